Context: an optimization exercise on an open-source flow, tuned for small area. The choices shown serve that exercise and are no tape-out recipe. At most, simulation tests tie the RTL to the original design; equivalence was not proved. Runs are listed by start time; runs that overlapped did not see each other's results, and the first one shown may already differ from the original design. Some runs may be left out. An edit can pass the tests and still lose a function that they never use. Function not checked in runs 3 and 4: the RTL went through the layout flow alone. No driver is modelled on the clock port, so clocking that relies on it looks cheaper here than on a real chip.

==> flow/design.v <==
module cordic_0 (
    input         aclk,
    input         aresetn,
    input         s_axis_cartesian_tvalid,
    input  [23:0] s_axis_cartesian_tdata,
    output        m_axis_dout_tvalid,
    output [15:0] m_axis_dout_tdata
);
reg [23:0] x;
reg [11:0] q;
reg [13:0] r;
reg [3:0]  cnt;
reg        busy;
reg        dout_val;
wire [13:0] r_sh  = {r[11:0], x[23:22]};
wire [13:0] trial = {q, 2'b01};
wire        ge    = r_sh >= trial;
always @(posedge aclk) begin
    if (!aresetn) begin
        x        <= 0;
        q        <= 0;
        r        <= 0;
        cnt      <= 0;
        busy     <= 0;
        dout_val <= 0;
    end else begin
        dout_val <= 0;
        if (s_axis_cartesian_tvalid) begin
            x    <= s_axis_cartesian_tdata;
            q    <= 0;
            r    <= 0;
            cnt  <= 0;
            busy <= 1;
        end else if (busy) begin
            x <= {x[21:0], 2'b00};
            if (ge) begin
                r <= r_sh - trial;
                q <= {q[10:0], 1'b1};
            end else begin
                r <= r_sh;
                q <= {q[10:0], 1'b0};
            end
            cnt <= cnt + 1;
            if (cnt == 11) begin
                busy     <= 0;
                dout_val <= 1;
            end
        end
    end
end
assign m_axis_dout_tvalid = dout_val;
assign m_axis_dout_tdata  = {4'b0000, q};
endmodule
module diff_square_calc #(
    parameter DATA_WIDTH = 10
)(
    input                   clk,
    input                   reset_n,
    input[2:0]              mode_i,
    input                   data_val_i,
    input                   enable_i,     
    input[DATA_WIDTH-1:0]   I_data_i,
    input[DATA_WIDTH-1:0]   Q_data_i,
    output                  valid_o,
    output[15:0]            sqrt_R_o      
);
localparam fm4_mode = 3'b001;
localparam fm8_mode = 3'b010;
localparam idealI_qpsk = 180;
localparam idealQ_qpsk = 180;
localparam idealI_8psk = 256;
localparam idealQ_8psk = 98;
reg cordic_in_data_val;
reg [23:0] square_R;	  
cordic_0 sqrt(
	.aclk					 (clk),					 
	.aresetn				 (reset_n),				 
	.s_axis_cartesian_tvalid (cordic_in_data_val),	 
	.s_axis_cartesian_tdata	 (square_R),			 
	.m_axis_dout_tvalid		 (valid_o),	             
	.m_axis_dout_tdata		 (sqrt_R_o)				 
);
reg[DATA_WIDTH-1:0] absI, absQ;
reg start_abs_calc, end_abs_calc;
always @( posedge clk ) begin
    if( !reset_n ) begin
        absI <= 0;
        absQ <= 0;
    end else begin
        if(start_abs_calc) begin
            if( I_data_i[DATA_WIDTH-1] ) absI <= ~I_data_i + 1;
            else                         absI <=  I_data_i;
            if( Q_data_i[DATA_WIDTH-1] ) absQ <= ~Q_data_i + 1;
            else                         absQ <=  Q_data_i;
            end_abs_calc <= 1;
        end else begin
            end_abs_calc <= 0;
        end
    end
end
reg signed [DATA_WIDTH:0] diff_I, diff_Q;  
reg[2*DATA_WIDTH:0] square_I, square_Q;  
reg start_sqar_calc;
reg end_sqar_calc;
always@(posedge clk) begin
    if( !reset_n ) begin
        diff_I <= 0;
        diff_Q <= 0;
        square_I <= 0;
        square_Q <= 0;
        square_R <= 0;
    end else begin
        if( start_sqar_calc ) begin
            if( mode_i == fm4_mode ) begin  
                diff_I   <= $signed({1'b0, absI}) - idealI_qpsk;
                diff_Q   <= $signed({1'b0, absQ}) - idealQ_qpsk;
                square_I <= diff_I * diff_I;
                square_Q <= diff_Q * diff_Q;
                square_R <= square_I + square_Q;
            end else begin
                if( absI < absQ ) begin
                    diff_I   <= $signed({1'b0, absQ}) - idealI_8psk;
					diff_Q   <= $signed({1'b0, absI}) - idealQ_8psk;
					square_I <= diff_I * diff_I;
					square_Q <= diff_Q * diff_Q;
					square_R <= square_I + square_Q;
                end else begin
                    diff_I   <= $signed({1'b0, absI}) - idealI_8psk;
					diff_Q   <= $signed({1'b0, absQ}) - idealQ_8psk;
					square_I <= diff_I * diff_I;
					square_Q <= diff_Q * diff_Q;
					square_R <= square_I + square_Q;
                end
            end
            end_sqar_calc <= 1;
        end else begin
            end_sqar_calc <= 0;
        end
    end        
end
reg[1:0] state, nextstate;
localparam IDLE_ST        = 0;
localparam ABS_CALC_ST    = 1;
localparam SQAR_CALC_ST   = 2;
localparam WAIT_CORDIC_ST = 3;
always@(posedge clk) begin
    if( !reset_n ) state <= IDLE_ST;
    else           state <= nextstate;
end
always@(*) begin
    nextstate          = IDLE_ST;
    start_abs_calc     = 0;
    start_sqar_calc    = 0;
    cordic_in_data_val = 0;
    case(state)
        IDLE_ST: begin
            nextstate = IDLE_ST;
            if( data_val_i && enable_i) begin
                start_abs_calc = 1;
                nextstate      = ABS_CALC_ST;
            end
        end
        ABS_CALC_ST: begin
            nextstate = ABS_CALC_ST;
            if( end_abs_calc ) begin
                start_sqar_calc = 1;
                nextstate       = SQAR_CALC_ST;
            end
        end
        SQAR_CALC_ST: begin
            nextstate = SQAR_CALC_ST;
            if( end_sqar_calc ) begin
                cordic_in_data_val = 1;
                nextstate          = WAIT_CORDIC_ST;
            end
        end
        WAIT_CORDIC_ST: begin
            nextstate = WAIT_CORDIC_ST;
            if( valid_o ) nextstate = IDLE_ST;            
        end
    endcase
end
endmodule
module statistic_accum #(
    parameter DATA_WIDTH      = 16,
    parameter BOUND_WIDTH     = 10,     
    parameter BOUND_NUM       = 32,     
    parameter BOUND_NUM_WIDTH = 5       
)(
    input                            clk,
    input                            reset_n,
    input                            data_val_i,        
    input                            start_search_max,  
    input                            clear_i,           
    input[DATA_WIDTH-1:0]            data_i,
    output                           data_val_o,
    output[BOUND_NUM_WIDTH-1:0]      max_num_o,
    output[DATA_WIDTH*BOUND_NUM-1:0] arr_o
);
reg[DATA_WIDTH-1:0] hit_arr[0:BOUND_NUM-1];
genvar i;
generate            
    for(i = 0; i < BOUND_NUM; i = i + 1) begin
        always@(posedge clk) begin
            if( !reset_n || clear_i ) begin
                hit_arr[i] <= 0;
            end else if( data_val_i ) begin 
                if( (data_i >= i*BOUND_WIDTH) && (data_i < i*BOUND_WIDTH + BOUND_WIDTH) ) begin
                    hit_arr[i] <= hit_arr[i] + 1;
                end
            end
        end        
    end    
endgenerate
generate
    for(i = 0; i < BOUND_NUM; i = i + 1) begin
        assign arr_o[(i*DATA_WIDTH + DATA_WIDTH)-1 : i*DATA_WIDTH] = hit_arr[i];
    end    
endgenerate 
reg data_val;
reg[DATA_WIDTH-1:0]      max_value;
reg[BOUND_NUM_WIDTH:0] max_num, cnt_max;
always@(posedge clk) begin
    if (!reset_n || clear_i ) begin
        cnt_max    <= 0;
        max_num    <= 0;
        max_value  <= 0;
        data_val   <= 0;
    end else if( start_search_max ) begin
        if( cnt_max < BOUND_NUM ) begin
            if( max_value < hit_arr[cnt_max] ) begin
                max_value <= hit_arr[cnt_max];
                max_num   <= cnt_max;
            end
            cnt_max <= cnt_max + 1;
        end else begin
            data_val <= 1;
        end    
    end
end
assign data_val_o = data_val;
assign max_num_o  = max_num;
endmodule
module lock_calc #(
    parameter DATA_WIDTH      = 16,
    parameter BOUND_WIDTH     = 10,     
    parameter BOUND_NUM       = 32,     
    parameter BOUND_NUM_WIDTH = 5       
)(
    input                           clk,
    input                           reset_n,
    input[2:0]                      mode_i,    
    input                           data_val_i,
    input[BOUND_NUM_WIDTH-1:0]      max_num_i,
    input[DATA_WIDTH*BOUND_NUM-1:0] data_i,
    output                          val_o,
    output                          lock_o   
);
localparam fm4_mode = 3'b001;
localparam fm8_mode = 3'b010;
localparam fm4_max_coef = 4;	 
localparam fm4_in_coef  = 3;	 
localparam fm8_max_coef = 2;	 
localparam fm8_in_coef  = 2;	 
localparam out_coef     = 1;	 
reg[DATA_WIDTH-1:0] arr_in[0:BOUND_NUM-1];
genvar i;
generate
    for(i = 0; i < BOUND_NUM; i = i + 1) begin
        always@(posedge clk) begin
            if( !reset_n ) begin
                arr_in[i] <= 0;
            end else if( data_val_i ) begin
                arr_in[i] <= data_i[(i*DATA_WIDTH + DATA_WIDTH)-1 : i*DATA_WIDTH];
            end
        end
    end
endgenerate
wire[DATA_WIDTH:0]   sum_0    [0:BOUND_NUM/2-1];
reg [DATA_WIDTH:0]   sum_0_reg[0:BOUND_NUM/2-1];
wire[DATA_WIDTH+1:0] sum_1    [0:BOUND_NUM/4-1];
reg [DATA_WIDTH+1:0] sum_1_reg[0:BOUND_NUM/4-1];
wire[DATA_WIDTH+2:0] sum_2    [0:BOUND_NUM/8-1];
reg [DATA_WIDTH+2:0] sum_2_reg[0:BOUND_NUM/8-1];
wire[DATA_WIDTH+3:0] sum_3    [0:BOUND_NUM/16-1];
reg [DATA_WIDTH+3:0] sum_3_reg[0:BOUND_NUM/16-1];
wire[DATA_WIDTH+4:0] sum_4;
reg [DATA_WIDTH+4:0] sum_4_reg;
reg lock_sum_0, lock_sum_1, lock_sum_2, lock_sum_3, lock_sum_4;
reg end_sum_0, end_sum_1, end_sum_2, end_sum_3, end_sum_4, end_calc;
generate
    for(i = 0; i < BOUND_NUM/2; i = i + 1) begin                    
        assign sum_0[i] = arr_in[2*i] + arr_in[2*i+1];
    end
endgenerate
generate
    for(i = 0; i < BOUND_NUM/2; i = i + 1) begin
        if( i == 0 ) begin
            always@(posedge clk) begin
                if( !reset_n ) begin
                    sum_0_reg[i] <= 0;
                    end_sum_0    <= 0;
                end else if(lock_sum_0) begin
                    sum_0_reg[i] <= sum_0[i];
                    end_sum_0    <= 1;
                end else begin
                    end_sum_0 <= 0;
                end
            end
        end else begin
            always@(posedge clk) begin
                if( !reset_n ) begin
                    sum_0_reg[i] <= 0;                   
                end else if(lock_sum_0) begin
                    sum_0_reg[i] <= sum_0[i];
                end
            end
        end
    end 
endgenerate
generate
    for(i = 0; i < BOUND_NUM/4; i = i + 1) begin        
        assign sum_1[i] = sum_0_reg[2*i] + sum_0_reg[2*i+1];        
    end
endgenerate
generate
    for(i = 0; i < BOUND_NUM/4; i = i + 1) begin
        if( i == 0 ) begin
            always@(posedge clk) begin
                if( !reset_n ) begin
                    sum_1_reg[i] <= 0;
                    end_sum_1    <= 0;
                end else if(lock_sum_1) begin
                    sum_1_reg[i] <= sum_1[i];
                    end_sum_1    <= 1;
                end else begin
                    end_sum_1 <= 0;
                end
            end
        end else begin
            always@(posedge clk) begin
                if( !reset_n ) begin
                    sum_1_reg[i] <= 0;
                end else if(lock_sum_1) begin
                    sum_1_reg[i] <= sum_1[i];
                end
            end
        end
    end 
endgenerate
generate
    for(i = 0; i < BOUND_NUM/8; i = i + 1) begin        
        assign sum_2[i] = sum_1_reg[2*i] + sum_1_reg[2*i+1];        
    end
endgenerate
generate
    for(i = 0; i < BOUND_NUM/8; i = i + 1) begin
        if( i == 0 ) begin
            always@(posedge clk) begin
                if( !reset_n ) begin
                    sum_2_reg[i] <= 0;
                    end_sum_2    <= 0;
                end else if(lock_sum_2) begin
                    sum_2_reg[i] <= sum_2[i];
                    end_sum_2    <= 1;
                end else begin
                    end_sum_2 <= 0;
                end
            end
        end else begin
            always@(posedge clk) begin
                if( !reset_n ) begin
                    sum_2_reg[i] <= 0;
                end else if(lock_sum_2) begin
                    sum_2_reg[i] <= sum_2[i];
                end
            end
        end 
    end 
endgenerate
generate
    for(i = 0; i < BOUND_NUM/16; i = i + 1) begin       
        assign sum_3[i] = sum_2_reg[2*i] + sum_2_reg[2*i+1];        
    end
endgenerate
generate
    for(i = 0; i < BOUND_NUM/16; i = i + 1) begin
        if ( i == 0 ) begin
            always@(posedge clk) begin
                if( !reset_n ) begin
                    sum_3_reg[i] <= 0;
                    end_sum_3    <= 0;
                end else if(lock_sum_3) begin
                    sum_3_reg[i] <= sum_3[i];
                    end_sum_3    <= 1;
                end else begin
                    end_sum_3 <= 0;
                end
            end
        end else begin
            always@(posedge clk) begin
                if( !reset_n ) begin
                    sum_3_reg[i] <= 0;
                end else if(lock_sum_3) begin
                    sum_3_reg[i] <= sum_3[i];
                end
            end
        end
    end 
endgenerate
assign sum_4 = sum_3_reg[0] + sum_3_reg[1];
always@(posedge clk) begin
    if( !reset_n ) begin
        sum_4_reg <= 0;
        end_sum_4 <= 0;
    end else if( lock_sum_4) begin
        sum_4_reg <= sum_4;
        end_sum_4 <= 1;
    end else begin
        end_sum_4 <= 0;
    end
end
reg[DATA_WIDTH-1:0] max_value;
reg[DATA_WIDTH:0]   closely_sum;
always@(posedge clk) begin
    if( !reset_n ) begin
        max_value   <= 0;
        closely_sum <= 0;
    end else if( lock_sum_1 ) begin
        if( max_num_i == 0 ) begin
            max_value   <= arr_in[0];
            closely_sum <= arr_in[1];
        end else if( max_num_i == 31 ) begin
            max_value   <= arr_in[31];
            closely_sum <= arr_in[30];
        end else begin
            max_value   <= arr_in[max_num_i];
            closely_sum <= arr_in[max_num_i-1] + arr_in[max_num_i+1];
        end
    end
end
reg[DATA_WIDTH+2:0] max_mult, closely_mult;
reg[DATA_WIDTH+1:0] sum_in;
always@(posedge clk) begin
    if( !reset_n ) begin
        max_mult     <= 0;
        closely_mult <= 0;
        sum_in       <= 0;
    end else if( lock_sum_3 ) begin
        if( mode_i == fm4_mode ) begin
            max_mult     <= max_value   * fm4_max_coef;
            closely_mult <= closely_sum * fm4_in_coef;
        end else begin
            max_mult     <= max_value   * fm8_max_coef;
            closely_mult <= closely_sum * fm8_in_coef;
        end
        sum_in <= max_value + closely_sum;
    end
end
reg[DATA_WIDTH+4:0] point_out, point_in;
reg start_last_calc;
always@(posedge clk) begin
    if( !reset_n ) begin
        point_in  <= 0;
        point_out <= 0;
        end_calc  <= 0;
    end else if( start_last_calc ) begin
        point_in  <= max_mult + closely_mult;
        point_out <= sum_4_reg - sum_in ;
        end_calc  <= 1;
    end else begin
        end_calc  <= 0;
    end
end
reg lock_flag, out_val;
reg start_check;    
always@(posedge clk) begin
    if( !reset_n ) begin
        lock_flag <= 0;
        out_val   <= 0;
    end else if ( start_check ) begin
        if( point_in >= point_out ) lock_flag <= 1;
        else                        lock_flag <= 0;
        out_val <= 1;
    end else begin
        out_val <= 0;
    end
end
reg[2:0] state, nextstate;
localparam IDLE_ST      = 0;
localparam SUM_0_ST     = 1;
localparam SUM_1_ST     = 2;
localparam SUM_2_ST     = 3;
localparam SUM_3_ST     = 4;
localparam SUM_4_ST     = 5;
localparam LAST_CALC_ST = 6;
localparam CHECK_ST     = 7;
always@(posedge clk) begin
    if( !reset_n ) state <= IDLE_ST;
    else           state <= nextstate;
end
always@(*) begin
    nextstate       = 'hX;
    lock_sum_0      = 0;
    lock_sum_1      = 0;
    lock_sum_2      = 0;
    lock_sum_3      = 0;
    lock_sum_4      = 0;
    start_last_calc = 0;
    start_check     = 0;
    case( state )
        IDLE_ST: begin
            nextstate = IDLE_ST;
            if( data_val_i ) begin
                nextstate   = SUM_0_ST;
            end
        end
        SUM_0_ST: begin
            lock_sum_0 = 1;
            nextstate  = SUM_1_ST;
        end
        SUM_1_ST: begin
            nextstate = SUM_1_ST;
            if( end_sum_0 ) begin
                lock_sum_1 = 1;
                nextstate  = SUM_2_ST;
            end
        end
        SUM_2_ST: begin
            nextstate = SUM_2_ST;
            if( end_sum_1 ) begin
                lock_sum_2 = 1;
                nextstate  = SUM_3_ST;
            end
        end
        SUM_3_ST: begin
            nextstate = SUM_3_ST;
            if( end_sum_2 ) begin
                lock_sum_3 = 1;
                nextstate  = SUM_4_ST;
            end
        end
        SUM_4_ST: begin
            nextstate = SUM_4_ST;
            if( end_sum_3 ) begin
                lock_sum_4 = 1;
                nextstate  = LAST_CALC_ST;
            end
        end
        LAST_CALC_ST: begin
            nextstate = LAST_CALC_ST;
            if( end_sum_4 ) begin
                start_last_calc = 1;
                nextstate       = CHECK_ST;
            end
        end
        CHECK_ST: begin
            nextstate = CHECK_ST;
            if( end_calc ) begin
                start_check = 1;
                nextstate   = IDLE_ST;
            end
        end 
    endcase
end
assign val_o  = out_val;
assign lock_o = lock_flag;
endmodule
module pcma_detector #(
    parameter DATA_WIDTH_IQ   = 10,   
    parameter DATA_WIDTH_CORD = 16,  
    parameter PERIOD_WIDTH 	  = 16,   
    parameter BOUND_WIDTH     = 10,   
    parameter BOUND_NUM       = 32,   
    parameter BOUND_NUM_WIDTH = 5     
)(							  
    input                     clk, 
    input                     reset_n,
    input [2:0]               mode_i,         
    input [DATA_WIDTH_IQ-1:0] I_data_i,       
    input [DATA_WIDTH_IQ-1:0] Q_data_i,       
    input                     data_val_i, 
    input [PERIOD_WIDTH-1:0]  period_seek_i,  
    input [PERIOD_WIDTH-1:0]  period_lock_i,  
    output                    lock_o
);
wire suare_calc_val;  
wire[15:0] sqrt_R;    
reg        sqare_en;  
wire                           stat_accum_val;   
wire[BOUND_NUM_WIDTH-1:0]      max_num;          
wire[DATA_WIDTH_CORD*BOUND_NUM-1:0] accum_arr;   
reg srart_calc;
wire lock_val;
reg start_search_max;
reg clear;
diff_square_calc #(
    .DATA_WIDTH(DATA_WIDTH_IQ)
)diff_square_calc_inst(
    .clk        (clk),
    .reset_n    (reset_n),
    .mode_i     (mode_i),
    .enable_i   (sqare_en),
    .data_val_i (data_val_i),
    .I_data_i   (I_data_i),
    .Q_data_i   (Q_data_i),
    .valid_o    (suare_calc_val),
    .sqrt_R_o   (sqrt_R)
);
statistic_accum #(
    .DATA_WIDTH      (DATA_WIDTH_CORD),     
    .BOUND_WIDTH     (BOUND_WIDTH),
    .BOUND_NUM       (BOUND_NUM),
    .BOUND_NUM_WIDTH (BOUND_NUM_WIDTH)
)statistic_accum_inst(
    .clk              (clk),
    .reset_n          (reset_n),
    .data_val_i       (suare_calc_val),
    .start_search_max (start_search_max),
    .clear_i          (clear),
    .data_i           (sqrt_R),
    .data_val_o       (stat_accum_val),
    .max_num_o        (max_num),
    .arr_o            (accum_arr)
);
lock_calc #(
    .DATA_WIDTH      (DATA_WIDTH_CORD),     
    .BOUND_WIDTH     (BOUND_WIDTH),
    .BOUND_NUM       (BOUND_NUM),
    .BOUND_NUM_WIDTH (BOUND_NUM_WIDTH)
)lock_calc_inst(
    .clk        (clk),
    .reset_n    (reset_n),
    .mode_i     (mode_i),
    .data_val_i (srart_calc),
    .max_num_i  (max_num),
    .data_i     (accum_arr),
    .val_o      (lock_val),
    .lock_o     (lock_o)
);
reg[PERIOD_WIDTH-1:0] cntr;
reg[PERIOD_WIDTH-1:0] meas_period;
always@(posedge clk) begin
    if( !reset_n ) begin
        cntr <= 0;
    end else begin
        if( cntr != 0 ) begin
            if( suare_calc_val ) begin
                cntr <= cntr - 1;
            end
        end else begin
            cntr <= meas_period;
        end
    end
end
reg[2:0] state, nextstate;
localparam IDLE_ST       = 0;
localparam ACCUM_ST      = 1;
localparam SEARCH_MAX_ST = 2;
localparam CALC_ST       = 3;
always@(posedge clk) begin
    if( !reset_n ) state <= IDLE_ST;
    else           state <= nextstate;
end
always@(*) begin
    nextstate        = 'hX;
    meas_period      = 0;
    start_search_max = 0;
    clear            = 0;
    srart_calc       = 0;
    sqare_en         = 0;
    case(state)
        IDLE_ST: begin
            nextstate = IDLE_ST;
            clear = 1;
            if( data_val_i ) begin
                if( lock_o ) meas_period = period_lock_i;
                else         meas_period = period_seek_i;
                sqare_en  = 1;
                clear     = 1;  
                nextstate = ACCUM_ST;
            end
        end
        ACCUM_ST: begin
            nextstate = ACCUM_ST;
            sqare_en  = 1;
            if( cntr == 0 ) begin
                start_search_max = 1;
                nextstate        = SEARCH_MAX_ST;
            end
        end
        SEARCH_MAX_ST: begin
            nextstate        = SEARCH_MAX_ST;
            start_search_max = 1;
            if( stat_accum_val ) begin
                srart_calc = 1;
                nextstate  = CALC_ST;
            end
        end
        CALC_ST: begin
            nextstate = CALC_ST;
            if( lock_val ) nextstate = IDLE_ST;                
        end
    endcase
end
endmodule
==> flow/run.sh <==
#!/bin/bash
# synth_recipe.tcl (not shown) runs the flow's synth.tcl, then flattens the netlist and writes it again
# the make line also repeats each setting of config.mk as NAME=value (left out here)
make -C /OpenROAD-flow-scripts/flow DESIGN_CONFIG=/design/flow/config.mk WORK_HOME=/design/flow/orfs CLKGATE_MAP_FILE= SYNTH_SCRIPT=/design/flow/synth_recipe.tcl finish
==> flow/config.mk <==
export PLATFORM = sky130hd
export DESIGN_NAME = pcma_detector
export DESIGN_NICKNAME = pcma_detector
export VERILOG_FILES = /design/flow/design.v
export SDC_FILE = /design/flow/constraint.sdc
export NUM_CORES = 4
export LEC_CHECK = 0
export CAP_MARGIN = 20
export CORE_MARGIN = 2
export CORE_UTILIZATION = 30
export PLACE_DENSITY = 0.45
export SLEW_MARGIN = 20
==> flow/constraint.sdc <==
create_clock -name core_clock -period 10.0 [get_ports {clk}]
set_input_delay 2.0000 -clock core_clock [delete_from_list [all_inputs] [get_ports {clk}]]
set_output_delay 2.0000 -clock core_clock [all_outputs]
set_load 0.01 [all_outputs]
==> results of run 1 <==
## worst max-delay path by stage
stage | startpoint | end | slack (ps) | depth (start not counted)
finish | statistic_accum_inst.max_num[3] | lock_calc_inst.closely_sum[16] | 2030 | 22
global route | statistic_accum_inst.max_num[3] | lock_calc_inst.closely_sum[10] | 1910 | 23
CTS | statistic_accum_inst.max_num[1] | lock_calc_inst.closely_sum[16] | 2360 | 22
detailed placement | statistic_accum_inst.max_num[1] | lock_calc_inst.closely_sum[16] | 2390 | 22
global placement | statistic_accum_inst.max_num[1] | lock_calc_inst.closely_sum[10] | 2310 | 23
floorplan | statistic_accum_inst.max_num[1] | lock_calc_inst.closely_sum[16] | 4590 | 25
## final cells by class
cell class              count  area (sq um)
fillers                 42649        262000
clock inverters            89          1210
inverters                 643          2420
diodes                     24          60.1
flip-flops and latches   1924         38500
well taps                5242          6560
repair buffers            459          3700
clock buffers             327          6620
multi-input cells       11788         75900
## layer usage
layer / routed length, microns / up-vias
li1: - / 53405
met1: 293000 / 57965
met2: 271000 / 5984
met3: 66900 / 1550
met4: 45700 / 39
met5: 440 / -
## tightest hold or removal path: stages (launching register included)
cell	delay, ps
dfxtp_1	310
nand2_1	50
a21oi_1	50
## cells in the mapped netlist (341+ instances only)
library cell and number:
a21oi_1 1630, a22oi_1 475, clkbuf_1 770, dfxtp_1 1922
ha_1 816, inv_1 637, nand2_1 2704, nand3_1 341
nor2_1 1098, o21ai_0 524, xnor2_1 444, xor2_1 452
## logic make-up (layout without fill, tap and decap cells)
logic type / Yosys count / in the layout / share of synthesized area
mux: 182 / 182 / 0.0154
buf+inv: 1480 / 1518 / 0.0466
simple gates: 5580 / 5580 / 0.210
xor+xnor: 896 / 896 / 0.0656
flops: 1924 / 1924 / 0.322
other cells: 0 / 24 / 0
compound gates: 4076 / 4076 / 0.215
fa+ha+maj: 1054 / 1054 / 0.125
## stage by stage
stage          std cells  worst slack (ps)  hold WS, ps
3_5_place_dp       20054              2390          445
5_1_grt            20474              1910          463
6_report           20496              2030          451
4_1_cts            20470              2360          443
3_3_place_gp       20054              2310          441
2_1_floorplan      15192              4590          425
==> flow_summary.yaml, run 1 <==
cts:
  cts_sinks: 1924
  htreeDepth: 4
  cts_root_buf: "clkbuf_16"
  cts_hold_buf: 0
  clock_path_buffers: 4
  clock_latency_ps: 1050
  post_cts_buffers: 0
  path_clk_slew_ps: 60
  cts.repair.resized: 0
  cts_tree: "built"
  cts_buffers: 229
floorplan:
  start_util: 0.302
  die_area_sq_um: 404000
  rows: 231
  fp.coreArea_sq_um: 397000
  io_pins: 59
  die_y_microns: 635
  die_w_microns: 635
grt:
  top_usage_layer: "met2"
  met2_usage: 0.458
  grt_max_degree: 195
  grt_pass1_wl_mm: 920
  met1_usage: 0.434
  grt-ovfl-total: 0
  met3_usage: 0.0911
  gr-usage-all-layers: 0.322
  antenna_found_initial: 54
  first_global_vias: 109443
worst_setup_path:
  path_buf_inv: 4
  crit_family: "compound AO/OA/AOI/OAI gates"
  critPathMaxFanout: 38
  critical_path_arrival_ps: 8850
  reg2reg_from: "statistic_accum_inst.max_num[3]"
  r2r_end: "lock_calc_inst.closely_sum[16]"
  slowest_delay_ps: 1010
  rrSetupSlack_ps: 2030
  worstSetupStartpointType: "flop"
  worst_path_max_delay_cell: "dfxtp_1"
  crit_path_cell_trace: "nand4_1 > buf_4 > inv_1 > ha_2 > buf_4 > nand2_1 > nor2_1 > a22oi_1 > nand4_1 > nor4_1 > a21oi_1 > ha_1 > inv_1 > fa_1 > nor2b_1 > o21ai_0 > a21o_1 > a211oi_1 > o221ai_1 > o21ai_1 > nand3_1 > a221oi_1"
  path_class: "reg -> reg"
  cp.required_ps: 10880
  worst_r2r_path_depth: 22
  worst_setup_path_end_kind: "flop"
logic_synthesis:
  ys_warn_count: 11
  ys.flop_type: "dfxtp_1"
  yosysSeqAreaShare: 0.322
  yosysTopAreaCell: "dfxtp_1"
  synth_top_area_frac: 0.322
  synth_area_sq_um: 120000
  avgSynthCellArea_sq_um: 7.87
  synth-async-reset-ratio: 0
  ys_ff_latch: 1924
  synth_cells: 15192
  syn_nets: 16304
  synthTopCellsByArea: "dfxtp_1 32%, ha_1 8.5%, nand2_1 8.5%"
  yosys.cell_types.count: 101
  synth-edff-count: 2
drt:
  antenna_left: 0
  wl_per_cell_microns: 33.1
  drt_first_pass_iters: 11
  route.detailed.drc: 0
  drtIter0Drc: 14940
  via_count: 118943
  via_per_inst: 5.80
  finalWirelength_mm: 677
hold_path:
  hp-class: "reg -> reg"
  worstHoldStart: "lock_calc_inst.point_out[13]"
  hold_depth: 2
  worstHoldEndpoint: "lock_calc_inst.point_out[13]"
layout:
  mostFrequentLayoutCell: "nand2_1"
  drive_above_1_share: 0.0627
  postLayoutCellArea_sq_um: 135000
  area_delta_synth_final_pct: 12.9
  mostFrequentLayoutCells: "2701 x nand2_1, 1919 x dfxtp_1, 1630 x a21oi_1"
  final_nets: 16157
  utilization: 0.340
sta:
  final_max_slew_viol_count: 0
  hold_viol: 0
  min_period_ps: 7970
  post-route-period-util: 0.797
  clock_skew_ps: 141
  maxSlewHeadroom: 0.120
  worst_pin_slew_ps: 1320
  rsz0062_at_grt: "no"
  finalSetupTns_ps: 0
  fmax_ghz: 0.125
  finalSetupViolCount: 0
placement:
  postPlaceCellArea_sq_um: 127000
  hpwl_mm: 533
  port_buffers: 58
  place_congestion: 1.08
run:
  maxCapViolCount: 0
status:
  outcome: "timing/DRC/antenna clean"
Power of run 1 is not shown: the default activity estimate is doubtful for this run.
==> inputs of run 2 (changes only) <==
==> flow/design.v (replaced) <==
module pcma_detector #(
    parameter DATA_WIDTH_IQ   = 10,
    parameter DATA_WIDTH_CORD = 16,
    parameter PERIOD_WIDTH    = 16,
    parameter BOUND_WIDTH     = 10,
    parameter BOUND_NUM       = 32,
    parameter BOUND_NUM_WIDTH = 5
)(
    input                     clk,
    input                     reset_n,
    input [2:0]               mode_i,
    input [DATA_WIDTH_IQ-1:0] I_data_i,
    input [DATA_WIDTH_IQ-1:0] Q_data_i,
    input                     data_val_i,
    input [PERIOD_WIDTH-1:0]  period_seek_i,
    input [PERIOD_WIDTH-1:0]  period_lock_i,
    output                    lock_o
);
localparam S_IDLE = 2'd0, S_ACC = 2'd1, S_POST = 2'd2;
reg  [1:0]  st;
reg  [15:0] cntr;      
reg  [3:0]  stm;       
reg         lock_r;
reg         res;
wire        idle_d = (stm == 4'd15);
wire        vld    = (stm == 4'd14);           
wire [15:0] per    = lock_r ? period_lock_i : period_seek_i;
wire        cz     = (cntr == 16'd0);
wire        at_c   = (st == S_ACC) && cz;      
wire        acc    = data_val_i && idle_d && (st != S_POST);   
wire        t37    = (st == S_POST) && (cntr[5:0] == 6'd28);
wire        t40    = (st == S_POST) && (cntr[5:0] == 6'd25);
wire        t41    = (st == S_POST) && (cntr[5:0] == 6'd24);
always @(posedge clk) begin
    if (!reset_n) begin
        st     <= S_IDLE;
        stm    <= 4'd15;
        lock_r <= 1'b0;
    end else begin
        case (st)
            S_IDLE: if (data_val_i) st <= S_ACC;
            S_ACC:  if (cz)         st <= S_POST;
            default: if (t41)       st <= S_IDLE;
        endcase
        if (acc)          stm <= 4'd0;
        else if (!idle_d) stm <= stm + 4'd1;
        if (t40) lock_r <= res;
    end
end
always @(posedge clk) begin
    if (st == S_IDLE)                      cntr <= per;
    else if ((st == S_POST) || (vld && !cz)) cntr <= cntr - 16'd1;
end
reg  [9:0] U, V;       
reg  [8:0] H;          
reg        oor;        
reg        have;       
reg  [5:0] W;          
wire [9:0] aI = U[9] ? (~U + 10'd1) : U;
wire [9:0] aQ = V[9] ? (~V + 10'd1) : V;
wire       qp = (mode_i == 3'b001);
wire       swp = !qp && (aI < aQ);
wire [9:0] cI = qp ? 10'd180 : (swp ? 10'd98  : 10'd256);
wire [9:0] cQ = qp ? 10'd180 : (swp ? 10'd256 : 10'd98);
wire [10:0] dI = {1'b0, aI} - {1'b0, cI};
wire [10:0] dQ = {1'b0, aQ} - {1'b0, cQ};
wire [9:0] uI = dI[10] ? (~dI[9:0] + 10'd1) : dI[9:0];
wire [9:0] uQ = dQ[10] ? (~dQ[9:0] + 10'd1) : dQ[9:0];
wire [3:0] sj   = stm - 4'd1;                  
wire [7:0] mask = 8'hff >> sj;
wire [7:0] up   = U[8:1] & mask;
wire [7:0] vp   = V[8:1] & mask;
wire [10:0] sq  = {2'b00, H} + (U[0] ? {1'b0, up, 2'b01} : 11'd0)
                             + (V[0] ? {1'b0, vp, 2'b01} : 11'd0);
wire [17:0] xs = {V[8], U[8], V[7], U[7], V[6], U[6], V[5], U[5], V[4], U[4],
                  V[3], U[3], V[2], U[2], V[1], U[1], V[0], U[0]};
reg  [5:0] binw;
integer t;
always @(*) begin
    binw = 6'd32;
    for (t = 31; t >= 0; t = t - 1)
        if (xs < 100 * (t + 1) * (t + 1)) binw = t;
    if (oor) binw = 6'd32;
    binw[5] = !binw[5];    
end
always @(posedge clk) begin
    if (!reset_n) begin
        have <= 1'b0;
    end else if (acc) begin
        have <= 1'b1;
    end
end
always @(posedge clk) begin
    if (acc) begin
        U <= I_data_i;
        V <= Q_data_i;
        W <= have ? binw : 6'b100000;
    end else if (stm == 4'd0) begin
        U[8:0] <= uI[8:0];
        V[8:0] <= uQ[8:0];
        oor    <= (uI >= 10'd320) || (uQ >= 10'd320);
        H      <= 9'd0;
    end else if (stm <= 4'd9) begin
        U[8:0] <= {sq[0], U[8:1]};
        V[8:0] <= {sq[1], V[8:1]};
        H      <= sq[10:2];
    end
end
reg  [3:0]  ph;        
reg         pend;      
reg         dpend;     
reg         inp;       
reg         isdec;     
reg         ia;        
reg         clr;       
reg         fresh;     
reg  [5:0]  IDX;       
reg  [5:0]  LIDX;      
reg  [4:0]  m;         
reg         cy, cT;    
reg         Tov;       
reg  [15:0] hr [0:31];
reg  [15:0] tr;
wire        ph0  = (ph == 4'd0);
wire        ph15 = (ph == 4'd15);
wire [31:0] tap;
genvar g;
generate
    for (g = 0; g < 32; g = g + 1) begin : g_tap
        assign tap[g] = hr[g][0];
    end
endgenerate
wire        cin  = ph0 ? ia : cy;
wire [31:0] dIDX = 32'd1 << IDX[4:0];
wire [31:0] dm   = 32'd1 << m;
wire [31:0] dL   = 32'd1 << LIDX[4:0];
wire [31:0] pre  = tap & {32{!clr}};
wire [31:0] inj  = dIDX & {32{cin}};
wire [31:0] post = pre ^ inj;
wire        preb  = |(pre & dIDX);
wire        postb = preb ^ cin;
wire        pm    = |(post & dm);
wire        pl    = |(post & (dm >> 1));
wire        pr    = |(post & (dm << 1));
wire        pL    = |(post & dL);
wire        tpre  = tr[0] & !clr;
wire        tcin  = ph0 ? ia : cT;
wire        tpost = tpre ^ tcin;
integer k;
always @(posedge clk) begin
    for (k = 0; k < 32; k = k + 1)
        hr[k] <= {post[k], hr[k][15:1]};
    tr <= {tpost, tr[15:1]};
    cy <= cin & preb;
    cT <= tcin & tpre;
end
reg  e0, e1, e0m, e1m, e0b, e1b, cL;
wire cLin = ph0 ? 1'b1 : cL;
wire lp1  = pL ^ cLin;                          
wire e0n  = (ph0 ? 1'b1 : e0)  & (preb  == pm);
wire e1n  = (ph0 ? 1'b1 : e1)  & (postb == pm);
wire e0mn = (ph0 ? 1'b1 : e0m) & (pL    == pm);
wire e1mn = (ph0 ? 1'b1 : e1m) & (lp1   == pm);
wire e0bn = (ph0 ? 1'b1 : e0b) & (pL    == postb);
wire e1bn = (ph0 ? 1'b1 : e1b) & (lp1   == postb);
always @(posedge clk) begin
    e0  <= e0n;  e1  <= e1n;
    e0m <= e0mn; e1m <= e1mn;
    e0b <= e0bn; e1b <= e1bn;
    cL  <= cLin & pL;
end
wire sw    = inp && ia && (e0n || (e1n && (IDX[4:0] < m)));
wire [4:0] mown = sw ? IDX[4:0] : m;
wire lsw   = LIDX[4] && (sw ? (e0bn || (e1bn && (LIDX[4:0] < IDX[4:0])))
                            : (e0mn || (e1mn && (LIDX[4:0] < m))));
wire late  = pend && LIDX[5];
always @(posedge clk) begin
    if (!reset_n) begin
        ph    <= 4'd0;
        pend  <= 1'b0;
        dpend <= 1'b0;
        inp   <= 1'b0;
        ia    <= 1'b0;
        isdec <= 1'b0;
        clr   <= 1'b0;
        fresh <= 1'b1;
        LIDX  <= 6'b100000;
    end else begin
        ph    <= ph + 4'd1;
        pend  <= acc || (pend && !ph15);
        dpend <= (st == S_IDLE && data_val_i && per == 16'd0) || (at_c && idle_d)
                 || (dpend && !ph15);
        if (st == S_IDLE)    fresh <= 1'b1;
        else if (ph15 && (pend || dpend)) fresh <= 1'b0;
        if (ph15) begin
            inp   <= pend || dpend;
            isdec <= dpend;
            ia    <= pend && LIDX[5];
            clr   <= fresh && (pend || dpend);
            if (pend) begin
                IDX  <= LIDX;
                LIDX <= W;
            end
        end
    end
end
always @(posedge clk) begin
    if (st == S_IDLE)
        m <= 5'd0;
    else if (ph15) begin
        if (dpend) begin
            if (fresh)    
                m <= (late && (LIDX[4] || LIDX[3:0] == 4'd15)) ? LIDX[4:0] : 5'd0;
            else
                m <= (late && lsw) ? LIDX[4:0] : mown;
        end else
            m <= mown;
    end
end
wire bco = cin & preb;
wire tco = tcin & tpre;
always @(posedge clk) begin
    if (ph15 && inp)
        Tov <= (Tov && !clr) || (tco && !bco);
end
reg  [1:0] cs;
reg        cq, c8, sd1, sd2, gq, g8, dpd;
wire       dact = inp && isdec;
wire       mi = dact & pm;
wire       li = dact & pl;
wire       ri = dact & pr;
wire       ti = dact ? tpost : (dpd && ph0 && Tov);
wire [2:0] s3 = mi + li + ri + cs;
wire       sb = s3[0];
wire [1:0] xq = mi + sd2 + cq;
wire [1:0] x8 = sb + sd1 + c8;
always @(posedge clk) begin
    if (ph15) dpd <= dact;
    if (ph15 && dpend) begin
        cs <= 2'd0; cq <= 1'b0; c8 <= 1'b0; sd1 <= 1'b0; sd2 <= 1'b0;
        gq <= 1'b1; g8 <= 1'b1;
    end else begin
        cs  <= s3[2:1];
        cq  <= xq[1];
        c8  <= x8[1];
        sd1 <= sb;
        sd2 <= sd1;
        if (xq[0] != ti) gq <= xq[0];
        if (x8[0] != ti) g8 <= x8[0];
    end
    if (t37) res <= qp ? gq : g8;
end
assign lock_o = lock_r;
endmodule
==> run 2 against run 1 <==
- synthesized cell count fell by 87%
- first-iteration DRC count down 92%
- synthesized area shrank 82%
- via count fell by 88%
- flip-flop and latch count shrank 1289
- die area decreased by 81%
- sequential share of layout area up 23 points
==> flow_summary.yaml, run 2 <==
status:
  outcome: "timing/DRC/antenna clean"
layout:
  largest_register_ffs: 512
  area_delta_synth_final_pct: 18.2
  fillCellCount: 7261
  final-seq-area_sq_um: 13300
  drive_above_1_share: 0.0830
  mostFrequentLayoutCells: "575 x dfxtp_1, 154 x nand2_1, 126 x nor2_1"
  mostFrequentLayoutCell: "dfxtp_1"
  multi_input_area_sq_um: 7990
  final_cells: 3095
  final_nets: 2217
  regMostFlops: "hr"
sta:
  clock_skew_ps: 35.1
  post-route-period-util: 0.622
  maxSlewHeadroom: 0.270
  final_max_slew_viol_count: 0
  worst_pin_slew_ps: 1090
  hold_viol: 0
  min_period_ps: 6220
  finalSetupTns_ps: 0
  finalSetupViolCount: 0
  rsz0062_at_grt: "no"
  fmax_ghz: 0.161
placement:
  place_congestion: 0.890
  hpwl_mm: 38.5
  port_buffers: 58
  dp.cells: 2969
drt:
  drtIter0Drc: 1219
  drt_first_pass_iters: 5
  antenna_left: 0
  finalWirelength_mm: 55.1
  wl_per_cell_microns: 17.8
  via_count: 14762
  route.detailed.drc: 0
  via_per_inst: 4.77
worst_setup_path:
  path_class: "reg -> reg"
  critPathMaxFanout: 6
  r2r_end: "oor"
  path_buf_inv: 3
  worst_path_max_delay_cell: "or3b_2"
  slowest_delay_ps: 490
  crit_family: "simple AND/OR/NAND/NOR gates"
  cp.required_ps: 10370
  worstSetupStartpointType: "flop"
  worst_r2r_path_depth: 25
  crit_start: "V[0]"
  crit_cells: 25
  reg2reg_from: "V[0]"
  crit_top_cell: "o21a_1"
  critical_path_arrival_ps: 6590
  rrSetupSlack_ps: 3780
  worst_setup_path_end_kind: "flop"
  critical_path.endpoint: "oor"
logic_synthesis:
  syn_nets: 2152
  synth-edff-count: 60
  yosysSeqAreaShare: 0.604
  synth_top_area_frac: 0.522
  yosys.cell_types.count: 94
  yosysTopAreaCell: "dfxtp_1"
  synth_cells: 2015
  synthTopCellsByArea: "dfxtp_1 52%, edfxtp_1 8.2%, ha_1 3.7%"
  ys_warn_count: 2
  ys.flop_type: "dfxtp_1"
  synth-async-reset-ratio: 0
  synth.most_common_cell: "dfxtp_1"
  ys_ff_latch: 635
  avgSynthCellArea_sq_um: 10.9
  synth_area_sq_um: 22000
  ys_top_cells_by_count: "575 x dfxtp_1, 154 x nand2_1, 127 x nor2_1, 95 x inv_1, 84 x a21oi_1"
cts:
  cts_root_buf: "clkbuf_16"
  cts_tree: "built"
  clock_latency_ps: 620
  path_clk_slew_ps: 60
  cts.repair.resized: 0
  post_cts_buffers: 0
  cts_sinks: 635
  htreeDepth: 3
  cts_buffers: 67
  clock_path_buffers: 3
  cts_hold_buf: 0
floorplan:
  die_w_microns: 275
  die_area_sq_um: 75600
  io_pins: 59
  fp.coreArea_sq_um: 72800
  die_y_microns: 275
  start_util: 0.302
  rows: 99
grt:
  met3_usage: 0.0280
  top_usage_layer: "met2"
  grt_pass1_wl_mm: 85.9
  met1_usage: 0.198
  met2_usage: 0.235
  gr-usage-all-layers: 0.147
  grt_max_degree: 35
  antenna_found_initial: 0
  first_global_vias: 14545
  grt-ovfl-total: 0
hold_path:
  hp-class: "reg -> reg"
run:
  maxCapViolCount: 0
## run 2: worst reg2reg max path, stage by stage, from the launching register on
cell and delay (ps):
edfxtp_1 450, inv_1 130, ha_1 230, nand2b_1 150, xnor2_1 340, inv_1 90, ha_1 280, o21a_1 100
o21a_1 160, o21a_1 160, o21a_1 170, o21a_1 170, o21a_1 160, o21ai_0 160, nand2b_1 100, a21o_1 190
nor2_1 210, ha_1 180, inv_1 60, fa_1 390, xnor2_1 290, or3b_2 490, or3_1 350, o41ai_1 380
xnor2_1 110, or4_1 460
## run 2: logic make-up (layout without fill, tap and decap cells)
| group | count (synthesis) | after routing | share of synthesized area |
|---|---|---|---|
| compound gates | 405 | 405 | 0.128 |
| mux | 25 | 25 | 0.0127 |
| simple gates | 584 | 584 | 0.134 |
| fa+ha+maj | 81 | 81 | 0.0505 |
| xor+xnor | 91 | 91 | 0.0365 |
| other cells | 0 | 3 | 0 |
| buf+inv | 194 | 312 | 0.0340 |
| flops | 635 | 635 | 0.604 |
## run 2: through the flow
stage	util	setup WS (ps)	hold slack, ps	cell area, sq um
floorplan	-	4330	310	22000
global placement	0.325	3080	309	23700
detailed placement	0.325	2970	312	23700
CTS	0.357	3380	310	26000
global route	0.357	3260	316	26000
finish	0.358	3780	314	26000
## run 2: per-layer routing
metal / wire length, microns / vias to the layer above
met5: 0 / -
met1: 25700 / 7042
met2: 25200 / 446
met3: 2770 / 96
met4: 1460 / 0
li1: - / 7178
## run 2: cell type report
type / count / share of cell area
Antenna cell: 3 / 0.000288
Clock buffer: 92 / 0.0731
Clock inverter: 30 / 0.0166
Inverter: 99 / 0.0143
Multi-Input combinational cell: 1186 / 0.307
Sequential cell: 635 / 0.511
Tap cell: 959 / 0.0461
Timing Repair Buffer: 91 / 0.0317
## run 2: worst min-delay path by stage
stage,start,endpoint,slack (ps),cells past startpoint
after global placement,hr[9][9],hr[9][8],310,0
after detailed placement,hr[5][2],hr[5][1],310,0
after floorplan,hr[0][1],hr[0][0],310,0
final,hr[18][12],hr[18][11],310,0
after CTS,hr[25][11],hr[25][10],310,0
after global routing,hr[30][13],hr[30][12],320,0
Power of run 2 is not shown: the default activity estimate is doubtful for this run.
==> inputs of run 3 (changes only) <==
--- a/flow/design.v
+++ b/flow/design.v
@@ -53,7 +53,6 @@
 end
 reg  [9:0] U, V;       
 reg  [8:0] H;          
-reg        oor;        
 reg        have;       
 reg  [5:0] W;          
 wire [9:0] aI = U[9] ? (~U + 10'd1) : U;
@@ -80,7 +79,7 @@
     binw = 6'd32;
     for (t = 31; t >= 0; t = t - 1)
         if (xs < 100 * (t + 1) * (t + 1)) binw = t;
-    if (oor) binw = 6'd32;
+    if (H != 9'd0) binw = 6'd32;    
     binw[5] = !binw[5];    
 end
 always @(posedge clk) begin
@@ -98,7 +97,6 @@
     end else if (stm == 4'd0) begin
         U[8:0] <= uI[8:0];
         V[8:0] <= uQ[8:0];
-        oor    <= (uI >= 10'd320) || (uQ >= 10'd320);
         H      <= 9'd0;
     end else if (stm <= 4'd9) begin
         U[8:0] <= {sq[0], U[8:1]};
@@ -132,17 +130,17 @@
 endgenerate
 wire        cin  = ph0 ? ia : cy;
 wire [31:0] dIDX = 32'd1 << IDX[4:0];
-wire [31:0] dm   = 32'd1 << m;
-wire [31:0] dL   = 32'd1 << LIDX[4:0];
 wire [31:0] pre  = tap & {32{!clr}};
 wire [31:0] inj  = dIDX & {32{cin}};
 wire [31:0] post = pre ^ inj;
-wire        preb  = |(pre & dIDX);
+wire [4:0]  mm1   = m - 5'd1;
+wire [4:0]  mp1   = m + 5'd1;
+wire        preb  = pre[IDX[4:0]];
 wire        postb = preb ^ cin;
-wire        pm    = |(post & dm);
-wire        pl    = |(post & (dm >> 1));
-wire        pr    = |(post & (dm << 1));
-wire        pL    = |(post & dL);
+wire        pm    = post[m];
+wire        pl    = (m != 5'd0)  && post[mm1];
+wire        pr    = (m != 5'd31) && post[mp1];
+wire        pL    = post[LIDX[4:0]];
 wire        tpre  = tr[0] & !clr;
 wire        tcin  = ph0 ? ia : cT;
 wire        tpost = tpre ^ tcin;
--- a/flow/config.mk
+++ b/flow/config.mk
@@ -5,8 +5,12 @@
 export SDC_FILE = /design/flow/constraint.sdc
 export NUM_CORES = 4
 export LEC_CHECK = 0
+export ABC_AREA = 1
 export CAP_MARGIN = 20
 export CORE_MARGIN = 2
-export CORE_UTILIZATION = 30
-export PLACE_DENSITY = 0.45
+export CORE_UTILIZATION = 60
+export CTS_BUF_LIST = sky130_fd_sc_hd__clkbuf_4 sky130_fd_sc_hd__clkbuf_8
+export CTS_CLUSTER_DIAMETER = 50
+export CTS_CLUSTER_SIZE = 12
+export PLACE_DENSITY = 0.75
 export SLEW_MARGIN = 20
==> run 3 against run 2 <==
- still clean
- count of clock-buffer cells in the layout shrank 14
- final cell count shrank 11%
- synthesized area shrank 2.5%
- setup slack gained 940 ps
==> flow_summary.yaml, run 3 <==
status:
  outcome: "timing/DRC/antenna clean"
logic_synthesis:
  synth_mux_area_frac: 0.00466
  ys_top_cells_by_count: "575 x dfxtp_1, 404 x nand2_1, 237 x inv_1, 156 x nor2_1, 127 x o21ai_0"
  synthTopCellsByArea: "dfxtp_1 54%, edfxtp_1 8.2%, nand2_1 7.1%"
  yosysSeqAreaShare: 0.618
  synth_compound_area_frac: 0.0930
  synth_adder_area_share: 0.0532
  yosys.cell_types.count: 58
  synth_cells: 2173
  yosys.area_share.simple: 0.148
  synth-edff-count: 59
  synth.most_common_cell: "dfxtp_1"
  synth_area_sq_um: 21500
  avgSynthCellArea_sq_um: 9.89
  synth_top_family_by_area: "simple AND/OR/NAND/NOR gates"
  synth_xor_area_frac: 0.0306
  ys.flop_type: "dfxtp_1"
  syn_nets: 2314
  synth-async-reset-ratio: 0
  ys_ff_latch: 634
  ys_warn_count: 2
  synth_top_area_frac: 0.536
  yosysTopAreaCell: "dfxtp_1"
sta:
  maxSlewHeadroom: 0.327
  rsz0062_at_grt: "no"
  clock_skew_ps: 43.5
  finalSetupTns_ps: 0
  fmax_ghz: 0.190
  setup_slack_ps: 4720
  post-route-period-util: 0.528
  worst_pin_slew_ps: 1010
  hold_viol: 0
  finalSetupViolCount: 0
  final_max_slew_viol_count: 0
  min_period_ps: 5280
floorplan:
  io_pins: 59
  die_area_sq_um: 37300
  start_util: 0.607
  die_w_microns: 193
  rows: 69
  die_y_microns: 193
  fp.coreArea_sq_um: 35400
worst_setup_path:
  reg2reg_from: "V[0]"
  crit_start: "mode_i[0]"
  worstSetupStartpointType: "primary input"
  critical_path_arrival_ps: 5650
  path_class: "in -> reg"
  cp.required_ps: 10370
  critPathMaxFanout: 10
  worst_setup_path_end_kind: "flop"
grt:
  grt-ovfl-total: 0
  antenna_found_initial: 0
  grt_pass1_wl_mm: 74.0
  gr-usage-all-layers: 0.246
  first_global_vias: 14501
  grt_max_degree: 34
placement:
  place_congestion: 0.987
  hpwl_mm: 32.5
  dp_slack_ps: 4000
  port_buffers: 58
layout:
  regMostFlops: "hr"
  largest_register_ffs: 512
  final-seq-area_sq_um: 13300
  multi_input_area_sq_um: 7090
  mostFrequentLayoutCells: "575 x dfxtp_1, 404 x nand2_1, 237 x inv_1"
  area_delta_synth_final_pct: 10.3
  drive_above_1_share: 0.0691
  final_nets: 2402
  antenna_cells: 0
  fillCellCount: 2794
  mostFrequentLayoutCell: "dfxtp_1"
cts:
  cts_hold_buf: 0
  cts_buffers: 70
  cts_root_buf: "clkbuf_8"
  cts_tree: "built"
  path_clk_slew_ps: 80
  cts_sinks: 634
  cts.repair.resized: 0
  clock_latency_ps: 650
  htreeDepth: 3
  post_cts_buffers: 0
  clock_path_buffers: 3
drt:
  finalWirelength_mm: 45.5
  antenna_left: 0
  via_count: 14810
  drtIter0Drc: 1238
  drt_first_pass_iters: 6
  wl_per_cell_microns: 16.6
  route.detailed.drc: 0
  via_per_inst: 5.39
hold_path:
  hp-class: "reg -> reg"
  worstHoldStart: "tr[11]"
run:
  maxCapViolCount: 0
-- run 3: cell count changes after synthesis, moves of 18 or more --
cell and delta:
o21ai_0 +49, a22oi_1 -23, nand2_1 +250, nor2_1 +29, xor2_1 +24, a21o_1 -18
nand3_1 +25, xnor2_1 -52, nor2b_1 -38, nand2b_1 -37, inv_1 +142, clkbuf_1 -40
-- run 3: worst max-delay path: stages --
cell and delay [ps]:
clkdlybuf4s50_1 450, inv_1 30, nor3_1 630, inv_1 420
nand2_1 240, inv_1 80, ha_1 180, inv_1 80
a21oi_1 60, nand2_1 100, a21oi_1 80, o21bai_1 200
a21oi_1 100, o21bai_1 200, nand2_1 80, nand2_1 210
nor2_1 80, a21oi_1 120, o21ai_0 100, o21ai_0 80
o21ai_0 110
-- run 3: stage by stage --
stage	std cells	util	instance area [sq um]	hold WS (ps)
floorplan	2173	-	21500	310
detailed placement	2650	0.635	22500	312
finish	2747	0.669	23700	314
global route	2747	0.669	23700	310
global placement	2650	0.635	22500	309
CTS	2747	0.669	23700	314
-- run 3: logic make-up after synthesis --
kind of cell             Yosys count
AO/OA/AOI/OAI                    340
XOR/XNOR                          69
adder cells (fa/ha/maj)           83
buffers and inverters            292
flip-flops                       634
multiplexers                      10
AND/OR/NAND/NOR                  745
-- run 3: final cells by class --
| cell class | count | share of cell area |
|---|---|---|
| flip-flops and latches | 634 | 0.561 |
| multi-input cells | 1247 | 0.299 |
| clock buffers | 78 | 0.0440 |
| inverters | 247 | 0.0393 |
| repair buffers | 61 | 0.0255 |
| well taps | 461 | 0.0243 |
| clock inverters | 19 | 0.00702 |
-- run 3: worst paths after layout --
kind         endpoint  slack (ps)  cells past startpoint
min reg2reg    tr[10]         310                      0
min            tr[10]         310                      0
max reg2reg      U[8]        4810                     27
max              V[6]        4720                     21
-- run 3: layer usage --
metal | track usage | up-vias | part of all wire
li1 | - | 7240 | -
met1 | 0.331 | 6882 | 0.44
met2 | 0.392 | 561 | 0.45
met3 | 0.0429 | 127 | 0.064
met4 | 0.111 | 0 | 0.039
met5 | 0 | - | 0
Power of run 3 is not shown: the default activity estimate is doubtful for this run.
==> inputs of run 4 (changes only) <==
--- a/flow/config.mk
+++ b/flow/config.mk
@@ -9,8 +9,8 @@
 export CAP_MARGIN = 20
 export CORE_MARGIN = 2
 export CORE_UTILIZATION = 60
-export CTS_BUF_LIST = sky130_fd_sc_hd__clkbuf_4 sky130_fd_sc_hd__clkbuf_8
-export CTS_CLUSTER_DIAMETER = 50
-export CTS_CLUSTER_SIZE = 12
+export CTS_BUF_LIST = sky130_fd_sc_hd__clkbuf_8
+export CTS_CLUSTER_DIAMETER = 60
+export CTS_CLUSTER_SIZE = 20
 export PLACE_DENSITY = 0.75
 export SLEW_MARGIN = 20
==> run 4 against run 3 <==
- final area shrank 1.5%
- count of clock-buffer cells in the layout fell by 33
- global-route usage shrank 0.55 points
- largest cell class unchanged
==> flow_summary.yaml, run 4 <==
status:
  outcome: "timing/DRC/antenna clean"
sta:
  worst_pin_slew_ps: 1020
  final_max_slew_viol_count: 0
  finalSetupViolCount: 0
  post-route-period-util: 0.521
  rsz0062_at_grt: "no"
  clock_skew_ps: 51.0
  finalSetupTns_ps: 0
  fmax_ghz: 0.192
  hold_viol: 0
  maxSlewHeadroom: 0.322
  min_period_ps: 5210
cts:
  cts_root_buf: "clkbuf_8"
  cts_tree: "built"
  cts_hold_buf: 0
  cts_buffers: 44
  path_clk_slew_ps: 110
  cts.repair.resized: 0
  clock_latency_ps: 670
  post_cts_buffers: 0
  cts_sinks: 634
  htreeDepth: 2
  clock_path_buffers: 3
floorplan:
  rows: 69
  die_area_sq_um: 37300
  io_pins: 59
  fp.coreArea_sq_um: 35400
  die_y_microns: 193
  start_util: 0.607
  die_w_microns: 193
worst_setup_path:
  worst_r2r_path_depth: 27
  worst_setup_path_end_kind: "flop"
  critPathMaxFanout: 10
  critical_path_arrival_ps: 5640
  path_class: "in -> reg"
  worstSetupStartpointType: "primary input"
  crit_start: "mode_i[0]"
  cp.required_ps: 10420
  reg2reg_from: "V[0]"
hold_path:
  worstHoldStart: "hr[13][8]"
  hold_depth: 0
  hp-class: "reg -> reg"
grt:
  gr-usage-all-layers: 0.241
  met2_usage: 0.384
  grt_max_degree: 34
  met1_usage: 0.329
  antenna_found_initial: 0
  top_usage_layer: "met2"
  first_global_vias: 14115
  grt_pass1_wl_mm: 72.5
  grt-ovfl-total: 0
  met3_usage: 0.0443
placement:
  place_congestion: 0.987
  port_buffers: 58
  hpwl_mm: 32.5
run:
  maxCapViolCount: 0
logic_synthesis:
  synth_area_sq_um: 21500
  yosysSeqAreaShare: 0.618
  yosysTopAreaCell: "dfxtp_1"
  synth-async-reset-ratio: 0
  ys.flop_type: "dfxtp_1"
  synth_top_area_frac: 0.536
  synth-edff-count: 59
  syn_nets: 2314
  synthTopCellsByArea: "dfxtp_1 54%, edfxtp_1 8.2%, nand2_1 7.1%"
  yosys.cell_types.count: 58
  ys_ff_latch: 634
  ys_warn_count: 2
  synth.most_common_cell: "dfxtp_1"
  ys_top_cells_by_count: "575 x dfxtp_1, 404 x nand2_1, 237 x inv_1, 156 x nor2_1, 127 x o21ai_0"
  synth_cells: 2173
  avgSynthCellArea_sq_um: 9.89
drt:
  drt_first_pass_iters: 6
  wl_per_cell_microns: 16.4
  finalWirelength_mm: 44.5
  route.detailed.drc: 0
  antenna_left: 0
  via_per_inst: 5.36
  drtIter0Drc: 1218
  via_count: 14544
layout:
  regMostFlops: "hr"
  largest_register_ffs: 512
  mostFrequentLayoutCell: "dfxtp_1"
  antenna_cells: 0
  area_delta_synth_final_pct: 8.62
  fillCellCount: 2827
  mostFrequentLayoutCells: "575 x dfxtp_1, 404 x nand2_1, 238 x inv_1"
  drive_above_1_share: 0.0550
  final_nets: 2376
==> run 4: cell types whose count changed in the layout (fill, tap and decap cells not counted), moves of 3 or more <==
cell        change
clkbuf_4        -5
clkbuf_8       -28
clkinvlp_4      -3
inv_6           -4
==> run 4: metrics by stage <==
step	cell area, sq um	util	hold slack, ps	instances	setup WS, ps
after global routing	23300	0.659	322	2714	4340
after detailed placement	22500	0.635	312	2650	4000
after CTS	23300	0.659	311	2714	4720
final	23300	0.659	312	2714	4790
after floorplan	21500	-	310	2173	5340
after global placement	22500	0.635	309	2650	4070
==> run 4: cells by family (layout without fill, tap and decap cells) <==
logic type,count (synthesis),after routing,share of synthesized area
AOI/OAI and AO/OA,340,340,0.0930
xor gates and xnor gates,69,69,0.0306
adders and majority gates,83,83,0.0532
buffers and inverters,292,372,0.0521
DFF,634,634,0.618
muxes,10,10,0.00466
and+or+nand+nor,745,745,0.148
==> run 4: worst paths after layout <==
kind / endpoint / slack (ps)
worst min register to register: hr[13][7] / 310
worst max-delay path: V[6] / 4790
worst max register to register: U[8] / 4790
worst min-delay path: hr[13][7] / 310
==> run 4: area by class of cell <==
type | instances | area (sq um) | area share
Multi-Input combinational cell | 1247 | 7090 | 0.304
Inverter | 247 | 932 | 0.0399
Tap cell | 461 | 577 | 0.0247
Timing Repair Buffer | 61 | 603 | 0.0258
Sequential cell | 634 | 13300 | 0.569
Clock buffer | 45 | 619 | 0.0265
Clock inverter | 19 | 234 | 0.0100
==> run 4: critical path, cell delays in order <==
cell	delay [ps]
clkdlybuf4s50_1	450
inv_1	30
nor3_1	630
inv_1	420
nand2_1	240
inv_1	80
ha_1	180
inv_1	80
a21oi_1	60
nand2_1	100
a21oi_1	80
o21bai_1	200
a21oi_1	100
o21bai_1	210
nand2_1	80
nand2_1	210
nor2_1	80
a21oi_1	120
o21ai_0	100
o21ai_0	80
o21ai_0	100
==> run 4: metal layers <==
metal | part of all wire | vias up
met1 | 0.45 | 6698
li1 | - | 7191
met2 | 0.45 | 538
met4 | 0.031 | 0
met3 | 0.069 | 117
met5 | 0 | -
Power of run 4 is not shown: the default activity estimate is doubtful for this run.
==> inputs of run 5 (changes only) <==
--- a/flow/design.v
+++ b/flow/design.v
@@ -16,6 +16,79 @@
     input [PERIOD_WIDTH-1:0]  period_lock_i,
     output                    lock_o
 );
+function [15:0] dec16;             
+    input [15:0] x;
+    integer i; reg b;
+    begin b = 1'b1;
+        for (i = 0; i < 16; i = i + 1) begin dec16[i] = x[i] ^ b; b = b & ~x[i]; end
+    end
+endfunction
+function [3:0] inc4;               
+    input [3:0] x;
+    integer i; reg c;
+    begin c = 1'b1;
+        for (i = 0; i < 4; i = i + 1) begin inc4[i] = x[i] ^ c; c = c & x[i]; end
+    end
+endfunction
+function [9:0] cneg10;             
+    input [9:0] x; input s;
+    integer i; reg seen;
+    begin seen = 1'b0;
+        for (i = 0; i < 10; i = i + 1) begin cneg10[i] = x[i] ^ (s & seen); seen = seen | x[i]; end
+    end
+endfunction
+function lt10;                     
+    input [9:0] a; input [9:0] b;
+    integer i;
+    begin lt10 = 1'b0;
+        for (i = 0; i < 10; i = i + 1) lt10 = (~a[i] & b[i]) | (~(a[i] ^ b[i]) & lt10);
+    end
+endfunction
+function lt4;                      
+    input [3:0] a; input [3:0] b;
+    integer i;
+    begin lt4 = 1'b0;
+        for (i = 0; i < 4; i = i + 1) lt4 = (~a[i] & b[i]) | (~(a[i] ^ b[i]) & lt4);
+    end
+endfunction
+function lt5;                      
+    input [4:0] a; input [4:0] b;
+    integer i;
+    begin lt5 = 1'b0;
+        for (i = 0; i < 5; i = i + 1) lt5 = (~a[i] & b[i]) | (~(a[i] ^ b[i]) & lt5);
+    end
+endfunction
+function lt18;                     
+    input [17:0] a; input [17:0] b;
+    integer i;
+    begin lt18 = 1'b0;
+        for (i = 0; i < 18; i = i + 1) lt18 = (~a[i] & b[i]) | (~(a[i] ^ b[i]) & lt18);
+    end
+endfunction
+function [10:0] sub10;             
+    input [9:0] a; input [9:0] b;
+    integer i; reg c;
+    begin c = 1'b1;
+        for (i = 0; i < 10; i = i + 1) begin
+            sub10[i] = a[i] ^ ~b[i] ^ c;
+            c = (a[i] & ~b[i]) | (a[i] & c) | (~b[i] & c);
+        end
+        sub10[10] = ~c;
+    end
+endfunction
+function [10:0] add3;              
+    input [10:0] a; input [10:0] b; input [10:0] c;
+    integer i; reg [10:0] ps, pc; reg cr;
+    begin
+        ps = a ^ b ^ c;
+        pc = ((a & b) | (a & c) | (b & c)) << 1;
+        cr = 1'b0;
+        for (i = 0; i < 11; i = i + 1) begin
+            add3[i] = ps[i] ^ pc[i] ^ cr;
+            cr = (ps[i] & pc[i]) | (ps[i] & cr) | (pc[i] & cr);
+        end
+    end
+endfunction
 localparam S_IDLE = 2'd0, S_ACC = 2'd1, S_POST = 2'd2;
 reg  [1:0]  st;
 reg  [15:0] cntr;      
@@ -43,34 +116,39 @@
             default: if (t41)       st <= S_IDLE;
         endcase
         if (acc)          stm <= 4'd0;
-        else if (!idle_d) stm <= stm + 4'd1;
+        else if (!idle_d) stm <= inc4(stm);
         if (t40) lock_r <= res;
     end
 end
 always @(posedge clk) begin
     if (st == S_IDLE)                      cntr <= per;
-    else if ((st == S_POST) || (vld && !cz)) cntr <= cntr - 16'd1;
+    else if ((st == S_POST) || (vld && !cz)) cntr <= dec16(cntr);
 end
 reg  [9:0] U, V;       
 reg  [8:0] H;          
 reg        have;       
 reg  [5:0] W;          
-wire [9:0] aI = U[9] ? (~U + 10'd1) : U;
-wire [9:0] aQ = V[9] ? (~V + 10'd1) : V;
+genvar g;
+wire [9:0] aI = cneg10(U, U[9]);
+wire [9:0] aQ = cneg10(V, V[9]);
 wire       qp = (mode_i == 3'b001);
-wire       swp = !qp && (aI < aQ);
+wire       swp = !qp && lt10(aI, aQ);
 wire [9:0] cI = qp ? 10'd180 : (swp ? 10'd98  : 10'd256);
 wire [9:0] cQ = qp ? 10'd180 : (swp ? 10'd256 : 10'd98);
-wire [10:0] dI = {1'b0, aI} - {1'b0, cI};
-wire [10:0] dQ = {1'b0, aQ} - {1'b0, cQ};
-wire [9:0] uI = dI[10] ? (~dI[9:0] + 10'd1) : dI[9:0];
-wire [9:0] uQ = dQ[10] ? (~dQ[9:0] + 10'd1) : dQ[9:0];
-wire [3:0] sj   = stm - 4'd1;                  
-wire [7:0] mask = 8'hff >> sj;
+wire [10:0] dI = sub10(aI, cI);
+wire [10:0] dQ = sub10(aQ, cQ);
+wire [9:0] uI = cneg10(dI[9:0], dI[10]);
+wire [9:0] uQ = cneg10(dQ[9:0], dQ[10]);
+wire [7:0] mask;
+generate
+    for (g = 0; g < 8; g = g + 1) begin : g_mask
+        assign mask[g] = lt4(stm, 4'd9 - g);
+    end
+endgenerate
 wire [7:0] up   = U[8:1] & mask;
 wire [7:0] vp   = V[8:1] & mask;
-wire [10:0] sq  = {2'b00, H} + (U[0] ? {1'b0, up, 2'b01} : 11'd0)
-                             + (V[0] ? {1'b0, vp, 2'b01} : 11'd0);
+wire [10:0] sq  = add3({2'b00, H}, U[0] ? {1'b0, up, 2'b01} : 11'd0,
+                                   V[0] ? {1'b0, vp, 2'b01} : 11'd0);
 wire [17:0] xs = {V[8], U[8], V[7], U[7], V[6], U[6], V[5], U[5], V[4], U[4],
                   V[3], U[3], V[2], U[2], V[1], U[1], V[0], U[0]};
 reg  [5:0] binw;
@@ -78,7 +156,7 @@
 always @(*) begin
     binw = 6'd32;
     for (t = 31; t >= 0; t = t - 1)
-        if (xs < 100 * (t + 1) * (t + 1)) binw = t;
+        if (lt18(xs, 100 * (t + 1) * (t + 1))) binw = t;
     if (H != 9'd0) binw = 6'd32;    
     binw[5] = !binw[5];    
 end
@@ -122,25 +200,33 @@
 wire        ph0  = (ph == 4'd0);
 wire        ph15 = (ph == 4'd15);
 wire [31:0] tap;
-genvar g;
 generate
     for (g = 0; g < 32; g = g + 1) begin : g_tap
         assign tap[g] = hr[g][0];
     end
 endgenerate
 wire        cin  = ph0 ? ia : cy;
-wire [31:0] dIDX = 32'd1 << IDX[4:0];
+wire [31:0] dIDX;
+generate
+    for (g = 0; g < 32; g = g + 1) begin : g_dec
+        assign dIDX[g] = (IDX[4:0] == g);
+    end
+endgenerate
 wire [31:0] pre  = tap & {32{!clr}};
 wire [31:0] inj  = dIDX & {32{cin}};
 wire [31:0] post = pre ^ inj;
-wire [4:0]  mm1   = m - 5'd1;
-wire [4:0]  mp1   = m + 5'd1;
 wire        preb  = pre[IDX[4:0]];
 wire        postb = preb ^ cin;
-wire        pm    = post[m];
-wire        pl    = (m != 5'd0)  && post[mm1];
-wire        pr    = (m != 5'd31) && post[mp1];
 wire        pL    = post[LIDX[4:0]];
+wire [33:0] pad   = {1'b0, post, 1'b0};
+wire [17:0] wn4   = m[4] ? pad[33:16] : pad[17:0];
+wire [9:0]  wn3   = m[3] ? wn4[17:8]  : wn4[9:0];
+wire [5:0]  wn2   = m[2] ? wn3[9:4]   : wn3[5:0];
+wire [3:0]  wn1   = m[1] ? wn2[5:2]   : wn2[3:0];
+wire [2:0]  wn0   = m[0] ? wn1[3:1]   : wn1[2:0];
+wire        pl    = wn0[0];
+wire        pm    = wn0[1];
+wire        pr    = wn0[2];
 wire        tpre  = tr[0] & !clr;
 wire        tcin  = ph0 ? ia : cT;
 wire        tpost = tpre ^ tcin;
@@ -167,10 +253,10 @@
     e0b <= e0bn; e1b <= e1bn;
     cL  <= cLin & pL;
 end
-wire sw    = inp && ia && (e0n || (e1n && (IDX[4:0] < m)));
+wire sw    = inp && ia && (e0n || (e1n && lt5(IDX[4:0], m)));
 wire [4:0] mown = sw ? IDX[4:0] : m;
-wire lsw   = LIDX[4] && (sw ? (e0bn || (e1bn && (LIDX[4:0] < IDX[4:0])))
-                            : (e0mn || (e1mn && (LIDX[4:0] < m))));
+wire lsw   = LIDX[4] && (sw ? (e0bn || (e1bn && lt5(LIDX[4:0], IDX[4:0])))
+                            : (e0mn || (e1mn && lt5(LIDX[4:0], m))));
 wire late  = pend && LIDX[5];
 always @(posedge clk) begin
     if (!reset_n) begin
@@ -184,7 +270,7 @@
         fresh <= 1'b1;
         LIDX  <= 6'b100000;
     end else begin
-        ph    <= ph + 4'd1;
+        ph    <= inc4(ph);
         pend  <= acc || (pend && !ph15);
         dpend <= (st == S_IDLE && data_val_i && per == 16'd0) || (at_c && idle_d)
                  || (dpend && !ph15);
@@ -228,10 +314,13 @@
 wire       li = dact & pl;
 wire       ri = dact & pr;
 wire       ti = dact ? tpost : (dpd && ph0 && Tov);
-wire [2:0] s3 = mi + li + ri + cs;
-wire       sb = s3[0];
-wire [1:0] xq = mi + sd2 + cq;
-wire [1:0] x8 = sb + sd1 + c8;
+wire       sa = mi ^ li ^ ri;                           
+wire       sm = (mi & li) | (mi & ri) | (li & ri);      
+wire       sb = sa ^ cs[0];
+wire       sk = sa & cs[0];                             
+wire [2:0] s3 = {(sm & cs[1]) | (sm & sk) | (cs[1] & sk), sm ^ cs[1] ^ sk, sb};
+wire [1:0] xq = {(mi & sd2) | (mi & cq) | (sd2 & cq), mi ^ sd2 ^ cq};
+wire [1:0] x8 = {(sb & sd1) | (sb & c8) | (sd1 & c8), sb ^ sd1 ^ c8};
 always @(posedge clk) begin
     if (ph15) dpd <= dact;
     if (ph15 && dpend) begin
==> run 5 against run 4 <==
- still clean on timing, DRC and antenna
- critical path type is now reg -> reg
- highest routed layer unchanged
- synthesized cell count is 12% lower
- critical path depth increased by 16
- flip-flop and latch count is the same
- setup slack worse by 1300 ps
- fmax down 20%
- via count decreased by 12%
- die area down 4.1%
==> flow_summary.yaml, run 5 <==
drt:
  drt_first_pass_iters: 7
  route.detailed.drc: 0
  antenna_left: 0
  finalWirelength_mm: 41.0
  drtIter0Drc: 847
  wl_per_cell_microns: 16.8
  via_count: 12763
  via_per_inst: 5.22
sta:
  finalSetupViolCount: 0
  post-route-period-util: 0.648
  hold_viol: 0
  maxSlewHeadroom: 0.324
  finalSetupTns_ps: 0
  worst_pin_slew_ps: 1010
  rsz0062_at_grt: "no"
  whs_ps: 323
  clock_skew_ps: 22.6
  min_period_ps: 6480
  fmax_ghz: 0.154
  final_max_slew_viol_count: 0
placement:
  port_buffers: 58
  hpwl_mm: 30.2
  place_congestion: 0.899
  dp.cells: 2385
floorplan:
  die_area_sq_um: 35800
  rows: 67
  die_y_microns: 189
  io_pins: 59
  start_util: 0.612
  die_w_microns: 189
  fp.coreArea_sq_um: 33600
cts:
  post_cts_buffers: 0
  cts_root_buf: "clkbuf_8"
  path_clk_slew_ps: 100
  cts.repair.resized: 0
  cts_sinks: 634
  cts_buffers: 44
  htreeDepth: 2
  clock_latency_ps: 630
  clock_path_buffers: 3
  cts_tree: "built"
  cts_hold_buf: 0
worst_setup_path:
  slowest_delay_ps: 430
  worstSetupStartpointType: "flop"
  critical_path_arrival_ps: 6850
  worst_path_max_delay_cell: "edfxtp_1"
  cp.required_ps: 10370
  path_class: "reg -> reg"
  worst_setup_path_end_kind: "flop"
  critPathMaxFanout: 14
  crit_top_cell: "inv_1"
logic_synthesis:
  synth_cells: 1919
  ys_top_cells_by_count: "575 x dfxtp_1, 376 x nand2_1, 187 x inv_1, 127 x nor2_1, 72 x nand3_1"
  ys_warn_count: 2
  yosysSeqAreaShare: 0.645
  synthTopCellsByArea: "dfxtp_1 56%, edfxtp_1 8.6%, nand2_1 6.9%"
  avgSynthCellArea_sq_um: 10.7
  yosysTopAreaCell: "dfxtp_1"
  synth_top_area_frac: 0.559
  yosys.cell_types.count: 65
  synth_area_sq_um: 20600
  synth-async-reset-ratio: 0
  syn_nets: 2065
  ys.flop_type: "dfxtp_1"
  synth.most_common_cell: "dfxtp_1"
  ys_ff_latch: 634
  synth-edff-count: 59
layout:
  multi_input_area_sq_um: 6360
  fillCellCount: 2636
  antenna_cells: 0
  largest_register_ffs: 512
  final_nets: 2129
  mostFrequentLayoutCells: "575 x dfxtp_1, 376 x nand2_1, 189 x inv_1"
  regMostFlops: "hr"
  area_delta_synth_final_pct: 8.58
  final-seq-area_sq_um: 13300
  drive_above_1_share: 0.0626
  mostFrequentLayoutCell: "dfxtp_1"
  final_cells: 2446
grt:
  grt_max_degree: 34
  grt_pass1_wl_mm: 65.4
  grt-ovfl-total: 0
  antenna_found_initial: 0
  first_global_vias: 12504
  gr-usage-all-layers: 0.235
run:
  maxCapViolCount: 0
hold_path:
  hp-class: "reg -> reg"
status:
  outcome: "timing/DRC/antenna clean"
[run 5: cell count changes after synthesis, sizes merged, moves of 7 or more]
cell    delta
a21oi     -31
nor3      -17
nand2     -32
xor2       -8
o22ai      -7
a31oi      -9
inv       -52
fa        +17
o21ai     -68
nor2      -33
clkbuf     -7
ha        -12
[run 5: routing by layer]
| metal | track usage | wire length, microns |
|---|---|---|
| met4 | 0.105 | 1440 |
| met2 | 0.386 | 19300 |
| met1 | 0.306 | 18000 |
| met3 | 0.0399 | 2310 |
| met5 | 0 | 0 |
[run 5: logic make-up after synthesis]
kind of cell               count (synthesis)  share of synthesized area
and+or+nand+nor                          669                      0.141
adders and majority gates                 88                     0.0648
muxes                                      4                    0.00195
AOI/OAI and AO/OA                        223                     0.0677
DFF                                      634                      0.645
buffers and inverters                    239                     0.0460
xor gates and xnor gates                  62                     0.0330
[run 5: per-stage QoR]
stage	utilization	setup slack, ps	cell area, sq um
4_1_cts	0.665	3560	22300
3_3_place_gp	0.641	3330	21500
2_1_floorplan	-	3430	20600
5_1_grt	0.665	2920	22300
3_5_place_dp	0.641	3200	21500
6_report	0.665	3520	22300
[run 5: final timing paths]
| check | start | endpoint | slack (ps) | depth (start not counted) |
|---|---|---|---|---|
| hold reg to reg | hr[9][14] | hr[9][13] | 320 | 0 |
| setup / recovery | U[0] | U[8] | 3520 | 37 |
| setup reg to reg | U[0] | U[8] | 3520 | 37 |
| hold / removal | hr[9][14] | hr[9][13] | 320 | 0 |
[run 5: critical path, delay by kind of cell (launching register included)]
family,cells,cell delay [ps]
adders and majority gates,9,2260
buffers and inverters,10,1050
xor gates and xnor gates,1,330
and+or+nand+nor,11,1280
DFF,1,430
AOI/OAI and AO/OA,6,850
[run 5: area by class of cell]
cell class | instances | share of cell area
clock buffer | 44 | 0.0271
clock inverter | 17 | 0.00868
inverter | 196 | 0.0331
multi-input combinational | 1046 | 0.285
sequential | 634 | 0.594
tap | 448 | 0.0251
timing repair buffer | 61 | 0.0270
Power of run 5 is not shown: the default activity estimate is doubtful for this run.
==> inputs of run 6 (changes only) <==
==> flow/flow/run.sh (new file) <==
#!/bin/bash
set -euo pipefail
export BUFFER_PORTS_ARGS="-buffer_cell sky130_fd_sc_hd__buf_1"
export CTS_ARGS="-sink_clustering_enable -repair_clock_nets -dont_use_dummy_load -sink_clustering_size 20 -sink_clustering_max_diameter 60 -buf_list sky130_fd_sc_hd__clkbuf_8"
bash standard.sh > standard.log 2>&1
==> flow/standard.sh (new file) <==
#!/bin/bash
# synth_recipe.tcl (not shown) runs the flow's synth.tcl, then flattens the netlist and writes it again
# the make line also repeats each setting of config.mk as NAME=value (left out here)
make -C /OpenROAD-flow-scripts/flow DESIGN_CONFIG=/design/flow/config.mk WORK_HOME=/design/flow/orfs CLKGATE_MAP_FILE= SYNTH_SCRIPT=/design/flow/synth_recipe.tcl "${@:-finish}"
removed: flow/run.sh
==> run 6 against run 5 <==
- via count rose by 0.32%
- global-route usage is 0.082 points higher
- utilization shrank 1.7 points
- critical path depth shrank 3
- final cell count shrank 0.70%
- non-clock buffer count rose by 1
- sequential share of layout area increased by 1.5 points
- die area stayed put
- final area down 2.5%
- wire length grew 0.39%
- synthesized area unchanged
- flip-flop and latch count is the same
- critical path type unchanged
- critical endpoint is now V[8]
- largest cell class unchanged
==> flow_summary.yaml, run 6 <==
logic_synthesis:
  yosys.cell_types.count: 65
  synth.most_common_cell: "dfxtp_1"
  avgSynthCellArea_sq_um: 10.7
  ys_ff_latch: 634
  ys_warn_count: 2
  synth_area_sq_um: 20600
  synth-edff-count: 59
  synth_cells: 1919
  synthTopCellsByArea: "dfxtp_1 56%, edfxtp_1 8.6%, nand2_1 6.9%"
  yosysSeqAreaShare: 0.645
  ys_top_cells_by_count: "575 x dfxtp_1, 376 x nand2_1, 187 x inv_1, 127 x nor2_1, 72 x nand3_1"
  ys.flop_type: "dfxtp_1"
  synth-async-reset-ratio: 0
  yosysTopAreaCell: "dfxtp_1"
  syn_nets: 2065
  synth_top_area_frac: 0.559
sta:
  finalSetupViolCount: 0
  finalSetupTns_ps: 0
  clock_skew_ps: 70.8
  setup_slack_ps: 3620
  worst_pin_slew_ps: 1030
  maxSlewHeadroom: 0.316
  hold_viol: 0
  fmax_ghz: 0.157
  final_max_slew_viol_count: 0
  min_period_ps: 6380
  rsz0062_at_grt: "no"
  post-route-period-util: 0.638
layout:
  mostFrequentLayoutCell: "dfxtp_1"
  drive_above_1_share: 0.0560
  utilization: 0.648
  fillCellCount: 2646
  largest_register_ffs: 512
  final_nets: 2129
  postLayoutCellArea_sq_um: 21800
  regMostFlops: "hr"
  area_delta_synth_final_pct: 5.85
  antenna_cells: 0
  mostFrequentLayoutCells: "575 x dfxtp_1, 376 x nand2_1, 187 x inv_1"
cts:
  cts_sinks: 634
  clock_path_buffers: 3
  cts_hold_buf: 0
  cts_root_buf: "clkbuf_8"
  post_cts_buffers: 0
  cts_buffers: 43
  htreeDepth: 2
  cts_tree: "built"
  cts.repair.resized: 0
  path_clk_slew_ps: 100
  clock_latency_ps: 660
run:
  maxCapViolCount: 0
floorplan:
  die_y_microns: 189
  fp.coreArea_sq_um: 33600
  io_pins: 59
  rows: 67
  die_w_microns: 189
  die_area_sq_um: 35800
  start_util: 0.612
status:
  outcome: "timing/DRC/antenna clean"
worst_setup_path:
  worst_path_max_delay_cell: "fa_1"
  worstSetupStartpointType: "flop"
  critPathMaxFanout: 14
  crit_top_cell: "inv_1"
  crit_family: "adder cells"
  slowest_delay_ps: 470
  path_buf_inv: 10
  rrSetupSlack_ps: 3620
  critical_path_arrival_ps: 6700
  cp.required_ps: 10310
  reg2reg_from: "U[0]"
  r2r_end: "V[8]"
  worst_r2r_path_depth: 34
  path_class: "reg -> reg"
  worst_setup_path_end_kind: "flop"
drt:
  drtIter0Drc: 1011
  antenna_left: 0
  via_per_inst: 5.27
  finalWirelength_mm: 41.2
  route.detailed.drc: 0
  via_count: 12804
  drt_first_pass_iters: 5
  wl_per_cell_microns: 17.0
placement:
  hpwl_mm: 29.7
  dp_slack_ps: 3590
  postPlaceCellArea_sq_um: 21200
  place_congestion: 0.926
  port_buffers: 58
grt:
  grt_max_degree: 34
  grt_pass1_wl_mm: 65.5
  first_global_vias: 12223
  gr-usage-all-layers: 0.236
  antenna_found_initial: 0
  grt-ovfl-total: 0
hold_path:
  worstHoldStart: "hr[11][12]"
  hp-class: "reg -> reg"
  hold_depth: 0
  worstHoldEndpoint: "hr[11][11]"
[run 6: cell counts after synthesis]
No cell type changed its count.
[run 6: worst max-delay path by stage]
stage                          from  cells after the start  slack [ps]  endpoint
after floorplan           mode_i[1]                     26        3430      U[8]
after global placement    mode_i[1]                     28        3690      U[8]
after detailed placement  mode_i[1]                     28        3590      U[8]
after CTS                      U[0]                     34        3650      V[8]
after global routing           U[0]                     39        3050      U[8]
final                          U[0]                     34        3620      V[8]
[run 6: logic make-up after synthesis]
group / count (synthesis) / share of synthesized area
AOI/OAI and AO/OA: 223 / 0.0677
xor gates and xnor gates: 62 / 0.0330
adders and majority gates: 88 / 0.0648
buffers and inverters: 239 / 0.0460
DFF: 634 / 0.645
muxes: 4 / 0.00195
and+or+nand+nor: 669 / 0.141
[run 6: metal layers]
metal,part of all wire,track usage,up-vias
met2,0.46,0.384,467
met5,0,0,-
met1,0.44,0.314,5951
met3,0.061,0.0352,110
li1,-,-,6276
met4,0.038,0.104,0
[run 6: final cells by class]
cell class	count	area, sq um	share of cell area
tap	448	561	0.0257
clock buffer	43	592	0.0272
inverter	196	741	0.0340
multi-input combinational	1046	6360	0.292
sequential	634	13300	0.610
timing repair buffer	62	248	0.0114
[run 6: per-stage QoR]
| step | hold WS [ps] | cells |
|---|---|---|
| 2_1_floorplan | 310 | 1919 |
| 3_3_place_gp | 310 | 2386 |
| 3_5_place_dp | 312 | 2386 |
| 4_1_cts | 283 | 2429 |
| 5_1_grt | 281 | 2429 |
| 6_report | 284 | 2429 |
Power of run 6 is not shown: the default activity estimate is doubtful for this run.
==> inputs of run 7 (changes only) <==
--- a/flow/design.v
+++ b/flow/design.v
@@ -194,11 +194,12 @@
 reg  [5:0]  LIDX;      
 reg  [4:0]  m;         
 reg         cy, cT;    
-reg         Tov;       
-reg  [15:0] hr [0:31];
-reg  [15:0] tr;
+reg  [1:0]  Tx;        
+reg         sat;       
+reg  [14:0] hr [0:31];
+reg  [14:0] tr;
 wire        ph0  = (ph == 4'd0);
-wire        ph15 = (ph == 4'd15);
+wire        ph15 = (ph == 4'd14);    
 wire [31:0] tap;
 generate
     for (g = 0; g < 32; g = g + 1) begin : g_tap
@@ -233,30 +234,30 @@
 integer k;
 always @(posedge clk) begin
     for (k = 0; k < 32; k = k + 1)
-        hr[k] <= {post[k], hr[k][15:1]};
-    tr <= {tpost, tr[15:1]};
+        hr[k] <= {post[k], hr[k][14:1]};
+    tr <= {tpost, tr[14:1]};
     cy <= cin & preb;
     cT <= tcin & tpre;
 end
-reg  e0, e1, e0m, e1m, e0b, e1b, cL;
+function gtstep;
+    input x; input y; input prev;
+    gtstep = (x & ~y) | (~(x ^ y) & prev);
+endfunction
+reg  gb, gLm, gLb, cL;
 wire cLin = ph0 ? 1'b1 : cL;
 wire lp1  = pL ^ cLin;                          
-wire e0n  = (ph0 ? 1'b1 : e0)  & (preb  == pm);
-wire e1n  = (ph0 ? 1'b1 : e1)  & (postb == pm);
-wire e0mn = (ph0 ? 1'b1 : e0m) & (pL    == pm);
-wire e1mn = (ph0 ? 1'b1 : e1m) & (lp1   == pm);
-wire e0bn = (ph0 ? 1'b1 : e0b) & (pL    == postb);
-wire e1bn = (ph0 ? 1'b1 : e1b) & (lp1   == postb);
-always @(posedge clk) begin
-    e0  <= e0n;  e1  <= e1n;
-    e0m <= e0mn; e1m <= e1mn;
-    e0b <= e0bn; e1b <= e1bn;
+wire gbn  = gtstep(postb, pm, ph0 ? lt5(IDX[4:0], m) : gb);
+wire gLmn = gtstep(lp1, pm,    ph0 ? lt5(LIDX[4:0], m)        : gLm);
+wire gLbn = gtstep(lp1, postb, ph0 ? lt5(LIDX[4:0], IDX[4:0]) : gLb);
+always @(posedge clk) begin
+    gb  <= gbn;
+    gLm <= gLmn;
+    gLb <= gLbn;
     cL  <= cLin & pL;
 end
-wire sw    = inp && ia && (e0n || (e1n && lt5(IDX[4:0], m)));
+wire sw    = inp && ia && gbn;
 wire [4:0] mown = sw ? IDX[4:0] : m;
-wire lsw   = LIDX[4] && (sw ? (e0bn || (e1bn && lt5(LIDX[4:0], IDX[4:0])))
-                            : (e0mn || (e1mn && lt5(LIDX[4:0], m))));
+wire lsw   = LIDX[4] && (sw ? gLbn : gLmn);
 wire late  = pend && LIDX[5];
 always @(posedge clk) begin
     if (!reset_n) begin
@@ -270,7 +271,7 @@
         fresh <= 1'b1;
         LIDX  <= 6'b100000;
     end else begin
-        ph    <= inc4(ph);
+        ph    <= ph15 ? 4'd0 : inc4(ph);
         pend  <= acc || (pend && !ph15);
         dpend <= (st == S_IDLE && data_val_i && per == 16'd0) || (at_c && idle_d)
                  || (dpend && !ph15);
@@ -304,8 +305,10 @@
 wire bco = cin & preb;
 wire tco = tcin & tpre;
 always @(posedge clk) begin
-    if (ph15 && inp)
-        Tov <= (Tov && !clr) || (tco && !bco);
+    if (ph15 && inp) begin
+        sat <= (sat && !clr) || bco;
+        Tx  <= (clr ? 2'd0 : Tx) + {1'b0, tco};
+    end
 end
 reg  [1:0] cs;
 reg        cq, c8, sd1, sd2, gq, g8, dpd;
@@ -313,7 +316,7 @@
 wire       mi = dact & pm;
 wire       li = dact & pl;
 wire       ri = dact & pr;
-wire       ti = dact ? tpost : (dpd && ph0 && Tov);
+wire       ti = dact ? tpost : (dpd && (ph0 ? Tx[0] : (ph == 4'd1) && Tx[1]));
 wire       sa = mi ^ li ^ ri;                           
 wire       sm = (mi & li) | (mi & ri) | (li & ri);      
 wire       sb = sa ^ cs[0];
@@ -335,7 +338,7 @@
         if (xq[0] != ti) gq <= xq[0];
         if (x8[0] != ti) g8 <= x8[0];
     end
-    if (t37) res <= qp ? gq : g8;
+    if (t37) res <= sat || (qp ? gq : g8);
 end
 assign lock_o = lock_r;
 endmodule
==> run 7 against run 6 <==
- clock skew up 12 ps
- sequential share of layout area shrank 0.22 points
- fmax is 0.59% higher
- synthesized area fell by 5.0%
- die area is 4.9% lower
- utilization shrank 0.45 points
- flip-flop and latch count fell by 34
- count of clock-buffer cells in the layout did not move
- critical path type unchanged
- highest routed layer unchanged
==> flow_summary.yaml, run 7 <==
placement:
  port_buffers: 58
  dp_slack_ps: 3620
  postPlaceCellArea_sq_um: 20200
  hpwl_mm: 27.8
  place_congestion: 0.920
layout:
  final-seq-area_sq_um: 12600
  multi_input_area_sq_um: 6060
  largest_register_ffs: 480
  postLayoutCellArea_sq_um: 20800
  final_nets: 2038
  drive_above_1_share: 0.0536
  mostFrequentLayoutCells: "539 x dfxtp_1, 324 x nand2_1, 164 x inv_1"
  fillCellCount: 2539
  area_delta_synth_final_pct: 6.26
  antenna_cells: 0
  mostFrequentLayoutCell: "dfxtp_1"
  regMostFlops: "hr"
cts:
  cts_root_buf: "clkbuf_8"
  cts_sinks: 600
  path_clk_slew_ps: 110
  clock_latency_ps: 580
  post_cts_buffers: 0
  cts_buffers: 43
  clock_path_buffers: 3
  cts_tree: "built"
  cts_hold_buf: 0
  htreeDepth: 2
  cts.repair.resized: 0
floorplan:
  die_w_microns: 185
  fp.coreArea_sq_um: 32300
  die_area_sq_um: 34000
  start_util: 0.606
  rows: 66
  die_y_microns: 185
  io_pins: 59
logic_synthesis:
  synth_adder_area_share: 0.0721
  yosysTopAreaCell: "dfxtp_1"
  ys_warn_count: 2
  synth-async-reset-ratio: 0
  synth_cells: 1820
  synth_xor_area_frac: 0.0282
  synth_area_sq_um: 19600
  synth_top_family_by_area: "simple AND/OR/NAND/NOR gates"
  synth_top_area_frac: 0.552
  ys_top_cells_by_count: "539 x dfxtp_1, 324 x nand2_1, 164 x inv_1, 136 x nor2_1, 76 x o21ai_0"
  yosysSeqAreaShare: 0.646
  ys_ff_latch: 600
  synth.most_common_cell: "dfxtp_1"
  synth-edff-count: 61
  ys.flop_type: "dfxtp_1"
  synth_compound_area_frac: 0.0704
  synth_mux_area_frac: 0.00947
  syn_nets: 1972
  synthTopCellsByArea: "dfxtp_1 55%, edfxtp_1 9.4%, nand2_1 6.2%"
  yosys.cell_types.count: 62
  avgSynthCellArea_sq_um: 10.7
  yosys.area_share.simple: 0.129
hold_path:
  hp-class: "reg -> reg"
  hold_depth: 0
worst_setup_path:
  worst_setup_path_end_kind: "flop"
  critPathMaxFanout: 13
  cp.required_ps: 10240
  slowest_delay_ps: 460
  path_class: "reg -> reg"
  critical_path_arrival_ps: 6590
  worst_path_max_delay_cell: "edfxtp_1"
  crit_top_cell: "inv_1"
  worst_r2r_path_depth: 37
  rrSetupSlack_ps: 3650
  worstSetupStartpointType: "flop"
sta:
  finalSetupTns_ps: 0
  finalSetupViolCount: 0
  post-route-period-util: 0.635
  maxSlewHeadroom: 0.350
  setup_slack_ps: 3650
  min_period_ps: 6350
  clock_skew_ps: 82.5
  final_max_slew_viol_count: 0
  rsz0062_at_grt: "no"
  fmax_ghz: 0.158
  hold_viol: 0
  worst_pin_slew_ps: 974
drt:
  via_count: 12103
  drtIter0Drc: 965
  finalWirelength_mm: 38.0
  wl_met2_mm: 17.6
  drt_first_pass_iters: 5
  route.top_layer_used: "met4"
  wl_met3_mm: 2.19
  route.detailed.drc: 0
  via_per_inst: 5.20
  drt-met1-wl_mm: 16.9
  antenna_left: 0
  wl_per_cell_microns: 16.3
grt:
  first_global_vias: 11936
  gr-usage-all-layers: 0.228
  grt_pass1_wl_mm: 60.9
  grt_max_degree: 36
  antenna_found_initial: 1
  grt-ovfl-total: 0
run:
  maxCapViolCount: 0
status:
  outcome: "timing/DRC/antenna clean"
[run 7: worst max-delay path: cells and delay by family (launching register included)]
kind | cells | cell delay (ps)
xor gates and xnor gates | 1 | 260
adders and majority gates | 9 | 2230
and+or+nand+nor | 6 | 570
AOI/OAI and AO/OA | 12 | 1590
buffers and inverters | 9 | 940
DFF | 1 | 460
[run 7: path summary, 6_finish.rpt]
path	start	end
worst max-delay path	U[0]	U[8]
worst min-delay path	hr[25][14]	hr[25][13]
worst max register to register	U[0]	U[8]
worst min register to register	hr[25][14]	hr[25][13]
[run 7: cell families after synthesis]
logic type	after synthesis
DFF	600
adders and majority gates	94
AOI/OAI and AO/OA	221
buffers and inverters	222
muxes	17
and+or+nand+nor	603
xor gates and xnor gates	63
[run 7: per-stage QoR]
step	std cells	hold slack, ps	utilization
after global placement	2282	310	0.624
after CTS	2325	254	0.643
after detailed placement	2282	312	0.624
final	2326	255	0.643
after global routing	2326	257	0.643
after floorplan	1820	310	-
[run 7: layout make-up]
class	instances	area share
timing repair buffer	63	0.0131
inverter	180	0.0328
tap	442	0.0266
multi-input combinational	998	0.291
clock buffer	43	0.0285
sequential	600	0.607
[run 7: layer usage]
| layer | vias up | GRT usage |
|---|---|---|
| met2 | 369 | 0.377 |
| met1 | 5632 | 0.306 |
| li1 | 6010 | - |
| met5 | - | 0 |
| met3 | 92 | 0.0336 |
| met4 | 0 | 0.0838 |
Power of run 7 is not shown: the default activity estimate is doubtful for this run.
==> inputs of run 8 (changes only) <==
==> flow/flow/run.sh (replaced) <==
#!/bin/bash
set -euo pipefail
export BUFFER_PORTS_ARGS="-buffer_cell sky130_fd_sc_hd__buf_1"
export CTS_ARGS="-sink_clustering_enable -repair_clock_nets -dont_use_dummy_load -sink_clustering_size 24 -sink_clustering_max_diameter 40 -buf_list sky130_fd_sc_hd__clkbuf_8"
bash standard.sh > standard.log 2>&1
==> run 8 against run 7 <==
- still clean on timing, DRC and antenna
- final area up 0.66%
- sequential share of layout area down 0.40 points
- critical path type unchanged
- hold slack better by 1.9 ps
- synthesized cell count unchanged
- register-to-register slack better by 20 ps
- setup slack better by 16 ps
- final cell count up 0.43%
- count of clock-buffer cells in the layout up 10
==> flow_summary.yaml, run 8 <==
cts:
  cts_tree: "built"
  cts_sinks: 600
  path_clk_slew_ps: 110
  clock_path_buffers: 3
  cts_hold_buf: 0
  cts.repair.resized: 0
  cts_buffers: 53
  htreeDepth: 2
  cts_root_buf: "clkbuf_8"
  clock_latency_ps: 660
  post_cts_buffers: 0
worst_setup_path:
  worstSetupStartpointType: "flop"
  crit_family: "adder cells"
  crit_top_cell: "inv_1"
  worst_path_max_delay_cell: "edfxtp_1"
  critical_path_arrival_ps: 6700
  critPathMaxFanout: 13
  path_buf_inv: 9
  slowest_delay_ps: 460
  path_class: "reg -> reg"
  cp.required_ps: 10370
  worst_setup_path_end_kind: "flop"
sta:
  clock_skew_ps: 79.3
  worst_pin_slew_ps: 969
  hold_viol: 0
  min_period_ps: 6330
  fmax_ghz: 0.158
  finalSetupViolCount: 0
  post-route-period-util: 0.633
  maxSlewHeadroom: 0.354
  finalSetupTns_ps: 0
  final_max_slew_viol_count: 0
  rsz0062_at_grt: "no"
layout:
  final_nets: 2048
  fillCellCount: 2522
  antenna_cells: 0
  regMostFlops: "hr"
  drive_above_1_share: 0.0586
  area_delta_synth_final_pct: 6.97
  multi_input_area_sq_um: 6060
  final-seq-area_sq_um: 12600
  mostFrequentLayoutCell: "dfxtp_1"
  mostFrequentLayoutCells: "539 x dfxtp_1, 324 x nand2_1, 164 x inv_1"
  largest_register_ffs: 480
drt:
  via_count: 12157
  drt_first_pass_iters: 10
  antenna_left: 0
  route.detailed.drc: 0
  via_per_inst: 5.20
  drtIter0Drc: 999
  finalWirelength_mm: 38.2
  wl_per_cell_microns: 16.4
logic_synthesis:
  synth-edff-count: 61
  synth_area_sq_um: 19600
  yosys.cell_types.count: 62
  synth-async-reset-ratio: 0
  ys_top_cells_by_count: "539 x dfxtp_1, 324 x nand2_1, 164 x inv_1, 136 x nor2_1, 76 x o21ai_0"
  synth_top_area_frac: 0.552
  synth_cells: 1820
  syn_nets: 1972
  yosysTopAreaCell: "dfxtp_1"
  yosysSeqAreaShare: 0.646
  ys_ff_latch: 600
  synthTopCellsByArea: "dfxtp_1 55%, edfxtp_1 9.4%, nand2_1 6.2%"
  synth.most_common_cell: "dfxtp_1"
  ys_warn_count: 2
  avgSynthCellArea_sq_um: 10.7
  ys.flop_type: "dfxtp_1"
floorplan:
  rows: 66
  die_w_microns: 185
  die_y_microns: 185
  io_pins: 59
  start_util: 0.606
  die_area_sq_um: 34000
  fp.coreArea_sq_um: 32300
grt:
  grt_pass1_wl_mm: 61.0
  grt-ovfl-total: 0
  antenna_found_initial: 1
  grt_max_degree: 36
  first_global_vias: 11912
  gr-usage-all-layers: 0.231
run:
  maxCapViolCount: 0
placement:
  port_buffers: 58
  hpwl_mm: 27.8
  place_congestion: 0.920
hold_path:
  hp-class: "reg -> reg"
status:
  outcome: "timing/DRC/antenna clean"
## run 8: cell counts after synthesis
Identical to the previous run, type by type.
## run 8: per-layer routing
layer | global-route usage | up-vias | part of all wire
li1 | - | 6032 | -
met1 | 0.305 | 5644 | 0.45
met2 | 0.381 | 381 | 0.46
met3 | 0.0415 | 100 | 0.057
met4 | 0.0890 | 0 | 0.034
met5 | 0 | - | 0
## run 8: worst paths after layout
check	to	depth (start not counted)	slack, ps	from
setup reg to reg	U[8]	37	3670	U[0]
hold / removal	hr[6][13]	0	260	hr[6][14]
setup / recovery	U[8]	37	3670	U[0]
hold reg to reg	hr[6][13]	0	260	hr[6][14]
## run 8: logic make-up after synthesis
| logic type | count (synthesis) | synth area share |
|---|---|---|
| multiplexers | 17 | 0.00947 |
| buffers and inverters | 222 | 0.0449 |
| AND/OR/NAND/NOR | 603 | 0.129 |
| XOR/XNOR | 63 | 0.0282 |
| AO/OA/AOI/OAI | 221 | 0.0704 |
| adder cells (fa/ha/maj) | 94 | 0.0721 |
| flip-flops | 600 | 0.646 |
## run 8: area by class of cell
class,instances,area share
tap,442,0.0264
inverter,180,0.0326
multi-input combinational,998,0.290
sequential,600,0.603
timing repair buffer,63,0.0130
clock buffer,53,0.0349
## run 8: per-stage QoR
stage / cell area (sq um) / hold WS [ps] / worst slack (ps) / util / instances
global placement: 20200 / 310 / 3670 / 0.624 / 2282
detailed placement: 20200 / 312 / 3620 / 0.624 / 2282
finish: 20900 / 257 / 3670 / 0.648 / 2336
floorplan: 19600 / 310 / 3430 / - / 1820
global route: 20900 / 239 / 3050 / 0.648 / 2336
CTS: 20900 / 260 / 3700 / 0.647 / 2335
Power of run 8 is not shown: the default activity estimate is doubtful for this run.
==> inputs of run 9 (changes only) <==
--- a/flow/design.v
+++ b/flow/design.v
@@ -37,11 +37,11 @@
         for (i = 0; i < 10; i = i + 1) begin cneg10[i] = x[i] ^ (s & seen); seen = seen | x[i]; end
     end
 endfunction
-function lt10;                     
-    input [9:0] a; input [9:0] b;
+function ltc10;                    
+    input [9:0] a; input [9:0] b; input tie;
     integer i;
-    begin lt10 = 1'b0;
-        for (i = 0; i < 10; i = i + 1) lt10 = (~a[i] & b[i]) | (~(a[i] ^ b[i]) & lt10);
+    begin ltc10 = tie;
+        for (i = 0; i < 10; i = i + 1) ltc10 = (~a[i] & b[i]) | (~(a[i] ^ b[i]) & ltc10);
     end
 endfunction
 function lt4;                      
@@ -129,20 +129,21 @@
 reg        have;       
 reg  [5:0] W;          
 genvar g;
-wire [9:0] aI = cneg10(U, U[9]);
-wire [9:0] aQ = cneg10(V, V[9]);
+wire       sIi = I_data_i[9], sQi = Q_data_i[9];
+wire       swi = ltc10(I_data_i ^ {10{sIi}}, Q_data_i ^ {10{sQi}}, !sIi && sQi);
+reg        swr, qpr;
 wire       qp = (mode_i == 3'b001);
-wire       swp = !qp && lt10(aI, aQ);
-wire [9:0] cI = qp ? 10'd180 : (swp ? 10'd98  : 10'd256);
-wire [9:0] cQ = qp ? 10'd180 : (swp ? 10'd256 : 10'd98);
-wire [10:0] dI = sub10(aI, cI);
-wire [10:0] dQ = sub10(aQ, cQ);
-wire [9:0] uI = cneg10(dI[9:0], dI[10]);
-wire [9:0] uQ = cneg10(dQ[9:0], dQ[10]);
+wire       selq = stm[0];
+wire [9:0] w  = selq ? V : U;
+wire       sgw = w[9];
+wire       qpx = selq ? qpr : qp;
+wire [9:0] cw = (qpx ? 10'd180 : ((swr ^ selq) ? 10'd98 : 10'd256));
+wire [10:0] dw = sub10(cneg10(w, sgw), cw);
+wire [9:0] uw = cneg10(dw[9:0], dw[10]);
 wire [7:0] mask;
 generate
     for (g = 0; g < 8; g = g + 1) begin : g_mask
-        assign mask[g] = lt4(stm, 4'd9 - g);
+        assign mask[g] = lt4(stm, 4'd10 - g);
     end
 endgenerate
 wire [7:0] up   = U[8:1] & mask;
@@ -168,15 +169,18 @@
     end
 end
 always @(posedge clk) begin
+    if (acc) swr <= swi;
+    if (stm == 4'd0) qpr <= qp;
     if (acc) begin
         U <= I_data_i;
         V <= Q_data_i;
         W <= have ? binw : 6'b100000;
     end else if (stm == 4'd0) begin
-        U[8:0] <= uI[8:0];
-        V[8:0] <= uQ[8:0];
+        U[8:0] <= uw[8:0];
+    end else if (stm == 4'd1) begin
+        V[8:0] <= uw[8:0];
         H      <= 9'd0;
-    end else if (stm <= 4'd9) begin
+    end else if (stm <= 4'd10) begin
         U[8:0] <= {sq[0], U[8:1]};
         V[8:0] <= {sq[1], V[8:1]};
         H      <= sq[10:2];
@@ -188,7 +192,6 @@
 reg         inp;       
 reg         isdec;     
 reg         ia;        
-reg         clr;       
 reg         fresh;     
 reg  [5:0]  IDX;       
 reg  [5:0]  LIDX;      
@@ -213,6 +216,7 @@
         assign dIDX[g] = (IDX[4:0] == g);
     end
 endgenerate
+wire        clr  = fresh && inp;    
 wire [31:0] pre  = tap & {32{!clr}};
 wire [31:0] inj  = dIDX & {32{cin}};
 wire [31:0] post = pre ^ inj;
@@ -267,7 +271,6 @@
         inp   <= 1'b0;
         ia    <= 1'b0;
         isdec <= 1'b0;
-        clr   <= 1'b0;
         fresh <= 1'b1;
         LIDX  <= 6'b100000;
     end else begin
@@ -276,12 +279,11 @@
         dpend <= (st == S_IDLE && data_val_i && per == 16'd0) || (at_c && idle_d)
                  || (dpend && !ph15);
         if (st == S_IDLE)    fresh <= 1'b1;
-        else if (ph15 && (pend || dpend)) fresh <= 1'b0;
+        else if (ph15 && inp) fresh <= 1'b0;
         if (ph15) begin
             inp   <= pend || dpend;
             isdec <= dpend;
             ia    <= pend && LIDX[5];
-            clr   <= fresh && (pend || dpend);
             if (pend) begin
                 IDX  <= LIDX;
                 LIDX <= W;
@@ -294,7 +296,7 @@
         m <= 5'd0;
     else if (ph15) begin
         if (dpend) begin
-            if (fresh)    
+            if (fresh && !inp)    
                 m <= (late && (LIDX[4] || LIDX[3:0] == 4'd15)) ? LIDX[4:0] : 5'd0;
             else
                 m <= (late && lsw) ? LIDX[4:0] : mown;
==> flow/flow/run.sh (replaced) <==
#!/bin/bash
set -euo pipefail
export BUFFER_PORTS_ARGS="-buffer_cell sky130_fd_sc_hd__buf_1"
export CTS_ARGS="-sink_clustering_enable -repair_clock_nets -dont_use_dummy_load -sink_clustering_size 34 -sink_clustering_max_diameter 120 -buf_list sky130_fd_sc_hd__clkbuf_16"
bash standard.sh > standard.log 2>&1
==> run 9 against run 8 <==
- wire length is 3.8% lower
- die area is 1.2% lower
- clock skew is 21 ps lower
- non-clock buffer count is 3 lower
- setup slack better by 210 ps
- critical endpoint is now V[8]
- largest cell class unchanged
==> flow_summary.yaml, run 9 <==
sta:
  rsz0062_at_grt: "no"
  post-route-period-util: 0.612
  fmax_ghz: 0.163
  finalSetupViolCount: 0
  maxSlewHeadroom: 0.353
  clock_skew_ps: 58.2
  hold_viol: 0
  worst_pin_slew_ps: 970
  final_max_slew_viol_count: 0
  min_period_ps: 6120
  finalSetupTns_ps: 0
layout:
  largest_register_ffs: 480
  regMostFlops: "hr"
  drive_above_1_share: 0.0347
  final_nets: 1991
  antenna_cells: 0
  mostFrequentLayoutCells: "538 x dfxtp_1, 352 x nand2_1, 165 x inv_1"
  fillCellCount: 2486
  area_delta_synth_final_pct: 6.02
  mostFrequentLayoutCell: "dfxtp_1"
status:
  outcome: "timing/DRC/antenna clean"
worst_setup_path:
  worstSetupStartpointType: "primary input"
  crit_path_cell_trace: "buf_1 > nor3_1 > inv_1 > o21ai_0 > inv_1 > fa_1 > inv_1 > ha_1 > inv_1 > fa_1 > inv_1 > fa_1 > inv_1 > fa_1 > inv_1 > fa_1 > inv_1 > fa_1 > a31o_2 > inv_1 > o21ai_1 > xnor2_1 > nand2_1 > nand3_1"
  critical_path_arrival_ps: 6360
  r2r_end: "m[3]"
  critPathMaxFanout: 5
  crit_family: "adder cells"
  path_buf_inv: 10
  rrSetupSlack_ps: 4470
  reg2reg_from: "ph[0]"
  worst_path_max_delay_cell: "o21ai_0"
  crit_top_cell: "inv_1"
  worst_setup_path_end_kind: "flop"
  slowest_delay_ps: 530
  worst_r2r_path_depth: 21
  path_class: "in -> reg"
  cp.required_ps: 10240
hold_path:
  worstHoldEndpoint: "hr[23][5]"
  worstHoldStart: "hr[23][6]"
  hp-class: "reg -> reg"
  hold_depth: 0
logic_synthesis:
  synth-edff-count: 63
  yosys.cell_types.count: 57
  ys_ff_latch: 601
  avgSynthCellArea_sq_um: 10.8
  synth.most_common_cell: "dfxtp_1"
  synthTopCellsByArea: "dfxtp_1 56%, edfxtp_1 9.8%, nand2_1 6.8%"
  ys_top_cells_by_count: "538 x dfxtp_1, 352 x nand2_1, 165 x inv_1, 111 x nor2_1, 86 x o21ai_0"
  synth_cells: 1795
  synth_area_sq_um: 19300
  ys_warn_count: 2
  synth_top_area_frac: 0.558
  ys.flop_type: "dfxtp_1"
  syn_nets: 1939
  synth-async-reset-ratio: 0
  yosysSeqAreaShare: 0.656
  yosysTopAreaCell: "dfxtp_1"
cts:
  path_clk_slew_ps: 110
  cts_buffers: 22
  clock_path_buffers: 3
  cts.repair.resized: 0
  post_cts_buffers: 0
  cts_sinks: 601
  htreeDepth: 1
  cts_hold_buf: 0
  cts_root_buf: "clkbuf_16"
  clock_latency_ps: 560
  cts_tree: "built"
floorplan:
  start_util: 0.611
  die_y_microns: 183
  die_area_sq_um: 33600
  rows: 65
  io_pins: 59
  fp.coreArea_sq_um: 31600
  die_w_microns: 183
drt:
  via_count: 11904
  via_per_inst: 5.30
  finalWirelength_mm: 36.7
  drtIter0Drc: 794
  wl_per_cell_microns: 16.3
  route.detailed.drc: 0
  antenna_left: 0
  drt_first_pass_iters: 5
run:
  maxCapViolCount: 0
placement:
  hpwl_mm: 26.7
  port_buffers: 58
  place_congestion: 0.938
grt:
  grt_max_degree: 35
  antenna_found_initial: 0
  gr-usage-all-layers: 0.224
  first_global_vias: 11662
  grt_pass1_wl_mm: 59.9
  grt-ovfl-total: 0
run 9: layout make-up:
cell class	count	area, sq um	share of cell area
tap	402	503	0.0246
sequential	601	12700	0.618
inverter	185	697	0.0340
clock buffer	22	551	0.0269
timing repair buffer	60	233	0.0114
multi-input combinational	977	5830	0.285
run 9: worst max-delay path by stage:
stage,from,endpoint,depth (start not counted)
2_1_floorplan,mode_i[1],V[7],23
3_3_place_gp,mode_i[1],V[7],24
3_5_place_dp,mode_i[1],V[8],24
4_1_cts,mode_i[1],V[8],24
5_1_grt,mode_i[1],U[7],24
6_report,mode_i[1],V[8],24
run 9: worst register-to-register path: stages, from the launching register on:
cell and delay (ps):
dfxtp_1 390, inv_1 80, ha_1 200, nand2_1 200, inv_2 120, o21ai_1 210
inv_1 140, nor2_2 520, nand2_1 140, xor2_1 400, o22ai_1 140, o32ai_1 530
o22a_1 250, o21ai_1 140, ha_1 320, nand2_1 60, o21bai_1 160, nand3_1 330
o211ai_1 550, o21ai_0 150, a221o_1 320, a21oi_1 140
run 9: per-layer routing:
| layer | part of all wire | global-route usage | wire [microns] | up-vias |
|---|---|---|---|---|
| met5 | 0 | 0 | 0 | - |
| li1 | - | - | - | 5916 |
| met2 | 0.46 | 0.374 | 17100 | 387 |
| met1 | 0.45 | 0.309 | 16500 | 5520 |
| met4 | 0.030 | 0.0685 | 1120 | 0 |
| met3 | 0.056 | 0.0267 | 2040 | 81 |
run 9: cell families after synthesis:
kind of cell | Yosys count | share of synthesized area
flip-flops | 601 | 0.656
buffers and inverters | 217 | 0.0429
multiplexers | 4 | 0.00207
adder cells (fa/ha/maj) | 86 | 0.0654
AND/OR/NAND/NOR | 567 | 0.121
AO/OA/AOI/OAI | 249 | 0.0813
XOR/XNOR | 71 | 0.0322
run 9: metrics by stage:
stage,setup WS [ps],cells,hold WS [ps],area [sq um],util
floorplan,4070,1795,310,19300,-
global placement,3500,2225,310,19900,0.630
detailed placement,3340,2225,312,19900,0.630
CTS,3870,2247,308,20500,0.647
global route,3530,2247,315,20500,0.647
finish,3880,2247,317,20500,0.647
Power of run 9 is not shown: the default activity estimate is doubtful for this run.
==> inputs of run 10 (changes only) <==
==> flow/flow/run.sh (replaced) <==
#!/bin/bash
set -euo pipefail
export BUFFER_PORTS_ARGS="-buffer_cell sky130_fd_sc_hd__buf_1"
export CTS_ARGS='-sink_clustering_enable -repair_clock_nets -dont_use_dummy_load -sink_clustering_size 28 -sink_clustering_max_diameter 90 -buf_list {sky130_fd_sc_hd__clkbuf_8 sky130_fd_sc_hd__clkbuf_16}'
bash standard.sh > standard.log 2>&1
==> run 10 against run 9 <==
- critical path depth unchanged
- hold slack lost 6.4 ps
- final area is 0.49% higher
- non-clock buffer count unchanged
- wire length down 0.11%
- setup slack worse by 20 ps
- still clean on timing, DRC and antenna
==> flow_summary.yaml, run 10 <==
status:
  outcome: "timing/DRC/antenna clean"
sta:
  finalSetupTns_ps: 0
  clock_skew_ps: 47.2
  post-route-period-util: 0.614
  hold_viol: 0
  finalSetupViolCount: 0
  worst_pin_slew_ps: 972
  final_max_slew_viol_count: 0
  rsz0062_at_grt: "no"
  fmax_ghz: 0.163
  min_period_ps: 6140
  maxSlewHeadroom: 0.352
floorplan:
  die_y_microns: 183
  start_util: 0.611
  die_w_microns: 183
  die_area_sq_um: 33600
  fp.coreArea_sq_um: 31600
  rows: 65
  io_pins: 59
cts:
  clock_path_buffers: 3
  cts_buffers: 26
  cts_hold_buf: 0
  cts_sinks: 601
  clock_latency_ps: 560
  cts_root_buf: "clkbuf_16"
  cts.repair.resized: 0
  post_cts_buffers: 0
  path_clk_slew_ps: 100
  cts_tree: "built"
  htreeDepth: 1
drt:
  drt-met1-wl_mm: 16.6
  wl_met2_mm: 17.1
  antenna_left: 0
  wl_met3_mm: 1.97
  via_per_inst: 5.30
  route.detailed.drc: 0
  wl_per_cell_microns: 16.3
  finalWirelength_mm: 36.7
  drt_first_pass_iters: 5
  drtIter0Drc: 709
  via_count: 11926
  route.top_layer_used: "met4"
logic_synthesis:
  ys_warn_count: 2
  synth_cells: 1795
  synthTopCellsByArea: "dfxtp_1 56%, edfxtp_1 9.8%, nand2_1 6.8%"
  synth_area_sq_um: 19300
  yosys.cell_types.count: 57
  ys_top_cells_by_count: "538 x dfxtp_1, 352 x nand2_1, 165 x inv_1, 111 x nor2_1, 86 x o21ai_0"
  syn_nets: 1939
  yosysSeqAreaShare: 0.656
  ys.flop_type: "dfxtp_1"
  avgSynthCellArea_sq_um: 10.8
  ys_ff_latch: 601
  synth_top_area_frac: 0.558
  synth.most_common_cell: "dfxtp_1"
  yosysTopAreaCell: "dfxtp_1"
  synth-async-reset-ratio: 0
  synth-edff-count: 63
placement:
  hpwl_mm: 26.7
  postPlaceCellArea_sq_um: 19900
  place_congestion: 0.938
  port_buffers: 58
grt:
  first_global_vias: 11592
  grt-ovfl-total: 0
  antenna_found_initial: 0
  grt_pass1_wl_mm: 59.5
  gr-usage-all-layers: 0.223
  grt_max_degree: 35
worst_setup_path:
  worst_setup_path_end_kind: "flop"
  path_class: "in -> reg"
  critPathMaxFanout: 5
  rrSetupSlack_ps: 4510
  worst_path_max_delay_cell: "o21ai_0"
  worstSetupStartpointType: "primary input"
  worst_r2r_path_depth: 21
  cp.required_ps: 10250
  crit_path_cell_trace: "buf_1 > nor3_1 > inv_1 > o21ai_0 > inv_1 > fa_1 > inv_1 > ha_1 > inv_1 > fa_1 > inv_1 > fa_1 > inv_1 > fa_1 > inv_1 > fa_1 > inv_1 > fa_1 > a31o_2 > inv_1 > o21ai_1 > xnor2_1 > nand2_1 > nand3_1"
  crit_top_cell: "inv_1"
  critical_path_arrival_ps: 6390
  crit_family: "adder cells"
  reg2reg_from: "ph[0]"
  path_buf_inv: 10
  r2r_end: "m[3]"
  slowest_delay_ps: 530
layout:
  final_nets: 1995
  antenna_cells: 0
  fillCellCount: 2486
  postLayoutCellArea_sq_um: 20600
  mostFrequentLayoutCells: "538 x dfxtp_1, 352 x nand2_1, 165 x inv_1"
  drive_above_1_share: 0.0368
  mostFrequentLayoutCell: "dfxtp_1"
  largest_register_ffs: 480
  regMostFlops: "hr"
  area_delta_synth_final_pct: 6.54
hold_path:
  worstHoldStart: "tr[7]"
  hp-class: "reg -> reg"
  worstHoldEndpoint: "tr[6]"
  hold_depth: 0
run:
  maxCapViolCount: 0
run 10: cell count changes in the layout (fill, tap and decap cells not counted):
cell / before / now
clkbuf_16: 22 / 26
run 10: cell families (layout without fill, tap and decap cells):
logic type | after synthesis | in the layout | share of synthesized area
AO/OA/AOI/OAI | 249 | 249 | 0.0813
XOR/XNOR | 71 | 71 | 0.0322
adder cells (fa/ha/maj) | 86 | 86 | 0.0654
buffers and inverters | 217 | 271 | 0.0429
flip-flops | 601 | 601 | 0.656
multiplexers | 4 | 4 | 0.00207
AND/OR/NAND/NOR | 567 | 567 | 0.121
run 10: through the flow:
stage / std cells / util / hold slack (ps) / setup slack [ps]
after floorplan: 1795 / - / 310 / 4070
after global placement: 2225 / 0.630 / 310 / 3500
after CTS: 2251 / 0.650 / 309 / 3880
final: 2251 / 0.650 / 311 / 3860
after detailed placement: 2225 / 0.630 / 312 / 3340
after global routing: 2251 / 0.650 / 321 / 3540
run 10: final cells by class:
type	count	area [sq um]	area share
Inverter	185	697	0.0339
Clock buffer	26	651	0.0316
Tap cell	402	503	0.0244
Multi-Input combinational cell	977	5830	0.283
Timing Repair Buffer	60	233	0.0113
Sequential cell	601	12700	0.615
run 10: routing by layer:
metal	global-route usage	vias to the layer above
met3	0.0260	80
met5	0	-
li1	-	5927
met4	0.0646	0
met2	0.373	353
met1	0.307	5566
run 10: how the worst max path moves through the flow:
stage               cells after the start   end  startpoint  slack [ps]
finish                                 24  V[8]   mode_i[1]        3860
global placement                       24  V[7]   mode_i[1]        3500
global route                           24  U[7]   mode_i[1]        3540
CTS                                    24  V[8]   mode_i[1]        3880
detailed placement                     24  V[8]   mode_i[1]        3340
floorplan                              23  V[7]   mode_i[1]        4070
Power of run 10 is not shown: the default activity estimate is doubtful for this run.
==> inputs of run 11 (changes only) <==
--- a/flow/design.v
+++ b/flow/design.v
@@ -191,7 +191,6 @@
 reg         dpend;     
 reg         inp;       
 reg         isdec;     
-reg         ia;        
 reg         fresh;     
 reg  [5:0]  IDX;       
 reg  [5:0]  LIDX;      
@@ -209,7 +208,7 @@
         assign tap[g] = hr[g][0];
     end
 endgenerate
-wire        cin  = ph0 ? ia : cy;
+wire        cin  = cy;
 wire [31:0] dIDX;
 generate
     for (g = 0; g < 32; g = g + 1) begin : g_dec
@@ -233,22 +232,22 @@
 wire        pm    = wn0[1];
 wire        pr    = wn0[2];
 wire        tpre  = tr[0] & !clr;
-wire        tcin  = ph0 ? ia : cT;
+wire        tcin  = cT;
 wire        tpost = tpre ^ tcin;
 integer k;
 always @(posedge clk) begin
     for (k = 0; k < 32; k = k + 1)
         hr[k] <= {post[k], hr[k][14:1]};
     tr <= {tpost, tr[14:1]};
-    cy <= cin & preb;
-    cT <= tcin & tpre;
+    cy <= ph15 ? (pend && LIDX[5]) : (cin & preb);
+    cT <= ph15 ? (pend && LIDX[5]) : (tcin & tpre);
 end
 function gtstep;
     input x; input y; input prev;
     gtstep = (x & ~y) | (~(x ^ y) & prev);
 endfunction
 reg  gb, gLm, gLb, cL;
-wire cLin = ph0 ? 1'b1 : cL;
+wire cLin = cL;
 wire lp1  = pL ^ cLin;                          
 wire gbn  = gtstep(postb, pm, ph0 ? lt5(IDX[4:0], m) : gb);
 wire gLmn = gtstep(lp1, pm,    ph0 ? lt5(LIDX[4:0], m)        : gLm);
@@ -257,9 +256,9 @@
     gb  <= gbn;
     gLm <= gLmn;
     gLb <= gLbn;
-    cL  <= cLin & pL;
+    cL  <= ph15 | (cLin & pL);
 end
-wire sw    = inp && ia && gbn;
+wire sw    = inp && gbn;
 wire [4:0] mown = sw ? IDX[4:0] : m;
 wire lsw   = LIDX[4] && (sw ? gLbn : gLmn);
 wire late  = pend && LIDX[5];
@@ -269,7 +268,6 @@
         pend  <= 1'b0;
         dpend <= 1'b0;
         inp   <= 1'b0;
-        ia    <= 1'b0;
         isdec <= 1'b0;
         fresh <= 1'b1;
         LIDX  <= 6'b100000;
@@ -282,8 +280,7 @@
         else if (ph15 && inp) fresh <= 1'b0;
         if (ph15) begin
             inp   <= pend || dpend;
-            isdec <= dpend;
-            ia    <= pend && LIDX[5];
+            isdec <= dpend || (isdec && inp);
             if (pend) begin
                 IDX  <= LIDX;
                 LIDX <= W;
@@ -313,12 +310,12 @@
     end
 end
 reg  [1:0] cs;
-reg        cq, c8, sd1, sd2, gq, g8, dpd;
+reg        cq, c8, sd1, sd2, gq, g8;
 wire       dact = inp && isdec;
 wire       mi = dact & pm;
 wire       li = dact & pl;
 wire       ri = dact & pr;
-wire       ti = dact ? tpost : (dpd && (ph0 ? Tx[0] : (ph == 4'd1) && Tx[1]));
+wire       ti = dact ? tpost : (isdec && (ph0 ? Tx[0] : (ph == 4'd1) && Tx[1]));
 wire       sa = mi ^ li ^ ri;                           
 wire       sm = (mi & li) | (mi & ri) | (li & ri);      
 wire       sb = sa ^ cs[0];
@@ -327,7 +324,6 @@
 wire [1:0] xq = {(mi & sd2) | (mi & cq) | (sd2 & cq), mi ^ sd2 ^ cq};
 wire [1:0] x8 = {(sb & sd1) | (sb & c8) | (sd1 & c8), sb ^ sd1 ^ c8};
 always @(posedge clk) begin
-    if (ph15) dpd <= dact;
     if (ph15 && dpend) begin
         cs <= 2'd0; cq <= 1'b0; c8 <= 1'b0; sd1 <= 1'b0; sd2 <= 1'b0;
         gq <= 1'b1; g8 <= 1'b1;
==> flow/flow/run.sh (replaced) <==
#!/bin/bash
set -euo pipefail
export BUFFER_PORTS_ARGS="-buffer_cell sky130_fd_sc_hd__buf_1"
export CTS_ARGS="-sink_clustering_enable -repair_clock_nets -dont_use_dummy_load -sink_clustering_size 34 -sink_clustering_max_diameter 120 -buf_list sky130_fd_sc_hd__clkbuf_16"
bash standard.sh > standard.log 2>&1
==> run 11 against run 10 <==
- final area down 0.46%
- flip-flop and latch count down 2
- synthesized cell count up 0.61%
- sequential share of layout area about the same
- fmax up 7.0%
- largest cell class unchanged
- non-clock buffer count up 1
- synthesized area up 0.18%
- count of clock-buffer cells in the layout down 5
- die area up 0.17%
- via count unchanged
- clock skew down 17 ps
- critical endpoint is now V[7]
==> flow_summary.yaml, run 11 <==
logic_synthesis:
  synth-edff-count: 62
  yosysTopAreaCell: "dfxtp_1"
  synth.most_common_cell: "dfxtp_1"
  syn_nets: 1950
  synth_cells: 1806
  synth-async-reset-ratio: 0
  yosys.cell_types.count: 57
  ys.flop_type: "dfxtp_1"
  synth_top_area_frac: 0.556
  ys_ff_latch: 599
  synth_area_sq_um: 19300
  ys_top_cells_by_count: "537 x dfxtp_1, 321 x nand2_1, 185 x inv_1, 113 x nor2_1, 95 x o21ai_0"
  yosysSeqAreaShare: 0.652
  ys_warn_count: 2
  synthTopCellsByArea: "dfxtp_1 56%, edfxtp_1 9.6%, nand2_1 6.2%"
  avgSynthCellArea_sq_um: 10.7
drt:
  finalWirelength_mm: 38.2
  via_per_inst: 5.28
  drt_first_pass_iters: 6
  antenna_left: 0
  wl_per_cell_microns: 16.9
  drtIter0Drc: 887
  via_count: 11926
  route.detailed.drc: 0
sta:
  rsz0062_at_grt: "no"
  final_max_slew_viol_count: 0
  worst_pin_slew_ps: 971
  maxSlewHeadroom: 0.353
  clock_skew_ps: 30.1
  finalSetupTns_ps: 0
  min_period_ps: 5740
  fmax_ghz: 0.174
  finalSetupViolCount: 0
  hold_viol: 0
  post-route-period-util: 0.574
grt:
  met1_usage: 0.327
  grt_pass1_wl_mm: 61.1
  first_global_vias: 11617
  antenna_found_initial: 2
  met2_usage: 0.375
  grt-ovfl-total: 0
  gr-usage-all-layers: 0.231
  grt_max_degree: 35
  met3_usage: 0.0261
  top_usage_layer: "met2"
floorplan:
  io_pins: 59
  start_util: 0.612
  fp.coreArea_sq_um: 31600
  rows: 65
  die_w_microns: 184
  die_y_microns: 184
  die_area_sq_um: 33700
placement:
  port_buffers: 58
  place_congestion: 0.909
  hpwl_mm: 28.2
worst_setup_path:
  path_class: "in -> reg"
  worst_r2r_path_depth: 16
  crit_family: "adder cells"
  worst_path_max_delay_cell: "fa_1"
  critical_path_arrival_ps: 6050
  path_buf_inv: 10
  slowest_delay_ps: 460
  worst_setup_path_end_kind: "flop"
  cp.required_ps: 10310
  crit_top_cell: "inv_1"
  crit_cells: 24
  crit_path_cell_trace: "buf_1 > nor3_1 > inv_1 > o21ai_0 > inv_1 > fa_1 > inv_1 > ha_1 > inv_1 > fa_1 > inv_1 > fa_1 > inv_1 > fa_1 > inv_1 > fa_1 > inv_1 > fa_1 > a31o_2 > inv_2 > nand2_1 > xor2_1 > nand2_1 > o211ai_1"
  critPathMaxFanout: 5
  worstSetupStartpointType: "primary input"
cts:
  cts_sinks: 599
  cts_tree: "built"
  cts_hold_buf: 0
  cts.repair.resized: 0
  clock_path_buffers: 3
  post_cts_buffers: 0
  cts_buffers: 21
  clock_latency_ps: 550
  path_clk_slew_ps: 120
  htreeDepth: 1
  cts_root_buf: "clkbuf_16"
layout:
  mostFrequentLayoutCell: "dfxtp_1"
  largest_register_ffs: 480
  drive_above_1_share: 0.0356
  area_delta_synth_final_pct: 5.85
  regMostFlops: "hr"
  final_nets: 2001
  final-seq-area_sq_um: 12600
  multi_input_area_sq_um: 5790
  mostFrequentLayoutCells: "537 x dfxtp_1, 321 x nand2_1, 185 x inv_1"
  fillCellCount: 2529
status:
  outcome: "timing/DRC/antenna clean"
hold_path:
  hold_depth: 0
  hp-class: "reg -> reg"
run:
  maxCapViolCount: 0
-- run 11: cell count changes after synthesis, moves of 7 or more --
cell     before  now
xor2_1       49   39
o21ai_0      86   95
inv_1       165  185
a21oi_1      42   54
nand2_1     352  321
xnor2_1      22   32
o22ai_1      11   18
-- run 11: logic make-up (layout without fill, tap and decap cells) --
logic type / Yosys count / count (layout) / share of synthesized area
AND/OR/NAND/NOR: 535 / 535 / 0.115
adder cells (fa/ha/maj): 87 / 87 / 0.0658
flip-flops: 599 / 599 / 0.652
XOR/XNOR: 71 / 71 / 0.0321
other: 0 / 1 / 0
buffers and inverters: 244 / 293 / 0.0489
AO/OA/AOI/OAI: 266 / 266 / 0.0843
multiplexers: 4 / 4 / 0.00207
-- run 11: final cells by class --
cell class / count / share of cell area
flip-flops and latches: 599 / 0.616
multi-input cells: 963 / 0.283
inverters: 211 / 0.0393
clock buffers: 21 / 0.0257
well taps: 402 / 0.0246
repair buffers: 61 / 0.0117
diodes: 1 / 0.000122
-- run 11: layer usage --
metal / wire length [microns] / vias up
met3: 2290 / 74
met5: 0 / -
met4: 1190 / 0
met2: 17100 / 385
li1: - / 5923
met1: 17600 / 5544
-- run 11: worst register-to-register path: cells and delay by family, from the launching register on --
family | cells | cell delay (ps)
xor+xnor | 1 | 140
simple gates | 2 | 130
fa+ha+maj | 9 | 3290
buf+inv | 3 | 400
flops | 1 | 930
compound gates | 1 | 190
-- run 11: path summary, 6_finish.rpt --
| check | to | startpoint | slack, ps |
|---|---|---|---|
| max | V[7] | mode_i[1] | 4260 |
| min | hr[8][6] | hr[8][7] | 310 |
| max reg2reg | H[8] | stm[0] | 4660 |
| min reg2reg | hr[8][6] | hr[8][7] | 310 |
-- run 11: through the flow --
step           utilization  setup slack, ps  hold WS (ps)  instances  instance area (sq um)
5_1_grt              0.647             3850           316       2257                  20500
2_1_floorplan            -             4140           310       1806                  19300
3_5_place_dp         0.631             3670           312       2236                  20000
3_3_place_gp         0.631             3740           310       2236                  20000
6_report             0.647             4260           312       2258                  20500
4_1_cts              0.647             4240           311       2257                  20500
Power of run 11 is not shown: the default activity estimate is doubtful for this run.

==> what the ideal ports hide <==
How much do the figures lean on ideal ports? The routed layouts below were timed once more, with nothing changed but the port constraints.
Step 1, drivers: a clkbuf_16 drives clk and a buf_2 each remaining input, both assumed.
Step 2 adds t to the input delays and takes it off the output delays; t is the mean of the earliest and latest rising clock arrival at the registers after step 1. Input paths then give back, and output paths get back, about the clock's delay inside the block.
Slacks: ideal ports / drivers / drivers and shift; pairs: ideal ports / drivers.
run	t, ns	slack for setup (ns)	worst register clock-pin slew, ns	worst data-port slew with drivers (ns)
run 1	1.085	2.030 / 2.030 / 2.030	0.08 / 0.08	0.07
run 2	0.666	3.779 / 3.779 / 3.491	0.07 / 0.07	0.04
run 3	0.680	4.723 / 4.753 / 4.073	0.08 / 0.08	0.04
run 4	0.698	4.789 / 4.791 / 4.119	0.11 / 0.11	0.04
run 5	0.676	3.521 / 3.521 / 3.174	0.11 / 0.11	0.03
run 6	0.656	3.616 / 3.616 / 3.573	0.11 / 0.11	0.04
run 7	0.595	3.653 / 3.653 / 3.531	0.11 / 0.11	0.03
run 8	0.668	3.669 / 3.669 / 3.611	0.12 / 0.12	0.03
run 9	0.587	3.882 / 3.914 / 3.327	0.12 / 0.12	0.03
run 10	0.591	3.862 / 3.895 / 3.304	0.11 / 0.11	0.03
run 11	0.595	4.263 / 4.296 / 3.702	0.12 / 0.12	0.03
After both steps setup and hold are still met in every run listed. For run 4, which loses most, drivers alone change the setup slack by +0.002 ns; drivers and shift together by -0.670 ns.
